What follows belongs to an exercise in optimizing a design on an open flow for small area and a short achievable clock period; a production flow would make more cautious choices. Function was checked by simulation only, so behaviour that the tests miss may differ from the original. Runs are listed by start time; runs that overlapped did not see each other's results, and the first one shown may already differ from the original design. Some runs may be left out. An edit can pass the tests and still lose a function that they never use.

===== flow/constraint.sdc =====
create_clock -name core_clock -period 25.0 [get_ports {CLK}]
set_input_delay 5.0000 -clock core_clock [delete_from_list [all_inputs] [get_ports {CLK}]]
set_output_delay 5.0000 -clock core_clock [all_outputs]
set_load 0.01 [all_outputs]

===== flow/design.v =====
module MUX #(
    parameter WIDTH = 32
) (
    input   wire [WIDTH - 1 : 0]  In1,
    input   wire [WIDTH - 1 : 0]  In2,
    input   wire                  sel,
    output  wire [WIDTH - 1 : 0]  Out
);
assign Out = !sel ? In1 : In2;    
endmodule
module Adder (
    input   wire    [31:0]  A,
    input   wire    [31:0]  B,
    output  wire    [31:0]  C
);
assign  C = A + B;
endmodule
module SignExtend
(
    input   wire    [15:0]  Inst,
    output  wire    [31:0]  SignImm
);
    assign  SignImm = {{16{Inst[15]}},Inst};
endmodule
module ALU 
(
    input   wire    [31:0]   SrcA,
    input   wire    [31:0]   SrcB,
    input   wire    [2:0]    ALUControl,
    output  reg     [31:0]  ALUResult,   
    output  wire            Zero
);
localparam AND  = 3'b000;
localparam OR   = 3'b001;
localparam PLS  = 3'b010;
localparam MIN  = 3'b100;
localparam MUL  = 3'b101;
localparam SLT  = 3'b110;
    always @ (*)
        begin
            case (ALUControl)
                AND :   ALUResult <= SrcA & SrcB ;
                OR  :   ALUResult <= SrcA | SrcB ;
                PLS :   ALUResult <= SrcA + SrcB ;
                MIN :   ALUResult <= SrcA - SrcB ;
                MUL :   ALUResult <= SrcA * SrcB ;
                SLT :   ALUResult <= (SrcA < SrcB);
                default :   ALUResult <= 32'b0 ;
            endcase
        end
    assign  Zero  = ~|ALUResult;
endmodule
module Register_file(
    output	wire	[31 : 0] RD1,
    output	wire	[31 : 0] RD2,
    input  	wire	[31 : 0] WD3,
    input  	wire	[ 4 : 0] A1,
    input  	wire	[ 4 : 0] A2,
    input  	wire	[ 4 : 0] A3,
    input   wire       		 CLK, 
    input   wire       		 WE3,
    input   wire       		 reset
);
	localparam 	FILE_SIZE = 32;
	integer 			k;
	reg		[31:0]		regfile [FILE_SIZE - 1 : 0];
	assign	RD1 = regfile[A1];
	assign	RD2 = regfile[A2];
	always @(posedge CLK, negedge reset ) 
		begin
			if (~reset) 
				begin
					for(k = 0; k < 32; k = k + 1) 
						begin
							regfile[k] <= 0;
						end
				end
			else 
				begin
					if (WE3) regfile[A3] <= WD3;
				end
		end
endmodule
module ProgramCounter
(
    input   wire            CLK,
    input   wire            reset,
    input   wire   [31:0]   PC_in,
    output  reg    [31:0]   PC
);
always @(posedge CLK , negedge reset)
    begin
        if (~reset)
            begin
                PC <= 32'b0;
            end
        else
            begin
                PC <= PC_in;
            end
    end
endmodule
module ControlUnit
(
    input   wire    [31:0]  Instruction,
    input   wire            Zero,
    output  reg             Jmp,
    output  reg             MemtoReg,
    output  reg             MemWrite,
    output  reg             PCSrc,
    output  reg             ALUSrc,
    output  reg             RegDst,
    output  reg             RegWrite,
    output  reg     [2:0]   ALUControl
);
    localparam  rType           = 6'b00_0000;
    localparam  loadWord        = 6'b10_0011;
    localparam  storeWord       = 6'b10_1011;
    localparam  addImmediate    = 6'b00_1000;
    localparam  branchIfEqual   = 6'b00_0100;
    localparam  jump_inst       = 6'b00_0010;
    localparam  AND =   6'b10_0100;
    localparam  OR  =   6'b10_0101;
    localparam  ADD =   6'b10_0000;
    localparam  SUB =   6'b10_0010;
    localparam  SLT =   6'b10_1010;
    localparam  MUL =   6'b01_1100;
    reg     [1:0]   ALUOp;
    reg             Branch;      
    wire    [5:0]   OpCode;
    wire    [5:0]   Funct;
    assign  OpCode  =   Instruction [31 : 26];
    assign  Funct   =   Instruction [5 : 0];
    always @(*) 
        begin
            case (OpCode)
                rType :
                    begin
                        Jmp         =   1'b0; 
                        ALUOp       =   2'b10;
                        MemWrite    =   1'b0;
                        RegWrite    =   1'b1;
                        RegDst      =   1'b1;
                        ALUSrc      =   1'b0;
                        MemtoReg    =   1'b0;
                        Branch      =   1'b0;
                    end
                loadWord :
                    begin
                        Jmp         =   1'b0; 
                        ALUOp       =   2'b00;
                        MemWrite    =   1'b0;
                        RegWrite    =   1'b1;
                        RegDst      =   1'b0;
                        ALUSrc      =   1'b1;
                        MemtoReg    =   1'b1;
                        Branch      =   1'b0;
                    end
                storeWord :
                    begin
                        Jmp         =   1'b0; 
                        ALUOp       =   2'b00;
                        MemWrite    =   1'b1;
                        RegWrite    =   1'b0;
                        RegDst      =   1'b0;
                        ALUSrc      =   1'b1;
                        MemtoReg    =   1'b1;
                        Branch      =   1'b0;
                    end
                addImmediate :
                    begin
                        Jmp         =   1'b0; 
                        ALUOp       =   2'b00;
                        MemWrite    =   1'b0;
                        RegWrite    =   1'b1;
                        RegDst      =   1'b0;
                        ALUSrc      =   1'b1;
                        MemtoReg    =   1'b0;
                        Branch      =   1'b0;
                    end
                branchIfEqual :
                    begin
                        Jmp         =   1'b0; 
                        ALUOp       =   2'b01;
                        MemWrite    =   1'b0;
                        RegWrite    =   1'b0;
                        RegDst      =   1'b0;
                        ALUSrc      =   1'b0;
                        MemtoReg    =   1'b0;
                        Branch      =   1'b1;
                    end
                jump_inst :
                    begin
                        Jmp         =   1'b1; 
                        ALUOp       =   2'b00;
                        MemWrite    =   1'b0;
                        RegWrite    =   1'b0;
                        RegDst      =   1'b0;
                        ALUSrc      =   1'b0;
                        MemtoReg    =   1'b0;
                        Branch      =   1'b0;
                    end
                default : 
                    begin
                        Jmp         =   1'b0; 
                        ALUOp       =   2'b00;
                        MemWrite    =   1'b0;
                        RegWrite    =   1'b0;
                        RegDst      =   1'b0;
                        ALUSrc      =   1'b0;
                        MemtoReg    =   1'b0;
                        Branch      =   1'b0;
                    end  
            endcase
        end
    always @(*) 
        begin
           case (ALUOp)
               2'b00    :   ALUControl  =   3'b010;
               2'b01    :   ALUControl  =   3'b100; 
               2'b10    :   
                    begin        
                        case (Funct)
                            AND :       ALUControl  =   3'b000;
                            OR  :       ALUControl  =   3'b001;
                            ADD :       ALUControl  =   3'b010;
                            SUB :       ALUControl  =   3'b100;
                            SLT :       ALUControl  =   3'b110;
                            MUL :       ALUControl  =   3'b101;
                            default:    ALUControl  =   3'b010;
                        endcase
                    end
               default  :   ALUControl  =   3'b010;
           endcase  
        end
     always @(*) 
        begin
            PCSrc = Branch & Zero;    
        end
endmodule
module DatapathUnit (
    input   wire            CLK,
    input   wire            reset,
    input   wire    [31:0]  Instr,
    input   wire            Jmp,
    input   wire            MemtoReg,
    input   wire            PCSrc,
    input   wire            ALUSrc,
    input   wire            RegDst,
    input   wire            RegWrite,    
    input   wire    [ 2:0]  ALUControl,
    input   wire    [31:0]  ReadData,
    output  wire    [31:0]  PC,
    output  wire    [31:0]  ALUResult,
    output  wire    [31:0]  WriteData,      
    output  wire            Zero
);
    wire            [ 4:0]   A1 ;
    wire            [ 4:0]   A2 ;
    wire            [ 4:0]   A3 ;
    wire            [31:0]   WD3;    
    wire            [31:0]   RD1;
    wire            [31:0]   RD2;
    wire            [31:0]   SrcA   ;
    wire            [31:0]   SrcB   ;   
    wire            [15:0]  Imm     ;
    wire            [31:0]  SignImm ;
    wire            [31:0]  PCBranch_in  ;
    wire            [31:0]  PCPlus4  ;
    wire            [31:0]  PCBranch ;
    wire            [31:0]  PC_in    ;
    wire            [31:0]  PC4      ;
    wire            [31:0]  PC_JUMP  ;
    wire            [31:0]  PC_JIn   ;
    wire            [27:0]  JUMP_IMM ;
    assign A1 = Instr[25:21];
    assign A2 = Instr[20:16];
    Register_file M1
    (   
        .RD1(RD1),
        .RD2(RD2),
        .WD3(WD3),
        .A1(A1),
        .A2(A2),
        .A3(A3),
        .CLK(CLK), 
        .WE3(RegWrite),
        .reset(reset)
    );
    MUX #(.WIDTH(32))   rData_MUX 
    ( 
        .In1(ALUResult), 
        .In2(ReadData), 
        .sel(MemtoReg), 
        .Out(WD3)
    );            
    MUX #(.WIDTH(5))    wReg_MUX 
    (  
        .In1(Instr[20:16]), 
        .In2(Instr[15:11]), 
        .sel(RegDst), 
        .Out(A3)
    );            
    SignExtend S1
    (
        .Inst(Instr[15:0]),
        .SignImm(SignImm)
    );
    assign  SrcA = RD1  ;
    MUX #(.WIDTH(32))   SrcB_mux 
    (  
        .In1(RD2), 
        .In2(SignImm), 
        .sel(ALUSrc), 
        .Out(SrcB)
    ); 
    assign WriteData = RD2;
    ALU AL1
    (
        .SrcA(SrcA), 
        .SrcB(SrcB), 
        .ALUControl(ALUControl), 
        .Zero(Zero), 
        .ALUResult(ALUResult) 
    );     
    assign PC4 = 32'b100    ;
    Adder ADD1 
    (    
        .A  (PC),
        .B  (PC4),
        .C  (PCPlus4)
    );
    assign  PCBranch_in = SignImm<<32'd2    ;
    Adder ADD2 
    (    
        .A(PCBranch_in),
        .B(PCPlus4),
        .C(PCBranch)
    );
    MUX #(.WIDTH(32))   PC_MUX 
    (
        .In1(PCPlus4), 
        .In2(PCBranch), 
        .sel(PCSrc), 
        .Out(PC_in)
    );
    assign JUMP_IMM     =   Instr[25:0] ;
    assign PC_JUMP      =   {PCPlus4[31:28],JUMP_IMM<<2}    ;
    MUX #(.WIDTH(32))   PC_J_MUX 
    (
        .In1(PC_in), 
        .In2(PC_JUMP), 
        .sel(Jmp), 
        .Out(PC_JIn)
    );
    ProgramCounter PC1 
    (
        .CLK(CLK), 
        .reset(reset), 
        .PC_in(PC_JIn), 
        .PC(PC)
    );
endmodule
module MIPS(
    input   wire                CLK,
    input   wire                reset,
    input   wire     [31:0]     Instr,
    input   wire     [31:0]     ReadData,
    output  wire     [31:0]     PC,
    output  wire     [31:0]     ALUResult,
    output  wire     [31:0]     WriteData,
    output  wire                MemWrite
);
    wire            Jmp;
    wire            MemtoReg;
    wire            PCSrc;
    wire            ALUSrc;
    wire            RegDst;
    wire            RegWrite;     
    wire    [2:0]   ALUControl;
    wire            Zero;
    ControlUnit C1
    (
        .Instruction(Instr),
        .Zero(Zero),
        .Jmp(Jmp),
        .MemtoReg(MemtoReg),
        .MemWrite(MemWrite),
        .PCSrc(PCSrc),
        .ALUSrc(ALUSrc),
        .RegDst(RegDst),
        .RegWrite(RegWrite),
        .ALUControl(ALUControl)
    );
    DatapathUnit D1 
    (
        .CLK(CLK),
        .reset(reset),
        .Instr(Instr),
        .Jmp(Jmp),
        .MemtoReg(MemtoReg),
        .PCSrc(PCSrc),
        .ALUSrc(ALUSrc),
        .RegDst(RegDst),
        .RegWrite(RegWrite),
        .ALUControl(ALUControl),
        .ReadData(ReadData),
        .PC(PC),
        .ALUResult(ALUResult),
        .WriteData(WriteData),    
        .Zero(Zero)
    );
endmodule

===== flow/run.sh =====
#!/bin/bash
# synth_recipe.tcl (not shown) runs the flow's synth.tcl, then flattens the netlist and writes it again
# the make line also repeats each setting of config.mk as NAME=value (left out here)
make -C /OpenROAD-flow-scripts/flow DESIGN_CONFIG=/design/flow/config.mk WORK_HOME=/design/flow/orfs CLKGATE_MAP_FILE= SYNTH_SCRIPT=/design/flow/synth_recipe.tcl finish

===== flow/config.mk =====
export PLATFORM = sky130hd
export DESIGN_NAME = MIPS
export DESIGN_NICKNAME = MIPS
export VERILOG_FILES = /design/flow/design.v
export SDC_FILE = /design/flow/constraint.sdc
export NUM_CORES = 4
export LEC_CHECK = 0
export CAP_MARGIN = 40
export CORE_MARGIN = 2
export CORE_UTILIZATION = 40
export PLACE_DENSITY = 0.6
export SLEW_MARGIN = 40

==> flow_summary_export.csv, run 1 <==
group,metric,value,unit
status,status,"finished clean",
sta,final_min_period_over_clock_period,91.82,%
clock_tree,clk_path_buf_depth,3,
clock_tree,cts_resized,0,
setup_path,critical_path.endpoint,"ALUResult[31]",
layout,drive_above_1_share,10.71,%
synthesis,synth.avg_cell_area,8.639,µm²
layout,instances_no_fill,11170,
sta,setup_tns,0,ns
layout,final_util,45.58,%
clock_tree,cts_root_buf,"clkbuf_16",
setup_path,worst_path_max_delay_cell,"nor2_2",
synthesis,yosysSeqAreaShare,35.15,%
setup_path,critPathLaunchType,"input pin",
synthesis,yosys_warnings,5,
setup_path,rr_worst_depth,35,
setup_path,r2r_start,"D1.M1.regfile[10][7]$_DFFE_PN0P_",
sta,setup_violations,0,
die,die_area,191100,µm²
die,fp.dieH,437.1,µm
sta,tightest_slew,1.038,ns
setup_path,crit_required,20.00,ns
clock_tree,cts_hold_buf,0,
route,vias_per_cell,6.806,
setup_path,worst_path_most_repeated_cell,"fa_1",
synthesis,synth_xor_area_share,1.836,%
synthesis,ys_ff_latch,1054,
sta,fmax,43.56,MHz
route,drt_iter0_drc,13150,
layout,layout_commonest_cell,"nand2_1",
grt,grtUsageTotal,43.34,%
run,maxCapViolCount,0,
sta,finalMaxSlewViolations,0,
setup_path,crit_path_max_incr_delay,0.80,ns
synthesis,synthMuxAreaShare,3.383,%
route,num_vias,76020,
die,io_pins,163,
setup_path,critical_path.endpoint_type,"primary output",
clock_tree,cts_setup_buffers,0,
route,wl,423200,µm
die,initial_core_util,40.38,%
route,ant_nets,0,
clock_tree,clock_latency,0.84,ns
placed_design,dpl.cell_count,10930,
sta,fin_worst_skew,0.09403,ns
placed_design,hpwlAfterDp,292700,µm
layout,final_cell_mix,"1,371 x nand2_1, 1,054 x dfrtp_1, 951 x o21ai_0",
grt,grt_pass1_wl,583500,µm
synthesis,synth_cell_type_count,97,
setup_path,cp.arrival,17.95,ns
synthesis,synth_edf_count,0,
grt,antenna_found_initial,43,
placed_design,gp_congestion,1.060,
placed_design,portBuffers,160,
die,die_w,437.1,µm
synthesis,yosys_most_used_dff,"dfrtp_1",
sta,max-slew-margin-rel,30.80,%
grt,grt_max_degree,91,
synthesis,synth-compound-area-share,19.20,%
setup_path,crit_start,"Instr[16]",
hold_path,hold_class,"flip-flop to flip-flop",
layout,fill_cells,18160,
synthesis,synthCells,8685,
layout,syn_to_final_growth,12.89,%
setup_path,path_class,"input pin to primary output",
route,post_drt_wl_per_cell,37.89,µm
synthesis,synthArstFlopShare,100.0,%
synthesis,synthesis.area,75030,µm²
route,dr.pass1.iters,10,
die,fp-row-count,158,
layout,fin_nets,9299,
die,core,185800,µm²
clock_tree,cts_tree,"done",
synthesis,synth_top_family_by_area,"compound AO/OA/AOI/OAI gates",
setup_path,r2r_end,"D1.PC1.PC[27]$_DFF_PN0_",
sta,min_period,22.95,ns
clock_tree,cts_htree_levels,3,
sta,rsz0062_at_grt,"false",
grt,grt_pass1_vias,72600,
synthesis,synthAdderAreaFrac,15.15,%
clock_tree,clk_pin_slew,0.06,ns
clock_tree,cts_sinks,1054,
sta,finalHoldViolCount,0,
grt,overflow,0,
clock_tree,cts_inserted_buffers,116,
route,drc,0,
setup_path,path_max_fanout,33,
sta,hold_slack,0.5084,ns
setup_path,regToRegSetupSlack,11.66,ns
synthesis,yosys.area_share.simple,18.06,%
cells in the mapped netlist, drive strengths merged, types with 60 or more instances:
library cell | count | share of area, %
clkbuf | 487 | 2.4
xnor2 | 106 | 1.2
mux2i | 60 | 0.82
buf | 215 | 1.5
dfrtp | 1054 | 35
mux2 | 171 | 2.6
nand3 | 315 | 2.1
o21ai | 968 | 6.5
nor2 | 558 | 2.8
nand2 | 1374 | 6.9
a2111oi | 66 | 0.80
ha | 251 | 4.2
a22oi | 621 | 6.2
a21oi | 194 | 1.3
inv | 645 | 3.2
nand4 | 148 | 1.2
and3 | 213 | 1.8
fa | 411 | 11
cell families (layout without fill, tap and decap cells):
| kind of cell | count (synthesis) | in the layout |
|---|---|---|
| simple gates | 2980 | 2980 |
| compound gates | 2247 | 2247 |
| buf+inv | 1363 | 1340 |
| flops | 1054 | 1054 |
| fa+ha+maj | 662 | 662 |
| mux | 231 | 231 |
| xor+xnor | 147 | 147 |
| other cells | 1 | 28 |
routing by layer:
layer	track usage, %	share of wire [%]
met5	0.2016	0.070
met4	28.89	8.4
met1	54.91	37
met3	18.49	15
met2	59.63	39
state kept, by name, summed over array words and instances (netlist names):
signal and flops:
D1.M1.regfile 1024, D1.PC1.PC 30
worst min-delay path by stage:
stage               slack, ns                           endpoint  cells past startpoint                               from
detailed placement       0.49  D1.M1.regfile[26][28]$_DFFE_PN0P_                      2  D1.M1.regfile[26][28]$_DFFE_PN0P_
finish                   0.51    D1.M1.regfile[6][8]$_DFFE_PN0P_                      2    D1.M1.regfile[6][8]$_DFFE_PN0P_
global route             0.53   D1.M1.regfile[16][5]$_DFFE_PN0P_                      2   D1.M1.regfile[16][5]$_DFFE_PN0P_
global placement         0.48  D1.M1.regfile[14][12]$_DFFE_PN0P_                      2  D1.M1.regfile[14][12]$_DFFE_PN0P_
floorplan                0.46   D1.M1.regfile[12][6]$_DFFE_PN0P_                      2   D1.M1.regfile[12][6]$_DFFE_PN0P_
CTS                      0.51  D1.M1.regfile[26][28]$_DFFE_PN0P_                      2  D1.M1.regfile[26][28]$_DFFE_PN0P_
critical path, delay by kind of cell:
| kind | cells | cell delay [ns] |
|---|---|---|
| XOR/XNOR | 1 | 0.31 |
| AND/OR/NAND/NOR | 8 | 2.74 |
| adder cells (fa/ha/maj) | 9 | 4.23 |
| buffers and inverters | 9 | 2.95 |
| AO/OA/AOI/OAI | 10 | 2.65 |
through the flow:
stage | cell area (µm²) | setup WS (ns)
2_1_floorplan | 75040 | 5.794
3_3_place_gp | 79830 | 1.978
3_5_place_dp | 80370 | 2.508
4_1_cts | 84440 | 2.490
5_1_grt | 84650 | 1.908
6_report | 84710 | 2.046
area by class of cell:
cell class	instances	area (µm²)	area share, %
well taps	2480	3103	3.663
repair buffers	469	4260	5.029
multi-input cells	6269	44350	52.36
flip-flops and latches	1054	26380	31.14
inverters	661	2482	2.930
clock inverters	56	834.6	0.9852
clock buffers	154	3237	3.821
diodes	26	65.06	0.07681
Power of run 1 is not shown: the default activity estimate is doubtful for this run.
==> run 2, diff against run 1 <==
==> flow/design.v (replaced) <==
module MUX #(
    parameter WIDTH = 32
) (
    input   wire [WIDTH - 1 : 0]  In1,
    input   wire [WIDTH - 1 : 0]  In2,
    input   wire                  sel,
    output  wire [WIDTH - 1 : 0]  Out
);
assign Out = !sel ? In1 : In2;    
endmodule
module AddrAdder(input wire [31:0] a, input wire [31:0] b, output wire [31:0] s);
    wire [31:0] p = a ^ b;
    wire [31:0] g = a & b;
    wire G0 = g[1] | (p[1] & g[0]);
    wire G1 = g[3] | (p[3] & g[2]);
    wire P2 = p[3] & p[2];
    wire G3 = g[5] | (p[5] & g[4]);
    wire P4 = p[5] & p[4];
    wire G5 = g[7] | (p[7] & g[6]);
    wire P6 = p[7] & p[6];
    wire G7 = g[9] | (p[9] & g[8]);
    wire P8 = p[9] & p[8];
    wire G9 = g[11] | (p[11] & g[10]);
    wire P10 = p[11] & p[10];
    wire G11 = g[13] | (p[13] & g[12]);
    wire P12 = p[13] & p[12];
    wire G13 = g[15] | (p[15] & g[14]);
    wire P14 = p[15] & p[14];
    wire G15 = g[17] | (p[17] & g[16]);
    wire P16 = p[17] & p[16];
    wire G17 = g[19] | (p[19] & g[18]);
    wire P18 = p[19] & p[18];
    wire G19 = g[21] | (p[21] & g[20]);
    wire P20 = p[21] & p[20];
    wire G21 = g[23] | (p[23] & g[22]);
    wire P22 = p[23] & p[22];
    wire G23 = g[25] | (p[25] & g[24]);
    wire P24 = p[25] & p[24];
    wire G25 = g[27] | (p[27] & g[26]);
    wire P26 = p[27] & p[26];
    wire G27 = g[29] | (p[29] & g[28]);
    wire P28 = p[29] & p[28];
    wire G29 = g[31] | (p[31] & g[30]);
    wire P30 = p[31] & p[30];
    wire G31 = g[2] | (p[2] & G0);
    wire G32 = G1 | (P2 & G0);
    wire G33 = g[6] | (p[6] & G3);
    wire P34 = p[6] & P4;
    wire G35 = G5 | (P6 & G3);
    wire P36 = P6 & P4;
    wire G37 = g[10] | (p[10] & G7);
    wire P38 = p[10] & P8;
    wire G39 = G9 | (P10 & G7);
    wire P40 = P10 & P8;
    wire G41 = g[14] | (p[14] & G11);
    wire P42 = p[14] & P12;
    wire G43 = G13 | (P14 & G11);
    wire P44 = P14 & P12;
    wire G45 = g[18] | (p[18] & G15);
    wire P46 = p[18] & P16;
    wire G47 = G17 | (P18 & G15);
    wire P48 = P18 & P16;
    wire G49 = g[22] | (p[22] & G19);
    wire P50 = p[22] & P20;
    wire G51 = G21 | (P22 & G19);
    wire P52 = P22 & P20;
    wire G53 = g[26] | (p[26] & G23);
    wire P54 = p[26] & P24;
    wire G55 = G25 | (P26 & G23);
    wire P56 = P26 & P24;
    wire G57 = g[30] | (p[30] & G27);
    wire P58 = p[30] & P28;
    wire G59 = G29 | (P30 & G27);
    wire P60 = P30 & P28;
    wire G61 = g[4] | (p[4] & G32);
    wire G62 = G3 | (P4 & G32);
    wire G63 = G33 | (P34 & G32);
    wire G64 = G35 | (P36 & G32);
    wire G65 = g[12] | (p[12] & G39);
    wire P66 = p[12] & P40;
    wire G67 = G11 | (P12 & G39);
    wire P68 = P12 & P40;
    wire G69 = G41 | (P42 & G39);
    wire P70 = P42 & P40;
    wire G71 = G43 | (P44 & G39);
    wire P72 = P44 & P40;
    wire G73 = g[20] | (p[20] & G47);
    wire P74 = p[20] & P48;
    wire G75 = G19 | (P20 & G47);
    wire P76 = P20 & P48;
    wire G77 = G49 | (P50 & G47);
    wire P78 = P50 & P48;
    wire G79 = G51 | (P52 & G47);
    wire P80 = P52 & P48;
    wire G81 = g[28] | (p[28] & G55);
    wire P82 = p[28] & P56;
    wire G83 = G27 | (P28 & G55);
    wire P84 = P28 & P56;
    wire G85 = G57 | (P58 & G55);
    wire P86 = P58 & P56;
    wire G87 = G59 | (P60 & G55);
    wire P88 = P60 & P56;
    wire G89 = g[8] | (p[8] & G64);
    wire G90 = G7 | (P8 & G64);
    wire G91 = G37 | (P38 & G64);
    wire G92 = G39 | (P40 & G64);
    wire G93 = G65 | (P66 & G64);
    wire G94 = G67 | (P68 & G64);
    wire G95 = G69 | (P70 & G64);
    wire G96 = G71 | (P72 & G64);
    wire G97 = g[24] | (p[24] & G79);
    wire P98 = p[24] & P80;
    wire G99 = G23 | (P24 & G79);
    wire P100 = P24 & P80;
    wire G101 = G53 | (P54 & G79);
    wire P102 = P54 & P80;
    wire G103 = G55 | (P56 & G79);
    wire P104 = P56 & P80;
    wire G105 = G81 | (P82 & G79);
    wire P106 = P82 & P80;
    wire G107 = G83 | (P84 & G79);
    wire P108 = P84 & P80;
    wire G109 = G85 | (P86 & G79);
    wire P110 = P86 & P80;
    wire G111 = G87 | (P88 & G79);
    wire P112 = P88 & P80;
    wire G113 = g[16] | (p[16] & G96);
    wire G114 = G15 | (P16 & G96);
    wire G115 = G45 | (P46 & G96);
    wire G116 = G47 | (P48 & G96);
    wire G117 = G73 | (P74 & G96);
    wire G118 = G75 | (P76 & G96);
    wire G119 = G77 | (P78 & G96);
    wire G120 = G79 | (P80 & G96);
    wire G121 = G97 | (P98 & G96);
    wire G122 = G99 | (P100 & G96);
    wire G123 = G101 | (P102 & G96);
    wire G124 = G103 | (P104 & G96);
    wire G125 = G105 | (P106 & G96);
    wire G126 = G107 | (P108 & G96);
    wire G127 = G109 | (P110 & G96);
    wire G128 = G111 | (P112 & G96);
    assign s = {p[31] ^ G127, p[30] ^ G126, p[29] ^ G125, p[28] ^ G124, p[27] ^ G123, p[26] ^ G122, p[25] ^ G121, p[24] ^ G120, p[23] ^ G119, p[22] ^ G118, p[21] ^ G117, p[20] ^ G116, p[19] ^ G115, p[18] ^ G114, p[17] ^ G113, p[16] ^ G96, p[15] ^ G95, p[14] ^ G94, p[13] ^ G93, p[12] ^ G92, p[11] ^ G91, p[10] ^ G90, p[9] ^ G89, p[8] ^ G64, p[7] ^ G63, p[6] ^ G62, p[5] ^ G61, p[4] ^ G32, p[3] ^ G31, p[2] ^ G0, p[1] ^ g[0], p[0]};
endmodule
module AluAdder(input wire [31:0] a, input wire [31:0] b, input wire ci, output wire [31:0] s, output wire co);
    wire [31:0] p = a ^ b;
    wire [31:0] g = {a[31:1] & b[31:1], (a[0] & b[0]) | (ci & (a[0] ^ b[0]))};
    wire G0 = g[1] | (p[1] & g[0]);
    wire G1 = g[3] | (p[3] & g[2]);
    wire P2 = p[3] & p[2];
    wire G3 = g[5] | (p[5] & g[4]);
    wire P4 = p[5] & p[4];
    wire G5 = g[7] | (p[7] & g[6]);
    wire P6 = p[7] & p[6];
    wire G7 = g[9] | (p[9] & g[8]);
    wire P8 = p[9] & p[8];
    wire G9 = g[11] | (p[11] & g[10]);
    wire P10 = p[11] & p[10];
    wire G11 = g[13] | (p[13] & g[12]);
    wire P12 = p[13] & p[12];
    wire G13 = g[15] | (p[15] & g[14]);
    wire P14 = p[15] & p[14];
    wire G15 = g[17] | (p[17] & g[16]);
    wire P16 = p[17] & p[16];
    wire G17 = g[19] | (p[19] & g[18]);
    wire P18 = p[19] & p[18];
    wire G19 = g[21] | (p[21] & g[20]);
    wire P20 = p[21] & p[20];
    wire G21 = g[23] | (p[23] & g[22]);
    wire P22 = p[23] & p[22];
    wire G23 = g[25] | (p[25] & g[24]);
    wire P24 = p[25] & p[24];
    wire G25 = g[27] | (p[27] & g[26]);
    wire P26 = p[27] & p[26];
    wire G27 = g[29] | (p[29] & g[28]);
    wire P28 = p[29] & p[28];
    wire G29 = g[31] | (p[31] & g[30]);
    wire P30 = p[31] & p[30];
    wire G31 = G1 | (P2 & G0);
    wire G32 = G5 | (P6 & G3);
    wire P33 = P6 & P4;
    wire G34 = G9 | (P10 & G7);
    wire P35 = P10 & P8;
    wire G36 = G13 | (P14 & G11);
    wire P37 = P14 & P12;
    wire G38 = G17 | (P18 & G15);
    wire P39 = P18 & P16;
    wire G40 = G21 | (P22 & G19);
    wire P41 = P22 & P20;
    wire G42 = G25 | (P26 & G23);
    wire P43 = P26 & P24;
    wire G44 = G29 | (P30 & G27);
    wire P45 = P30 & P28;
    wire G46 = G32 | (P33 & G31);
    wire G47 = G36 | (P37 & G34);
    wire P48 = P37 & P35;
    wire G49 = G40 | (P41 & G38);
    wire P50 = P41 & P39;
    wire G51 = G44 | (P45 & G42);
    wire P52 = P45 & P43;
    wire G53 = G47 | (P48 & G46);
    wire G54 = G51 | (P52 & G49);
    wire P55 = P52 & P50;
    wire G56 = G54 | (P55 & G53);
    wire G57 = G49 | (P50 & G53);
    wire G58 = G34 | (P35 & G46);
    wire G59 = G38 | (P39 & G53);
    wire G60 = G42 | (P43 & G57);
    wire G61 = G3 | (P4 & G31);
    wire G62 = G7 | (P8 & G46);
    wire G63 = G11 | (P12 & G58);
    wire G64 = G15 | (P16 & G53);
    wire G65 = G19 | (P20 & G59);
    wire G66 = G23 | (P24 & G57);
    wire G67 = G27 | (P28 & G60);
    wire G68 = g[2] | (p[2] & G0);
    wire G69 = g[4] | (p[4] & G31);
    wire G70 = g[6] | (p[6] & G61);
    wire G71 = g[8] | (p[8] & G46);
    wire G72 = g[10] | (p[10] & G62);
    wire G73 = g[12] | (p[12] & G58);
    wire G74 = g[14] | (p[14] & G63);
    wire G75 = g[16] | (p[16] & G53);
    wire G76 = g[18] | (p[18] & G64);
    wire G77 = g[20] | (p[20] & G59);
    wire G78 = g[22] | (p[22] & G65);
    wire G79 = g[24] | (p[24] & G57);
    wire G80 = g[26] | (p[26] & G66);
    wire G81 = g[28] | (p[28] & G60);
    wire G82 = g[30] | (p[30] & G67);
    assign co = G56;
    assign s = {p[31] ^ G82, p[30] ^ G67, p[29] ^ G81, p[28] ^ G60, p[27] ^ G80, p[26] ^ G66, p[25] ^ G79, p[24] ^ G57, p[23] ^ G78, p[22] ^ G65, p[21] ^ G77, p[20] ^ G59, p[19] ^ G76, p[18] ^ G64, p[17] ^ G75, p[16] ^ G53, p[15] ^ G74, p[14] ^ G63, p[13] ^ G73, p[12] ^ G58, p[11] ^ G72, p[10] ^ G62, p[9] ^ G71, p[8] ^ G46, p[7] ^ G70, p[6] ^ G61, p[5] ^ G69, p[4] ^ G31, p[3] ^ G68, p[2] ^ G0, p[1] ^ g[0], p[0] ^ ci};
endmodule
module MulAdder(input wire [31:0] a, input wire [31:0] b, output wire [31:0] s);
    wire [31:0] p = a ^ b;
    wire [31:0] g = a & b;
    wire G0 = g[1] | (p[1] & g[0]);
    wire G1 = g[3] | (p[3] & g[2]);
    wire P2 = p[3] & p[2];
    wire G3 = g[5] | (p[5] & g[4]);
    wire P4 = p[5] & p[4];
    wire G5 = g[7] | (p[7] & g[6]);
    wire P6 = p[7] & p[6];
    wire G7 = g[9] | (p[9] & g[8]);
    wire P8 = p[9] & p[8];
    wire G9 = g[11] | (p[11] & g[10]);
    wire P10 = p[11] & p[10];
    wire G11 = g[13] | (p[13] & g[12]);
    wire P12 = p[13] & p[12];
    wire G13 = g[15] | (p[15] & g[14]);
    wire P14 = p[15] & p[14];
    wire G15 = g[17] | (p[17] & g[16]);
    wire P16 = p[17] & p[16];
    wire G17 = g[19] | (p[19] & g[18]);
    wire P18 = p[19] & p[18];
    wire G19 = g[21] | (p[21] & g[20]);
    wire P20 = p[21] & p[20];
    wire G21 = g[23] | (p[23] & g[22]);
    wire P22 = p[23] & p[22];
    wire G23 = g[25] | (p[25] & g[24]);
    wire P24 = p[25] & p[24];
    wire G25 = g[27] | (p[27] & g[26]);
    wire P26 = p[27] & p[26];
    wire G27 = g[29] | (p[29] & g[28]);
    wire P28 = p[29] & p[28];
    wire G29 = g[31] | (p[31] & g[30]);
    wire P30 = p[31] & p[30];
    wire G31 = g[2] | (p[2] & G0);
    wire G32 = G1 | (P2 & G0);
    wire G33 = g[6] | (p[6] & G3);
    wire P34 = p[6] & P4;
    wire G35 = G5 | (P6 & G3);
    wire P36 = P6 & P4;
    wire G37 = g[10] | (p[10] & G7);
    wire P38 = p[10] & P8;
    wire G39 = G9 | (P10 & G7);
    wire P40 = P10 & P8;
    wire G41 = g[14] | (p[14] & G11);
    wire P42 = p[14] & P12;
    wire G43 = G13 | (P14 & G11);
    wire P44 = P14 & P12;
    wire G45 = g[18] | (p[18] & G15);
    wire P46 = p[18] & P16;
    wire G47 = G17 | (P18 & G15);
    wire P48 = P18 & P16;
    wire G49 = g[22] | (p[22] & G19);
    wire P50 = p[22] & P20;
    wire G51 = G21 | (P22 & G19);
    wire P52 = P22 & P20;
    wire G53 = g[26] | (p[26] & G23);
    wire P54 = p[26] & P24;
    wire G55 = G25 | (P26 & G23);
    wire P56 = P26 & P24;
    wire G57 = g[30] | (p[30] & G27);
    wire P58 = p[30] & P28;
    wire G59 = G29 | (P30 & G27);
    wire P60 = P30 & P28;
    wire G61 = g[4] | (p[4] & G32);
    wire G62 = G3 | (P4 & G32);
    wire G63 = G33 | (P34 & G32);
    wire G64 = G35 | (P36 & G32);
    wire G65 = g[12] | (p[12] & G39);
    wire P66 = p[12] & P40;
    wire G67 = G11 | (P12 & G39);
    wire P68 = P12 & P40;
    wire G69 = G41 | (P42 & G39);
    wire P70 = P42 & P40;
    wire G71 = G43 | (P44 & G39);
    wire P72 = P44 & P40;
    wire G73 = g[20] | (p[20] & G47);
    wire P74 = p[20] & P48;
    wire G75 = G19 | (P20 & G47);
    wire P76 = P20 & P48;
    wire G77 = G49 | (P50 & G47);
    wire P78 = P50 & P48;
    wire G79 = G51 | (P52 & G47);
    wire P80 = P52 & P48;
    wire G81 = g[28] | (p[28] & G55);
    wire P82 = p[28] & P56;
    wire G83 = G27 | (P28 & G55);
    wire P84 = P28 & P56;
    wire G85 = G57 | (P58 & G55);
    wire P86 = P58 & P56;
    wire G87 = G59 | (P60 & G55);
    wire P88 = P60 & P56;
    wire G89 = g[8] | (p[8] & G64);
    wire G90 = G7 | (P8 & G64);
    wire G91 = G37 | (P38 & G64);
    wire G92 = G39 | (P40 & G64);
    wire G93 = G65 | (P66 & G64);
    wire G94 = G67 | (P68 & G64);
    wire G95 = G69 | (P70 & G64);
    wire G96 = G71 | (P72 & G64);
    wire G97 = g[24] | (p[24] & G79);
    wire P98 = p[24] & P80;
    wire G99 = G23 | (P24 & G79);
    wire P100 = P24 & P80;
    wire G101 = G53 | (P54 & G79);
    wire P102 = P54 & P80;
    wire G103 = G55 | (P56 & G79);
    wire P104 = P56 & P80;
    wire G105 = G81 | (P82 & G79);
    wire P106 = P82 & P80;
    wire G107 = G83 | (P84 & G79);
    wire P108 = P84 & P80;
    wire G109 = G85 | (P86 & G79);
    wire P110 = P86 & P80;
    wire G111 = G87 | (P88 & G79);
    wire P112 = P88 & P80;
    wire G113 = g[16] | (p[16] & G96);
    wire G114 = G15 | (P16 & G96);
    wire G115 = G45 | (P46 & G96);
    wire G116 = G47 | (P48 & G96);
    wire G117 = G73 | (P74 & G96);
    wire G118 = G75 | (P76 & G96);
    wire G119 = G77 | (P78 & G96);
    wire G120 = G79 | (P80 & G96);
    wire G121 = G97 | (P98 & G96);
    wire G122 = G99 | (P100 & G96);
    wire G123 = G101 | (P102 & G96);
    wire G124 = G103 | (P104 & G96);
    wire G125 = G105 | (P106 & G96);
    wire G126 = G107 | (P108 & G96);
    wire G127 = G109 | (P110 & G96);
    wire G128 = G111 | (P112 & G96);
    assign s = {p[31] ^ G127, p[30] ^ G126, p[29] ^ G125, p[28] ^ G124, p[27] ^ G123, p[26] ^ G122, p[25] ^ G121, p[24] ^ G120, p[23] ^ G119, p[22] ^ G118, p[21] ^ G117, p[20] ^ G116, p[19] ^ G115, p[18] ^ G114, p[17] ^ G113, p[16] ^ G96, p[15] ^ G95, p[14] ^ G94, p[13] ^ G93, p[12] ^ G92, p[11] ^ G91, p[10] ^ G90, p[9] ^ G89, p[8] ^ G64, p[7] ^ G63, p[6] ^ G62, p[5] ^ G61, p[4] ^ G32, p[3] ^ G31, p[2] ^ G0, p[1] ^ g[0], p[0]};
endmodule
module SignExtend
(
    input   wire    [15:0]  Inst,
    output  wire    [31:0]  SignImm
);
    assign  SignImm = {{16{Inst[15]}},Inst};
endmodule
module ALU
(
    input   wire    [31:0]  SrcA,
    input   wire    [31:0]  SrcB,
    input   wire    [ 4:0]  ROp,
    output  wire    [31:0]  ALUResult,
    output  wire    [31:0]  Product
);
    wire            Sub = ROp[2] | ROp[3];
    wire    [31:0]  Sum;
    wire            Carry;
    wire            Less = ~Carry;
    AluAdder ADD1
    (
        .a(SrcA),
        .b(SrcB ^ {32{Sub}}),
        .ci(Sub),
        .s(Sum),
        .co(Carry)
    );
    wire            Logic = ROp[0] | ROp[1];
    wire    [31:0]  LogicResult = (SrcA & SrcB) | ({32{ROp[1]}} & (SrcA | SrcB));
    wire    [31:0]  ArithResult = ROp[3] ? {31'b0, Less} : Sum;
    assign ALUResult = Logic ? LogicResult : ArithResult;
    Multiplier MUL1
    (
        .A(SrcA),
        .B(SrcB),
        .P(Product)
    );
endmodule
module Multiplier
(
    input   wire    [31:0]  A,
    input   wire    [31:0]  B,
    output  wire    [31:0]  P
);
    wire    [32:0]  bb = {B, 1'b0};
    wire one0  = bb[0] ^ bb[1];
    wire two0  = (bb[2] & ~bb[1] & ~bb[0]) | (~bb[2] & bb[1] & bb[0]);
    wire neg0  = bb[2] & ~(bb[1] & bb[0]);
    wire [31:0] pp0;
    assign pp0[0] = (one0 & A[0]) ^ neg0;
    assign pp0[1] = ((one0 & A[1]) | (two0 & A[0])) ^ neg0;
    assign pp0[2] = ((one0 & A[2]) | (two0 & A[1])) ^ neg0;
    assign pp0[3] = ((one0 & A[3]) | (two0 & A[2])) ^ neg0;
    assign pp0[4] = ((one0 & A[4]) | (two0 & A[3])) ^ neg0;
    assign pp0[5] = ((one0 & A[5]) | (two0 & A[4])) ^ neg0;
    assign pp0[6] = ((one0 & A[6]) | (two0 & A[5])) ^ neg0;
    assign pp0[7] = ((one0 & A[7]) | (two0 & A[6])) ^ neg0;
    assign pp0[8] = ((one0 & A[8]) | (two0 & A[7])) ^ neg0;
    assign pp0[9] = ((one0 & A[9]) | (two0 & A[8])) ^ neg0;
    assign pp0[10] = ((one0 & A[10]) | (two0 & A[9])) ^ neg0;
    assign pp0[11] = ((one0 & A[11]) | (two0 & A[10])) ^ neg0;
    assign pp0[12] = ((one0 & A[12]) | (two0 & A[11])) ^ neg0;
    assign pp0[13] = ((one0 & A[13]) | (two0 & A[12])) ^ neg0;
    assign pp0[14] = ((one0 & A[14]) | (two0 & A[13])) ^ neg0;
    assign pp0[15] = ((one0 & A[15]) | (two0 & A[14])) ^ neg0;
    assign pp0[16] = ((one0 & A[16]) | (two0 & A[15])) ^ neg0;
    assign pp0[17] = ((one0 & A[17]) | (two0 & A[16])) ^ neg0;
    assign pp0[18] = ((one0 & A[18]) | (two0 & A[17])) ^ neg0;
    assign pp0[19] = ((one0 & A[19]) | (two0 & A[18])) ^ neg0;
    assign pp0[20] = ((one0 & A[20]) | (two0 & A[19])) ^ neg0;
    assign pp0[21] = ((one0 & A[21]) | (two0 & A[20])) ^ neg0;
    assign pp0[22] = ((one0 & A[22]) | (two0 & A[21])) ^ neg0;
    assign pp0[23] = ((one0 & A[23]) | (two0 & A[22])) ^ neg0;
    assign pp0[24] = ((one0 & A[24]) | (two0 & A[23])) ^ neg0;
    assign pp0[25] = ((one0 & A[25]) | (two0 & A[24])) ^ neg0;
    assign pp0[26] = ((one0 & A[26]) | (two0 & A[25])) ^ neg0;
    assign pp0[27] = ((one0 & A[27]) | (two0 & A[26])) ^ neg0;
    assign pp0[28] = ((one0 & A[28]) | (two0 & A[27])) ^ neg0;
    assign pp0[29] = ((one0 & A[29]) | (two0 & A[28])) ^ neg0;
    assign pp0[30] = ((one0 & A[30]) | (two0 & A[29])) ^ neg0;
    assign pp0[31] = ((one0 & A[31]) | (two0 & A[30])) ^ neg0;
    wire one1  = bb[2] ^ bb[3];
    wire two1  = (bb[4] & ~bb[3] & ~bb[2]) | (~bb[4] & bb[3] & bb[2]);
    wire neg1  = bb[4] & ~(bb[3] & bb[2]);
    wire [29:0] pp1;
    assign pp1[0] = (one1 & A[0]) ^ neg1;
    assign pp1[1] = ((one1 & A[1]) | (two1 & A[0])) ^ neg1;
    assign pp1[2] = ((one1 & A[2]) | (two1 & A[1])) ^ neg1;
    assign pp1[3] = ((one1 & A[3]) | (two1 & A[2])) ^ neg1;
    assign pp1[4] = ((one1 & A[4]) | (two1 & A[3])) ^ neg1;
    assign pp1[5] = ((one1 & A[5]) | (two1 & A[4])) ^ neg1;
    assign pp1[6] = ((one1 & A[6]) | (two1 & A[5])) ^ neg1;
    assign pp1[7] = ((one1 & A[7]) | (two1 & A[6])) ^ neg1;
    assign pp1[8] = ((one1 & A[8]) | (two1 & A[7])) ^ neg1;
    assign pp1[9] = ((one1 & A[9]) | (two1 & A[8])) ^ neg1;
    assign pp1[10] = ((one1 & A[10]) | (two1 & A[9])) ^ neg1;
    assign pp1[11] = ((one1 & A[11]) | (two1 & A[10])) ^ neg1;
    assign pp1[12] = ((one1 & A[12]) | (two1 & A[11])) ^ neg1;
    assign pp1[13] = ((one1 & A[13]) | (two1 & A[12])) ^ neg1;
    assign pp1[14] = ((one1 & A[14]) | (two1 & A[13])) ^ neg1;
    assign pp1[15] = ((one1 & A[15]) | (two1 & A[14])) ^ neg1;
    assign pp1[16] = ((one1 & A[16]) | (two1 & A[15])) ^ neg1;
    assign pp1[17] = ((one1 & A[17]) | (two1 & A[16])) ^ neg1;
    assign pp1[18] = ((one1 & A[18]) | (two1 & A[17])) ^ neg1;
    assign pp1[19] = ((one1 & A[19]) | (two1 & A[18])) ^ neg1;
    assign pp1[20] = ((one1 & A[20]) | (two1 & A[19])) ^ neg1;
    assign pp1[21] = ((one1 & A[21]) | (two1 & A[20])) ^ neg1;
    assign pp1[22] = ((one1 & A[22]) | (two1 & A[21])) ^ neg1;
    assign pp1[23] = ((one1 & A[23]) | (two1 & A[22])) ^ neg1;
    assign pp1[24] = ((one1 & A[24]) | (two1 & A[23])) ^ neg1;
    assign pp1[25] = ((one1 & A[25]) | (two1 & A[24])) ^ neg1;
    assign pp1[26] = ((one1 & A[26]) | (two1 & A[25])) ^ neg1;
    assign pp1[27] = ((one1 & A[27]) | (two1 & A[26])) ^ neg1;
    assign pp1[28] = ((one1 & A[28]) | (two1 & A[27])) ^ neg1;
    assign pp1[29] = ((one1 & A[29]) | (two1 & A[28])) ^ neg1;
    wire one2  = bb[4] ^ bb[5];
    wire two2  = (bb[6] & ~bb[5] & ~bb[4]) | (~bb[6] & bb[5] & bb[4]);
    wire neg2  = bb[6] & ~(bb[5] & bb[4]);
    wire [27:0] pp2;
    assign pp2[0] = (one2 & A[0]) ^ neg2;
    assign pp2[1] = ((one2 & A[1]) | (two2 & A[0])) ^ neg2;
    assign pp2[2] = ((one2 & A[2]) | (two2 & A[1])) ^ neg2;
    assign pp2[3] = ((one2 & A[3]) | (two2 & A[2])) ^ neg2;
    assign pp2[4] = ((one2 & A[4]) | (two2 & A[3])) ^ neg2;
    assign pp2[5] = ((one2 & A[5]) | (two2 & A[4])) ^ neg2;
    assign pp2[6] = ((one2 & A[6]) | (two2 & A[5])) ^ neg2;
    assign pp2[7] = ((one2 & A[7]) | (two2 & A[6])) ^ neg2;
    assign pp2[8] = ((one2 & A[8]) | (two2 & A[7])) ^ neg2;
    assign pp2[9] = ((one2 & A[9]) | (two2 & A[8])) ^ neg2;
    assign pp2[10] = ((one2 & A[10]) | (two2 & A[9])) ^ neg2;
    assign pp2[11] = ((one2 & A[11]) | (two2 & A[10])) ^ neg2;
    assign pp2[12] = ((one2 & A[12]) | (two2 & A[11])) ^ neg2;
    assign pp2[13] = ((one2 & A[13]) | (two2 & A[12])) ^ neg2;
    assign pp2[14] = ((one2 & A[14]) | (two2 & A[13])) ^ neg2;
    assign pp2[15] = ((one2 & A[15]) | (two2 & A[14])) ^ neg2;
    assign pp2[16] = ((one2 & A[16]) | (two2 & A[15])) ^ neg2;
    assign pp2[17] = ((one2 & A[17]) | (two2 & A[16])) ^ neg2;
    assign pp2[18] = ((one2 & A[18]) | (two2 & A[17])) ^ neg2;
    assign pp2[19] = ((one2 & A[19]) | (two2 & A[18])) ^ neg2;
    assign pp2[20] = ((one2 & A[20]) | (two2 & A[19])) ^ neg2;
    assign pp2[21] = ((one2 & A[21]) | (two2 & A[20])) ^ neg2;
    assign pp2[22] = ((one2 & A[22]) | (two2 & A[21])) ^ neg2;
    assign pp2[23] = ((one2 & A[23]) | (two2 & A[22])) ^ neg2;
    assign pp2[24] = ((one2 & A[24]) | (two2 & A[23])) ^ neg2;
    assign pp2[25] = ((one2 & A[25]) | (two2 & A[24])) ^ neg2;
    assign pp2[26] = ((one2 & A[26]) | (two2 & A[25])) ^ neg2;
    assign pp2[27] = ((one2 & A[27]) | (two2 & A[26])) ^ neg2;
    wire one3  = bb[6] ^ bb[7];
    wire two3  = (bb[8] & ~bb[7] & ~bb[6]) | (~bb[8] & bb[7] & bb[6]);
    wire neg3  = bb[8] & ~(bb[7] & bb[6]);
    wire [25:0] pp3;
    assign pp3[0] = (one3 & A[0]) ^ neg3;
    assign pp3[1] = ((one3 & A[1]) | (two3 & A[0])) ^ neg3;
    assign pp3[2] = ((one3 & A[2]) | (two3 & A[1])) ^ neg3;
    assign pp3[3] = ((one3 & A[3]) | (two3 & A[2])) ^ neg3;
    assign pp3[4] = ((one3 & A[4]) | (two3 & A[3])) ^ neg3;
    assign pp3[5] = ((one3 & A[5]) | (two3 & A[4])) ^ neg3;
    assign pp3[6] = ((one3 & A[6]) | (two3 & A[5])) ^ neg3;
    assign pp3[7] = ((one3 & A[7]) | (two3 & A[6])) ^ neg3;
    assign pp3[8] = ((one3 & A[8]) | (two3 & A[7])) ^ neg3;
    assign pp3[9] = ((one3 & A[9]) | (two3 & A[8])) ^ neg3;
    assign pp3[10] = ((one3 & A[10]) | (two3 & A[9])) ^ neg3;
    assign pp3[11] = ((one3 & A[11]) | (two3 & A[10])) ^ neg3;
    assign pp3[12] = ((one3 & A[12]) | (two3 & A[11])) ^ neg3;
    assign pp3[13] = ((one3 & A[13]) | (two3 & A[12])) ^ neg3;
    assign pp3[14] = ((one3 & A[14]) | (two3 & A[13])) ^ neg3;
    assign pp3[15] = ((one3 & A[15]) | (two3 & A[14])) ^ neg3;
    assign pp3[16] = ((one3 & A[16]) | (two3 & A[15])) ^ neg3;
    assign pp3[17] = ((one3 & A[17]) | (two3 & A[16])) ^ neg3;
    assign pp3[18] = ((one3 & A[18]) | (two3 & A[17])) ^ neg3;
    assign pp3[19] = ((one3 & A[19]) | (two3 & A[18])) ^ neg3;
    assign pp3[20] = ((one3 & A[20]) | (two3 & A[19])) ^ neg3;
    assign pp3[21] = ((one3 & A[21]) | (two3 & A[20])) ^ neg3;
    assign pp3[22] = ((one3 & A[22]) | (two3 & A[21])) ^ neg3;
    assign pp3[23] = ((one3 & A[23]) | (two3 & A[22])) ^ neg3;
    assign pp3[24] = ((one3 & A[24]) | (two3 & A[23])) ^ neg3;
    assign pp3[25] = ((one3 & A[25]) | (two3 & A[24])) ^ neg3;
    wire one4  = bb[8] ^ bb[9];
    wire two4  = (bb[10] & ~bb[9] & ~bb[8]) | (~bb[10] & bb[9] & bb[8]);
    wire neg4  = bb[10] & ~(bb[9] & bb[8]);
    wire [23:0] pp4;
    assign pp4[0] = (one4 & A[0]) ^ neg4;
    assign pp4[1] = ((one4 & A[1]) | (two4 & A[0])) ^ neg4;
    assign pp4[2] = ((one4 & A[2]) | (two4 & A[1])) ^ neg4;
    assign pp4[3] = ((one4 & A[3]) | (two4 & A[2])) ^ neg4;
    assign pp4[4] = ((one4 & A[4]) | (two4 & A[3])) ^ neg4;
    assign pp4[5] = ((one4 & A[5]) | (two4 & A[4])) ^ neg4;
    assign pp4[6] = ((one4 & A[6]) | (two4 & A[5])) ^ neg4;
    assign pp4[7] = ((one4 & A[7]) | (two4 & A[6])) ^ neg4;
    assign pp4[8] = ((one4 & A[8]) | (two4 & A[7])) ^ neg4;
    assign pp4[9] = ((one4 & A[9]) | (two4 & A[8])) ^ neg4;
    assign pp4[10] = ((one4 & A[10]) | (two4 & A[9])) ^ neg4;
    assign pp4[11] = ((one4 & A[11]) | (two4 & A[10])) ^ neg4;
    assign pp4[12] = ((one4 & A[12]) | (two4 & A[11])) ^ neg4;
    assign pp4[13] = ((one4 & A[13]) | (two4 & A[12])) ^ neg4;
    assign pp4[14] = ((one4 & A[14]) | (two4 & A[13])) ^ neg4;
    assign pp4[15] = ((one4 & A[15]) | (two4 & A[14])) ^ neg4;
    assign pp4[16] = ((one4 & A[16]) | (two4 & A[15])) ^ neg4;
    assign pp4[17] = ((one4 & A[17]) | (two4 & A[16])) ^ neg4;
    assign pp4[18] = ((one4 & A[18]) | (two4 & A[17])) ^ neg4;
    assign pp4[19] = ((one4 & A[19]) | (two4 & A[18])) ^ neg4;
    assign pp4[20] = ((one4 & A[20]) | (two4 & A[19])) ^ neg4;
    assign pp4[21] = ((one4 & A[21]) | (two4 & A[20])) ^ neg4;
    assign pp4[22] = ((one4 & A[22]) | (two4 & A[21])) ^ neg4;
    assign pp4[23] = ((one4 & A[23]) | (two4 & A[22])) ^ neg4;
    wire one5  = bb[10] ^ bb[11];
    wire two5  = (bb[12] & ~bb[11] & ~bb[10]) | (~bb[12] & bb[11] & bb[10]);
    wire neg5  = bb[12] & ~(bb[11] & bb[10]);
    wire [21:0] pp5;
    assign pp5[0] = (one5 & A[0]) ^ neg5;
    assign pp5[1] = ((one5 & A[1]) | (two5 & A[0])) ^ neg5;
    assign pp5[2] = ((one5 & A[2]) | (two5 & A[1])) ^ neg5;
    assign pp5[3] = ((one5 & A[3]) | (two5 & A[2])) ^ neg5;
    assign pp5[4] = ((one5 & A[4]) | (two5 & A[3])) ^ neg5;
    assign pp5[5] = ((one5 & A[5]) | (two5 & A[4])) ^ neg5;
    assign pp5[6] = ((one5 & A[6]) | (two5 & A[5])) ^ neg5;
    assign pp5[7] = ((one5 & A[7]) | (two5 & A[6])) ^ neg5;
    assign pp5[8] = ((one5 & A[8]) | (two5 & A[7])) ^ neg5;
    assign pp5[9] = ((one5 & A[9]) | (two5 & A[8])) ^ neg5;
    assign pp5[10] = ((one5 & A[10]) | (two5 & A[9])) ^ neg5;
    assign pp5[11] = ((one5 & A[11]) | (two5 & A[10])) ^ neg5;
    assign pp5[12] = ((one5 & A[12]) | (two5 & A[11])) ^ neg5;
    assign pp5[13] = ((one5 & A[13]) | (two5 & A[12])) ^ neg5;
    assign pp5[14] = ((one5 & A[14]) | (two5 & A[13])) ^ neg5;
    assign pp5[15] = ((one5 & A[15]) | (two5 & A[14])) ^ neg5;
    assign pp5[16] = ((one5 & A[16]) | (two5 & A[15])) ^ neg5;
    assign pp5[17] = ((one5 & A[17]) | (two5 & A[16])) ^ neg5;
    assign pp5[18] = ((one5 & A[18]) | (two5 & A[17])) ^ neg5;
    assign pp5[19] = ((one5 & A[19]) | (two5 & A[18])) ^ neg5;
    assign pp5[20] = ((one5 & A[20]) | (two5 & A[19])) ^ neg5;
    assign pp5[21] = ((one5 & A[21]) | (two5 & A[20])) ^ neg5;
    wire one6  = bb[12] ^ bb[13];
    wire two6  = (bb[14] & ~bb[13] & ~bb[12]) | (~bb[14] & bb[13] & bb[12]);
    wire neg6  = bb[14] & ~(bb[13] & bb[12]);
    wire [19:0] pp6;
    assign pp6[0] = (one6 & A[0]) ^ neg6;
    assign pp6[1] = ((one6 & A[1]) | (two6 & A[0])) ^ neg6;
    assign pp6[2] = ((one6 & A[2]) | (two6 & A[1])) ^ neg6;
    assign pp6[3] = ((one6 & A[3]) | (two6 & A[2])) ^ neg6;
    assign pp6[4] = ((one6 & A[4]) | (two6 & A[3])) ^ neg6;
    assign pp6[5] = ((one6 & A[5]) | (two6 & A[4])) ^ neg6;
    assign pp6[6] = ((one6 & A[6]) | (two6 & A[5])) ^ neg6;
    assign pp6[7] = ((one6 & A[7]) | (two6 & A[6])) ^ neg6;
    assign pp6[8] = ((one6 & A[8]) | (two6 & A[7])) ^ neg6;
    assign pp6[9] = ((one6 & A[9]) | (two6 & A[8])) ^ neg6;
    assign pp6[10] = ((one6 & A[10]) | (two6 & A[9])) ^ neg6;
    assign pp6[11] = ((one6 & A[11]) | (two6 & A[10])) ^ neg6;
    assign pp6[12] = ((one6 & A[12]) | (two6 & A[11])) ^ neg6;
    assign pp6[13] = ((one6 & A[13]) | (two6 & A[12])) ^ neg6;
    assign pp6[14] = ((one6 & A[14]) | (two6 & A[13])) ^ neg6;
    assign pp6[15] = ((one6 & A[15]) | (two6 & A[14])) ^ neg6;
    assign pp6[16] = ((one6 & A[16]) | (two6 & A[15])) ^ neg6;
    assign pp6[17] = ((one6 & A[17]) | (two6 & A[16])) ^ neg6;
    assign pp6[18] = ((one6 & A[18]) | (two6 & A[17])) ^ neg6;
    assign pp6[19] = ((one6 & A[19]) | (two6 & A[18])) ^ neg6;
    wire one7  = bb[14] ^ bb[15];
    wire two7  = (bb[16] & ~bb[15] & ~bb[14]) | (~bb[16] & bb[15] & bb[14]);
    wire neg7  = bb[16] & ~(bb[15] & bb[14]);
    wire [17:0] pp7;
    assign pp7[0] = (one7 & A[0]) ^ neg7;
    assign pp7[1] = ((one7 & A[1]) | (two7 & A[0])) ^ neg7;
    assign pp7[2] = ((one7 & A[2]) | (two7 & A[1])) ^ neg7;
    assign pp7[3] = ((one7 & A[3]) | (two7 & A[2])) ^ neg7;
    assign pp7[4] = ((one7 & A[4]) | (two7 & A[3])) ^ neg7;
    assign pp7[5] = ((one7 & A[5]) | (two7 & A[4])) ^ neg7;
    assign pp7[6] = ((one7 & A[6]) | (two7 & A[5])) ^ neg7;
    assign pp7[7] = ((one7 & A[7]) | (two7 & A[6])) ^ neg7;
    assign pp7[8] = ((one7 & A[8]) | (two7 & A[7])) ^ neg7;
    assign pp7[9] = ((one7 & A[9]) | (two7 & A[8])) ^ neg7;
    assign pp7[10] = ((one7 & A[10]) | (two7 & A[9])) ^ neg7;
    assign pp7[11] = ((one7 & A[11]) | (two7 & A[10])) ^ neg7;
    assign pp7[12] = ((one7 & A[12]) | (two7 & A[11])) ^ neg7;
    assign pp7[13] = ((one7 & A[13]) | (two7 & A[12])) ^ neg7;
    assign pp7[14] = ((one7 & A[14]) | (two7 & A[13])) ^ neg7;
    assign pp7[15] = ((one7 & A[15]) | (two7 & A[14])) ^ neg7;
    assign pp7[16] = ((one7 & A[16]) | (two7 & A[15])) ^ neg7;
    assign pp7[17] = ((one7 & A[17]) | (two7 & A[16])) ^ neg7;
    wire one8  = bb[16] ^ bb[17];
    wire two8  = (bb[18] & ~bb[17] & ~bb[16]) | (~bb[18] & bb[17] & bb[16]);
    wire neg8  = bb[18] & ~(bb[17] & bb[16]);
    wire [15:0] pp8;
    assign pp8[0] = (one8 & A[0]) ^ neg8;
    assign pp8[1] = ((one8 & A[1]) | (two8 & A[0])) ^ neg8;
    assign pp8[2] = ((one8 & A[2]) | (two8 & A[1])) ^ neg8;
    assign pp8[3] = ((one8 & A[3]) | (two8 & A[2])) ^ neg8;
    assign pp8[4] = ((one8 & A[4]) | (two8 & A[3])) ^ neg8;
    assign pp8[5] = ((one8 & A[5]) | (two8 & A[4])) ^ neg8;
    assign pp8[6] = ((one8 & A[6]) | (two8 & A[5])) ^ neg8;
    assign pp8[7] = ((one8 & A[7]) | (two8 & A[6])) ^ neg8;
    assign pp8[8] = ((one8 & A[8]) | (two8 & A[7])) ^ neg8;
    assign pp8[9] = ((one8 & A[9]) | (two8 & A[8])) ^ neg8;
    assign pp8[10] = ((one8 & A[10]) | (two8 & A[9])) ^ neg8;
    assign pp8[11] = ((one8 & A[11]) | (two8 & A[10])) ^ neg8;
    assign pp8[12] = ((one8 & A[12]) | (two8 & A[11])) ^ neg8;
    assign pp8[13] = ((one8 & A[13]) | (two8 & A[12])) ^ neg8;
    assign pp8[14] = ((one8 & A[14]) | (two8 & A[13])) ^ neg8;
    assign pp8[15] = ((one8 & A[15]) | (two8 & A[14])) ^ neg8;
    wire one9  = bb[18] ^ bb[19];
    wire two9  = (bb[20] & ~bb[19] & ~bb[18]) | (~bb[20] & bb[19] & bb[18]);
    wire neg9  = bb[20] & ~(bb[19] & bb[18]);
    wire [13:0] pp9;
    assign pp9[0] = (one9 & A[0]) ^ neg9;
    assign pp9[1] = ((one9 & A[1]) | (two9 & A[0])) ^ neg9;
    assign pp9[2] = ((one9 & A[2]) | (two9 & A[1])) ^ neg9;
    assign pp9[3] = ((one9 & A[3]) | (two9 & A[2])) ^ neg9;
    assign pp9[4] = ((one9 & A[4]) | (two9 & A[3])) ^ neg9;
    assign pp9[5] = ((one9 & A[5]) | (two9 & A[4])) ^ neg9;
    assign pp9[6] = ((one9 & A[6]) | (two9 & A[5])) ^ neg9;
    assign pp9[7] = ((one9 & A[7]) | (two9 & A[6])) ^ neg9;
    assign pp9[8] = ((one9 & A[8]) | (two9 & A[7])) ^ neg9;
    assign pp9[9] = ((one9 & A[9]) | (two9 & A[8])) ^ neg9;
    assign pp9[10] = ((one9 & A[10]) | (two9 & A[9])) ^ neg9;
    assign pp9[11] = ((one9 & A[11]) | (two9 & A[10])) ^ neg9;
    assign pp9[12] = ((one9 & A[12]) | (two9 & A[11])) ^ neg9;
    assign pp9[13] = ((one9 & A[13]) | (two9 & A[12])) ^ neg9;
    wire one10  = bb[20] ^ bb[21];
    wire two10  = (bb[22] & ~bb[21] & ~bb[20]) | (~bb[22] & bb[21] & bb[20]);
    wire neg10  = bb[22] & ~(bb[21] & bb[20]);
    wire [11:0] pp10;
    assign pp10[0] = (one10 & A[0]) ^ neg10;
    assign pp10[1] = ((one10 & A[1]) | (two10 & A[0])) ^ neg10;
    assign pp10[2] = ((one10 & A[2]) | (two10 & A[1])) ^ neg10;
    assign pp10[3] = ((one10 & A[3]) | (two10 & A[2])) ^ neg10;
    assign pp10[4] = ((one10 & A[4]) | (two10 & A[3])) ^ neg10;
    assign pp10[5] = ((one10 & A[5]) | (two10 & A[4])) ^ neg10;
    assign pp10[6] = ((one10 & A[6]) | (two10 & A[5])) ^ neg10;
    assign pp10[7] = ((one10 & A[7]) | (two10 & A[6])) ^ neg10;
    assign pp10[8] = ((one10 & A[8]) | (two10 & A[7])) ^ neg10;
    assign pp10[9] = ((one10 & A[9]) | (two10 & A[8])) ^ neg10;
    assign pp10[10] = ((one10 & A[10]) | (two10 & A[9])) ^ neg10;
    assign pp10[11] = ((one10 & A[11]) | (two10 & A[10])) ^ neg10;
    wire one11  = bb[22] ^ bb[23];
    wire two11  = (bb[24] & ~bb[23] & ~bb[22]) | (~bb[24] & bb[23] & bb[22]);
    wire neg11  = bb[24] & ~(bb[23] & bb[22]);
    wire [9:0] pp11;
    assign pp11[0] = (one11 & A[0]) ^ neg11;
    assign pp11[1] = ((one11 & A[1]) | (two11 & A[0])) ^ neg11;
    assign pp11[2] = ((one11 & A[2]) | (two11 & A[1])) ^ neg11;
    assign pp11[3] = ((one11 & A[3]) | (two11 & A[2])) ^ neg11;
    assign pp11[4] = ((one11 & A[4]) | (two11 & A[3])) ^ neg11;
    assign pp11[5] = ((one11 & A[5]) | (two11 & A[4])) ^ neg11;
    assign pp11[6] = ((one11 & A[6]) | (two11 & A[5])) ^ neg11;
    assign pp11[7] = ((one11 & A[7]) | (two11 & A[6])) ^ neg11;
    assign pp11[8] = ((one11 & A[8]) | (two11 & A[7])) ^ neg11;
    assign pp11[9] = ((one11 & A[9]) | (two11 & A[8])) ^ neg11;
    wire one12  = bb[24] ^ bb[25];
    wire two12  = (bb[26] & ~bb[25] & ~bb[24]) | (~bb[26] & bb[25] & bb[24]);
    wire neg12  = bb[26] & ~(bb[25] & bb[24]);
    wire [7:0] pp12;
    assign pp12[0] = (one12 & A[0]) ^ neg12;
    assign pp12[1] = ((one12 & A[1]) | (two12 & A[0])) ^ neg12;
    assign pp12[2] = ((one12 & A[2]) | (two12 & A[1])) ^ neg12;
    assign pp12[3] = ((one12 & A[3]) | (two12 & A[2])) ^ neg12;
    assign pp12[4] = ((one12 & A[4]) | (two12 & A[3])) ^ neg12;
    assign pp12[5] = ((one12 & A[5]) | (two12 & A[4])) ^ neg12;
    assign pp12[6] = ((one12 & A[6]) | (two12 & A[5])) ^ neg12;
    assign pp12[7] = ((one12 & A[7]) | (two12 & A[6])) ^ neg12;
    wire one13  = bb[26] ^ bb[27];
    wire two13  = (bb[28] & ~bb[27] & ~bb[26]) | (~bb[28] & bb[27] & bb[26]);
    wire neg13  = bb[28] & ~(bb[27] & bb[26]);
    wire [5:0] pp13;
    assign pp13[0] = (one13 & A[0]) ^ neg13;
    assign pp13[1] = ((one13 & A[1]) | (two13 & A[0])) ^ neg13;
    assign pp13[2] = ((one13 & A[2]) | (two13 & A[1])) ^ neg13;
    assign pp13[3] = ((one13 & A[3]) | (two13 & A[2])) ^ neg13;
    assign pp13[4] = ((one13 & A[4]) | (two13 & A[3])) ^ neg13;
    assign pp13[5] = ((one13 & A[5]) | (two13 & A[4])) ^ neg13;
    wire one14  = bb[28] ^ bb[29];
    wire two14  = (bb[30] & ~bb[29] & ~bb[28]) | (~bb[30] & bb[29] & bb[28]);
    wire neg14  = bb[30] & ~(bb[29] & bb[28]);
    wire [3:0] pp14;
    assign pp14[0] = (one14 & A[0]) ^ neg14;
    assign pp14[1] = ((one14 & A[1]) | (two14 & A[0])) ^ neg14;
    assign pp14[2] = ((one14 & A[2]) | (two14 & A[1])) ^ neg14;
    assign pp14[3] = ((one14 & A[3]) | (two14 & A[2])) ^ neg14;
    wire one15  = bb[30] ^ bb[31];
    wire two15  = (bb[32] & ~bb[31] & ~bb[30]) | (~bb[32] & bb[31] & bb[30]);
    wire neg15  = bb[32] & ~(bb[31] & bb[30]);
    wire [1:0] pp15;
    assign pp15[0] = (one15 & A[0]) ^ neg15;
    assign pp15[1] = ((one15 & A[1]) | (two15 & A[0])) ^ neg15;
    wire s1, s2;
    HA ha0 (.a(pp0[24]), .b(pp1[22]), .s(s1), .co(s2));
    wire s3, s4;
    HA ha1 (.a(pp0[25]), .b(pp1[23]), .s(s3), .co(s4));
    wire s5, s6;
    FA fa0 (.a(pp0[26]), .b(pp1[24]), .c(pp2[22]), .s(s5), .co(s6));
    wire s7, s8;
    HA ha2 (.a(pp3[20]), .b(pp4[18]), .s(s7), .co(s8));
    wire s9, s10;
    FA fa1 (.a(pp0[27]), .b(pp1[25]), .c(pp2[23]), .s(s9), .co(s10));
    wire s11, s12;
    HA ha3 (.a(pp3[21]), .b(pp4[19]), .s(s11), .co(s12));
    wire s13, s14;
    FA fa2 (.a(pp0[28]), .b(pp1[26]), .c(pp2[24]), .s(s13), .co(s14));
    wire s15, s16;
    FA fa3 (.a(pp3[22]), .b(pp4[20]), .c(pp5[18]), .s(s15), .co(s16));
    wire s17, s18;
    HA ha4 (.a(pp6[16]), .b(pp7[14]), .s(s17), .co(s18));
    wire s19, s20;
    FA fa4 (.a(pp0[29]), .b(pp1[27]), .c(pp2[25]), .s(s19), .co(s20));
    wire s21, s22;
    FA fa5 (.a(pp3[23]), .b(pp4[21]), .c(pp5[19]), .s(s21), .co(s22));
    wire s23, s24;
    HA ha5 (.a(pp6[17]), .b(pp7[15]), .s(s23), .co(s24));
    wire s25, s26;
    FA fa6 (.a(pp0[30]), .b(pp1[28]), .c(pp2[26]), .s(s25), .co(s26));
    wire s27, s28;
    FA fa7 (.a(pp3[24]), .b(pp4[22]), .c(pp5[20]), .s(s27), .co(s28));
    wire s29, s30;
    FA fa8 (.a(pp6[18]), .b(pp7[16]), .c(pp8[14]), .s(s29), .co(s30));
    wire s31, s32;
    HA ha6 (.a(pp9[12]), .b(pp10[10]), .s(s31), .co(s32));
    wire s33 = pp0[31] ^ pp1[29] ^ pp2[27];
    wire s35 = pp3[25] ^ pp4[23] ^ pp5[21];
    wire s37 = pp6[19] ^ pp7[17] ^ pp8[15];
    wire s39 = pp9[13] ^ pp10[11];
    wire s41, s42;
    HA ha8 (.a(pp0[16]), .b(pp1[14]), .s(s41), .co(s42));
    wire s43, s44;
    HA ha9 (.a(pp0[17]), .b(pp1[15]), .s(s43), .co(s44));
    wire s45, s46;
    FA fa12 (.a(pp0[18]), .b(pp1[16]), .c(pp2[14]), .s(s45), .co(s46));
    wire s47, s48;
    HA ha10 (.a(pp3[12]), .b(pp4[10]), .s(s47), .co(s48));
    wire s49, s50;
    FA fa13 (.a(pp0[19]), .b(pp1[17]), .c(pp2[15]), .s(s49), .co(s50));
    wire s51, s52;
    HA ha11 (.a(pp3[13]), .b(pp4[11]), .s(s51), .co(s52));
    wire s53, s54;
    FA fa14 (.a(pp0[20]), .b(pp1[18]), .c(pp2[16]), .s(s53), .co(s54));
    wire s55, s56;
    FA fa15 (.a(pp3[14]), .b(pp4[12]), .c(pp5[10]), .s(s55), .co(s56));
    wire s57, s58;
    HA ha12 (.a(pp6[8]), .b(pp7[6]), .s(s57), .co(s58));
    wire s59, s60;
    FA fa16 (.a(pp0[21]), .b(pp1[19]), .c(pp2[17]), .s(s59), .co(s60));
    wire s61, s62;
    FA fa17 (.a(pp3[15]), .b(pp4[13]), .c(pp5[11]), .s(s61), .co(s62));
    wire s63, s64;
    HA ha13 (.a(pp6[9]), .b(pp7[7]), .s(s63), .co(s64));
    wire s65, s66;
    FA fa18 (.a(pp0[22]), .b(pp1[20]), .c(pp2[18]), .s(s65), .co(s66));
    wire s67, s68;
    FA fa19 (.a(pp3[16]), .b(pp4[14]), .c(pp5[12]), .s(s67), .co(s68));
    wire s69, s70;
    FA fa20 (.a(pp6[10]), .b(pp7[8]), .c(pp8[6]), .s(s69), .co(s70));
    wire s71, s72;
    HA ha14 (.a(pp9[4]), .b(pp10[2]), .s(s71), .co(s72));
    wire s73, s74;
    FA fa21 (.a(pp0[23]), .b(pp1[21]), .c(pp2[19]), .s(s73), .co(s74));
    wire s75, s76;
    FA fa22 (.a(pp3[17]), .b(pp4[15]), .c(pp5[13]), .s(s75), .co(s76));
    wire s77, s78;
    FA fa23 (.a(pp6[11]), .b(pp7[9]), .c(pp8[7]), .s(s77), .co(s78));
    wire s79, s80;
    HA ha15 (.a(pp9[5]), .b(pp10[3]), .s(s79), .co(s80));
    wire s81, s82;
    FA fa24 (.a(s1), .b(pp2[20]), .c(pp3[18]), .s(s81), .co(s82));
    wire s83, s84;
    FA fa25 (.a(pp4[16]), .b(pp5[14]), .c(pp6[12]), .s(s83), .co(s84));
    wire s85, s86;
    FA fa26 (.a(pp7[10]), .b(pp8[8]), .c(pp9[6]), .s(s85), .co(s86));
    wire s87, s88;
    FA fa27 (.a(pp10[4]), .b(pp11[2]), .c(pp12[0]), .s(s87), .co(s88));
    wire s89, s90;
    FA fa28 (.a(s3), .b(pp2[21]), .c(pp3[19]), .s(s89), .co(s90));
    wire s91, s92;
    FA fa29 (.a(pp4[17]), .b(pp5[15]), .c(pp6[13]), .s(s91), .co(s92));
    wire s93, s94;
    FA fa30 (.a(pp7[11]), .b(pp8[9]), .c(pp9[7]), .s(s93), .co(s94));
    wire s95, s96;
    FA fa31 (.a(pp10[5]), .b(pp11[3]), .c(pp12[1]), .s(s95), .co(s96));
    wire s97, s98;
    FA fa32 (.a(s5), .b(s7), .c(pp5[16]), .s(s97), .co(s98));
    wire s99, s100;
    FA fa33 (.a(pp6[14]), .b(pp7[12]), .c(pp8[10]), .s(s99), .co(s100));
    wire s101, s102;
    FA fa34 (.a(pp9[8]), .b(pp10[6]), .c(pp11[4]), .s(s101), .co(s102));
    wire s103, s104;
    FA fa35 (.a(pp12[2]), .b(pp13[0]), .c(neg13), .s(s103), .co(s104));
    wire s105, s106;
    FA fa36 (.a(s9), .b(s11), .c(pp5[17]), .s(s105), .co(s106));
    wire s107, s108;
    FA fa37 (.a(pp6[15]), .b(pp7[13]), .c(pp8[11]), .s(s107), .co(s108));
    wire s109, s110;
    FA fa38 (.a(pp9[9]), .b(pp10[7]), .c(pp11[5]), .s(s109), .co(s110));
    wire s111, s112;
    FA fa39 (.a(pp12[3]), .b(pp13[1]), .c(s6), .s(s111), .co(s112));
    wire s113, s114;
    FA fa40 (.a(s13), .b(s15), .c(s17), .s(s113), .co(s114));
    wire s115, s116;
    FA fa41 (.a(pp8[12]), .b(pp9[10]), .c(pp10[8]), .s(s115), .co(s116));
    wire s117, s118;
    FA fa42 (.a(pp11[6]), .b(pp12[4]), .c(pp13[2]), .s(s117), .co(s118));
    wire s119, s120;
    FA fa43 (.a(pp14[0]), .b(neg14), .c(s10), .s(s119), .co(s120));
    wire s121, s122;
    FA fa44 (.a(s19), .b(s21), .c(s23), .s(s121), .co(s122));
    wire s123, s124;
    FA fa45 (.a(pp8[13]), .b(pp9[11]), .c(pp10[9]), .s(s123), .co(s124));
    wire s125, s126;
    FA fa46 (.a(pp11[7]), .b(pp12[5]), .c(pp13[3]), .s(s125), .co(s126));
    wire s127, s128;
    FA fa47 (.a(pp14[1]), .b(s14), .c(s16), .s(s127), .co(s128));
    wire s129, s130;
    FA fa48 (.a(s25), .b(s27), .c(s29), .s(s129), .co(s130));
    wire s131, s132;
    FA fa49 (.a(s31), .b(pp11[8]), .c(pp12[6]), .s(s131), .co(s132));
    wire s133, s134;
    FA fa50 (.a(pp13[4]), .b(pp14[2]), .c(pp15[0]), .s(s133), .co(s134));
    wire s135, s136;
    FA fa51 (.a(neg15), .b(s20), .c(s22), .s(s135), .co(s136));
    wire s137 = s33 ^ s35 ^ s37;
    wire s139 = s39 ^ pp11[9] ^ pp12[7];
    wire s141 = pp13[5] ^ pp14[3] ^ pp15[1];
    wire s143 = s26 ^ s28 ^ s30;
    wire s145, s146;
    HA ha16 (.a(pp0[10]), .b(pp1[8]), .s(s145), .co(s146));
    wire s147, s148;
    HA ha17 (.a(pp0[11]), .b(pp1[9]), .s(s147), .co(s148));
    wire s149, s150;
    FA fa56 (.a(pp0[12]), .b(pp1[10]), .c(pp2[8]), .s(s149), .co(s150));
    wire s151, s152;
    HA ha18 (.a(pp3[6]), .b(pp4[4]), .s(s151), .co(s152));
    wire s153, s154;
    FA fa57 (.a(pp0[13]), .b(pp1[11]), .c(pp2[9]), .s(s153), .co(s154));
    wire s155, s156;
    HA ha19 (.a(pp3[7]), .b(pp4[5]), .s(s155), .co(s156));
    wire s157, s158;
    FA fa58 (.a(pp0[14]), .b(pp1[12]), .c(pp2[10]), .s(s157), .co(s158));
    wire s159, s160;
    FA fa59 (.a(pp3[8]), .b(pp4[6]), .c(pp5[4]), .s(s159), .co(s160));
    wire s161, s162;
    HA ha20 (.a(pp6[2]), .b(pp7[0]), .s(s161), .co(s162));
    wire s163, s164;
    FA fa60 (.a(pp0[15]), .b(pp1[13]), .c(pp2[11]), .s(s163), .co(s164));
    wire s165, s166;
    FA fa61 (.a(pp3[9]), .b(pp4[7]), .c(pp5[5]), .s(s165), .co(s166));
    wire s167, s168;
    HA ha21 (.a(pp6[3]), .b(pp7[1]), .s(s167), .co(s168));
    wire s169, s170;
    FA fa62 (.a(s41), .b(pp2[12]), .c(pp3[10]), .s(s169), .co(s170));
    wire s171, s172;
    FA fa63 (.a(pp4[8]), .b(pp5[6]), .c(pp6[4]), .s(s171), .co(s172));
    wire s173, s174;
    FA fa64 (.a(pp7[2]), .b(pp8[0]), .c(neg8), .s(s173), .co(s174));
    wire s175, s176;
    FA fa65 (.a(s43), .b(pp2[13]), .c(pp3[11]), .s(s175), .co(s176));
    wire s177, s178;
    FA fa66 (.a(pp4[9]), .b(pp5[7]), .c(pp6[5]), .s(s177), .co(s178));
    wire s179, s180;
    FA fa67 (.a(pp7[3]), .b(pp8[1]), .c(s42), .s(s179), .co(s180));
    wire s181, s182;
    FA fa68 (.a(s45), .b(s47), .c(pp5[8]), .s(s181), .co(s182));
    wire s183, s184;
    FA fa69 (.a(pp6[6]), .b(pp7[4]), .c(pp8[2]), .s(s183), .co(s184));
    wire s185, s186;
    FA fa70 (.a(pp9[0]), .b(neg9), .c(s44), .s(s185), .co(s186));
    wire s187, s188;
    FA fa71 (.a(s49), .b(s51), .c(pp5[9]), .s(s187), .co(s188));
    wire s189, s190;
    FA fa72 (.a(pp6[7]), .b(pp7[5]), .c(pp8[3]), .s(s189), .co(s190));
    wire s191, s192;
    FA fa73 (.a(pp9[1]), .b(s46), .c(s48), .s(s191), .co(s192));
    wire s193, s194;
    FA fa74 (.a(s53), .b(s55), .c(s57), .s(s193), .co(s194));
    wire s195, s196;
    FA fa75 (.a(pp8[4]), .b(pp9[2]), .c(pp10[0]), .s(s195), .co(s196));
    wire s197, s198;
    FA fa76 (.a(neg10), .b(s50), .c(s52), .s(s197), .co(s198));
    wire s199, s200;
    FA fa77 (.a(s59), .b(s61), .c(s63), .s(s199), .co(s200));
    wire s201, s202;
    FA fa78 (.a(pp8[5]), .b(pp9[3]), .c(pp10[1]), .s(s201), .co(s202));
    wire s203, s204;
    FA fa79 (.a(s54), .b(s56), .c(s58), .s(s203), .co(s204));
    wire s205, s206;
    FA fa80 (.a(s65), .b(s67), .c(s69), .s(s205), .co(s206));
    wire s207, s208;
    FA fa81 (.a(s71), .b(pp11[0]), .c(neg11), .s(s207), .co(s208));
    wire s209, s210;
    FA fa82 (.a(s60), .b(s62), .c(s64), .s(s209), .co(s210));
    wire s211, s212;
    FA fa83 (.a(s73), .b(s75), .c(s77), .s(s211), .co(s212));
    wire s213, s214;
    FA fa84 (.a(s79), .b(pp11[1]), .c(s66), .s(s213), .co(s214));
    wire s215, s216;
    FA fa85 (.a(s68), .b(s70), .c(s72), .s(s215), .co(s216));
    wire s217, s218;
    FA fa86 (.a(s81), .b(s83), .c(s85), .s(s217), .co(s218));
    wire s219, s220;
    FA fa87 (.a(s87), .b(neg12), .c(s74), .s(s219), .co(s220));
    wire s221, s222;
    FA fa88 (.a(s76), .b(s78), .c(s80), .s(s221), .co(s222));
    wire s223, s224;
    FA fa89 (.a(s89), .b(s91), .c(s93), .s(s223), .co(s224));
    wire s225, s226;
    FA fa90 (.a(s95), .b(s2), .c(s82), .s(s225), .co(s226));
    wire s227, s228;
    FA fa91 (.a(s84), .b(s86), .c(s88), .s(s227), .co(s228));
    wire s229, s230;
    FA fa92 (.a(s97), .b(s99), .c(s101), .s(s229), .co(s230));
    wire s231, s232;
    FA fa93 (.a(s103), .b(s4), .c(s90), .s(s231), .co(s232));
    wire s233, s234;
    FA fa94 (.a(s92), .b(s94), .c(s96), .s(s233), .co(s234));
    wire s235, s236;
    FA fa95 (.a(s105), .b(s107), .c(s109), .s(s235), .co(s236));
    wire s237, s238;
    FA fa96 (.a(s111), .b(s8), .c(s98), .s(s237), .co(s238));
    wire s239, s240;
    FA fa97 (.a(s100), .b(s102), .c(s104), .s(s239), .co(s240));
    wire s241, s242;
    FA fa98 (.a(s113), .b(s115), .c(s117), .s(s241), .co(s242));
    wire s243, s244;
    FA fa99 (.a(s119), .b(s12), .c(s106), .s(s243), .co(s244));
    wire s245, s246;
    FA fa100 (.a(s108), .b(s110), .c(s112), .s(s245), .co(s246));
    wire s247, s248;
    FA fa101 (.a(s121), .b(s123), .c(s125), .s(s247), .co(s248));
    wire s249, s250;
    FA fa102 (.a(s127), .b(s18), .c(s114), .s(s249), .co(s250));
    wire s251, s252;
    FA fa103 (.a(s116), .b(s118), .c(s120), .s(s251), .co(s252));
    wire s253, s254;
    FA fa104 (.a(s129), .b(s131), .c(s133), .s(s253), .co(s254));
    wire s255, s256;
    FA fa105 (.a(s135), .b(s24), .c(s122), .s(s255), .co(s256));
    wire s257, s258;
    FA fa106 (.a(s124), .b(s126), .c(s128), .s(s257), .co(s258));
    wire s259 = s137 ^ s139 ^ s141;
    wire s261 = s143 ^ s32 ^ s130;
    wire s263 = s132 ^ s134 ^ s136;
    wire s265, s266;
    HA ha22 (.a(pp0[6]), .b(pp1[4]), .s(s265), .co(s266));
    wire s267, s268;
    HA ha23 (.a(pp0[7]), .b(pp1[5]), .s(s267), .co(s268));
    wire s269, s270;
    FA fa110 (.a(pp0[8]), .b(pp1[6]), .c(pp2[4]), .s(s269), .co(s270));
    wire s271, s272;
    HA ha24 (.a(pp3[2]), .b(pp4[0]), .s(s271), .co(s272));
    wire s273, s274;
    FA fa111 (.a(pp0[9]), .b(pp1[7]), .c(pp2[5]), .s(s273), .co(s274));
    wire s275, s276;
    HA ha25 (.a(pp3[3]), .b(pp4[1]), .s(s275), .co(s276));
    wire s277, s278;
    FA fa112 (.a(s145), .b(pp2[6]), .c(pp3[4]), .s(s277), .co(s278));
    wire s279, s280;
    FA fa113 (.a(pp4[2]), .b(pp5[0]), .c(neg5), .s(s279), .co(s280));
    wire s281, s282;
    FA fa114 (.a(s147), .b(pp2[7]), .c(pp3[5]), .s(s281), .co(s282));
    wire s283, s284;
    FA fa115 (.a(pp4[3]), .b(pp5[1]), .c(s146), .s(s283), .co(s284));
    wire s285, s286;
    FA fa116 (.a(s149), .b(s151), .c(pp5[2]), .s(s285), .co(s286));
    wire s287, s288;
    FA fa117 (.a(pp6[0]), .b(neg6), .c(s148), .s(s287), .co(s288));
    wire s289, s290;
    FA fa118 (.a(s153), .b(s155), .c(pp5[3]), .s(s289), .co(s290));
    wire s291, s292;
    FA fa119 (.a(pp6[1]), .b(s150), .c(s152), .s(s291), .co(s292));
    wire s293, s294;
    FA fa120 (.a(s157), .b(s159), .c(s161), .s(s293), .co(s294));
    wire s295, s296;
    FA fa121 (.a(neg7), .b(s154), .c(s156), .s(s295), .co(s296));
    wire s297, s298;
    FA fa122 (.a(s163), .b(s165), .c(s167), .s(s297), .co(s298));
    wire s299, s300;
    FA fa123 (.a(s158), .b(s160), .c(s162), .s(s299), .co(s300));
    wire s301, s302;
    FA fa124 (.a(s169), .b(s171), .c(s173), .s(s301), .co(s302));
    wire s303, s304;
    FA fa125 (.a(s164), .b(s166), .c(s168), .s(s303), .co(s304));
    wire s305, s306;
    FA fa126 (.a(s175), .b(s177), .c(s179), .s(s305), .co(s306));
    wire s307, s308;
    FA fa127 (.a(s170), .b(s172), .c(s174), .s(s307), .co(s308));
    wire s309, s310;
    FA fa128 (.a(s181), .b(s183), .c(s185), .s(s309), .co(s310));
    wire s311, s312;
    FA fa129 (.a(s176), .b(s178), .c(s180), .s(s311), .co(s312));
    wire s313, s314;
    FA fa130 (.a(s187), .b(s189), .c(s191), .s(s313), .co(s314));
    wire s315, s316;
    FA fa131 (.a(s182), .b(s184), .c(s186), .s(s315), .co(s316));
    wire s317, s318;
    FA fa132 (.a(s193), .b(s195), .c(s197), .s(s317), .co(s318));
    wire s319, s320;
    FA fa133 (.a(s188), .b(s190), .c(s192), .s(s319), .co(s320));
    wire s321, s322;
    FA fa134 (.a(s199), .b(s201), .c(s203), .s(s321), .co(s322));
    wire s323, s324;
    FA fa135 (.a(s194), .b(s196), .c(s198), .s(s323), .co(s324));
    wire s325, s326;
    FA fa136 (.a(s205), .b(s207), .c(s209), .s(s325), .co(s326));
    wire s327, s328;
    FA fa137 (.a(s200), .b(s202), .c(s204), .s(s327), .co(s328));
    wire s329, s330;
    FA fa138 (.a(s211), .b(s213), .c(s215), .s(s329), .co(s330));
    wire s331, s332;
    FA fa139 (.a(s206), .b(s208), .c(s210), .s(s331), .co(s332));
    wire s333, s334;
    FA fa140 (.a(s217), .b(s219), .c(s221), .s(s333), .co(s334));
    wire s335, s336;
    FA fa141 (.a(s212), .b(s214), .c(s216), .s(s335), .co(s336));
    wire s337, s338;
    FA fa142 (.a(s223), .b(s225), .c(s227), .s(s337), .co(s338));
    wire s339, s340;
    FA fa143 (.a(s218), .b(s220), .c(s222), .s(s339), .co(s340));
    wire s341, s342;
    FA fa144 (.a(s229), .b(s231), .c(s233), .s(s341), .co(s342));
    wire s343, s344;
    FA fa145 (.a(s224), .b(s226), .c(s228), .s(s343), .co(s344));
    wire s345, s346;
    FA fa146 (.a(s235), .b(s237), .c(s239), .s(s345), .co(s346));
    wire s347, s348;
    FA fa147 (.a(s230), .b(s232), .c(s234), .s(s347), .co(s348));
    wire s349, s350;
    FA fa148 (.a(s241), .b(s243), .c(s245), .s(s349), .co(s350));
    wire s351, s352;
    FA fa149 (.a(s236), .b(s238), .c(s240), .s(s351), .co(s352));
    wire s353, s354;
    FA fa150 (.a(s247), .b(s249), .c(s251), .s(s353), .co(s354));
    wire s355, s356;
    FA fa151 (.a(s242), .b(s244), .c(s246), .s(s355), .co(s356));
    wire s357, s358;
    FA fa152 (.a(s253), .b(s255), .c(s257), .s(s357), .co(s358));
    wire s359, s360;
    FA fa153 (.a(s248), .b(s250), .c(s252), .s(s359), .co(s360));
    wire s361 = s259 ^ s261 ^ s263;
    wire s363 = s254 ^ s256 ^ s258;
    wire s365, s366;
    HA ha26 (.a(pp0[4]), .b(pp1[2]), .s(s365), .co(s366));
    wire s367, s368;
    HA ha27 (.a(pp0[5]), .b(pp1[3]), .s(s367), .co(s368));
    wire s369, s370;
    FA fa156 (.a(s265), .b(pp2[2]), .c(pp3[0]), .s(s369), .co(s370));
    wire s371, s372;
    FA fa157 (.a(s267), .b(pp2[3]), .c(pp3[1]), .s(s371), .co(s372));
    wire s373, s374;
    FA fa158 (.a(s269), .b(s271), .c(neg4), .s(s373), .co(s374));
    wire s375, s376;
    FA fa159 (.a(s273), .b(s275), .c(s270), .s(s375), .co(s376));
    wire s377, s378;
    FA fa160 (.a(s277), .b(s279), .c(s274), .s(s377), .co(s378));
    wire s379, s380;
    FA fa161 (.a(s281), .b(s283), .c(s278), .s(s379), .co(s380));
    wire s381, s382;
    FA fa162 (.a(s285), .b(s287), .c(s282), .s(s381), .co(s382));
    wire s383, s384;
    FA fa163 (.a(s289), .b(s291), .c(s286), .s(s383), .co(s384));
    wire s385, s386;
    FA fa164 (.a(s293), .b(s295), .c(s290), .s(s385), .co(s386));
    wire s387, s388;
    FA fa165 (.a(s297), .b(s299), .c(s294), .s(s387), .co(s388));
    wire s389, s390;
    FA fa166 (.a(s301), .b(s303), .c(s298), .s(s389), .co(s390));
    wire s391, s392;
    FA fa167 (.a(s305), .b(s307), .c(s302), .s(s391), .co(s392));
    wire s393, s394;
    FA fa168 (.a(s309), .b(s311), .c(s306), .s(s393), .co(s394));
    wire s395, s396;
    FA fa169 (.a(s313), .b(s315), .c(s310), .s(s395), .co(s396));
    wire s397, s398;
    FA fa170 (.a(s317), .b(s319), .c(s314), .s(s397), .co(s398));
    wire s399, s400;
    FA fa171 (.a(s321), .b(s323), .c(s318), .s(s399), .co(s400));
    wire s401, s402;
    FA fa172 (.a(s325), .b(s327), .c(s322), .s(s401), .co(s402));
    wire s403, s404;
    FA fa173 (.a(s329), .b(s331), .c(s326), .s(s403), .co(s404));
    wire s405, s406;
    FA fa174 (.a(s333), .b(s335), .c(s330), .s(s405), .co(s406));
    wire s407, s408;
    FA fa175 (.a(s337), .b(s339), .c(s334), .s(s407), .co(s408));
    wire s409, s410;
    FA fa176 (.a(s341), .b(s343), .c(s338), .s(s409), .co(s410));
    wire s411, s412;
    FA fa177 (.a(s345), .b(s347), .c(s342), .s(s411), .co(s412));
    wire s413, s414;
    FA fa178 (.a(s349), .b(s351), .c(s346), .s(s413), .co(s414));
    wire s415, s416;
    FA fa179 (.a(s353), .b(s355), .c(s350), .s(s415), .co(s416));
    wire s417, s418;
    FA fa180 (.a(s357), .b(s359), .c(s354), .s(s417), .co(s418));
    wire s419 = s361 ^ s363 ^ s358;
    wire s421, s422;
    HA ha28 (.a(pp0[2]), .b(pp1[0]), .s(s421), .co(s422));
    wire s423, s424;
    HA ha29 (.a(pp0[3]), .b(pp1[1]), .s(s423), .co(s424));
    wire s425, s426;
    FA fa182 (.a(s365), .b(pp2[0]), .c(neg2), .s(s425), .co(s426));
    wire s427, s428;
    FA fa183 (.a(s367), .b(pp2[1]), .c(s366), .s(s427), .co(s428));
    wire s429, s430;
    FA fa184 (.a(s369), .b(neg3), .c(s368), .s(s429), .co(s430));
    wire s431, s432;
    FA fa185 (.a(s371), .b(s266), .c(s370), .s(s431), .co(s432));
    wire s433, s434;
    FA fa186 (.a(s373), .b(s268), .c(s372), .s(s433), .co(s434));
    wire s435, s436;
    FA fa187 (.a(s375), .b(s272), .c(s374), .s(s435), .co(s436));
    wire s437, s438;
    FA fa188 (.a(s377), .b(s276), .c(s376), .s(s437), .co(s438));
    wire s439, s440;
    FA fa189 (.a(s379), .b(s280), .c(s378), .s(s439), .co(s440));
    wire s441, s442;
    FA fa190 (.a(s381), .b(s284), .c(s380), .s(s441), .co(s442));
    wire s443, s444;
    FA fa191 (.a(s383), .b(s288), .c(s382), .s(s443), .co(s444));
    wire s445, s446;
    FA fa192 (.a(s385), .b(s292), .c(s384), .s(s445), .co(s446));
    wire s447, s448;
    FA fa193 (.a(s387), .b(s296), .c(s386), .s(s447), .co(s448));
    wire s449, s450;
    FA fa194 (.a(s389), .b(s300), .c(s388), .s(s449), .co(s450));
    wire s451, s452;
    FA fa195 (.a(s391), .b(s304), .c(s390), .s(s451), .co(s452));
    wire s453, s454;
    FA fa196 (.a(s393), .b(s308), .c(s392), .s(s453), .co(s454));
    wire s455, s456;
    FA fa197 (.a(s395), .b(s312), .c(s394), .s(s455), .co(s456));
    wire s457, s458;
    FA fa198 (.a(s397), .b(s316), .c(s396), .s(s457), .co(s458));
    wire s459, s460;
    FA fa199 (.a(s399), .b(s320), .c(s398), .s(s459), .co(s460));
    wire s461, s462;
    FA fa200 (.a(s401), .b(s324), .c(s400), .s(s461), .co(s462));
    wire s463, s464;
    FA fa201 (.a(s403), .b(s328), .c(s402), .s(s463), .co(s464));
    wire s465, s466;
    FA fa202 (.a(s405), .b(s332), .c(s404), .s(s465), .co(s466));
    wire s467, s468;
    FA fa203 (.a(s407), .b(s336), .c(s406), .s(s467), .co(s468));
    wire s469, s470;
    FA fa204 (.a(s409), .b(s340), .c(s408), .s(s469), .co(s470));
    wire s471, s472;
    FA fa205 (.a(s411), .b(s344), .c(s410), .s(s471), .co(s472));
    wire s473, s474;
    FA fa206 (.a(s413), .b(s348), .c(s412), .s(s473), .co(s474));
    wire s475, s476;
    FA fa207 (.a(s415), .b(s352), .c(s414), .s(s475), .co(s476));
    wire s477, s478;
    FA fa208 (.a(s417), .b(s356), .c(s416), .s(s477), .co(s478));
    wire s479 = s419 ^ s360 ^ s418;
    wire [31:0] x = {s479, s477, s475, s473, s471, s469, s467, s465, s463, s461, s459, s457, s455, s453, s451, s449, s447, s445, s443, s441, s439, s437, s435, s433, s431, s429, s427, s425, s423, s421, pp0[1], pp0[0]};
    wire [31:0] y = {s478, s476, s474, s472, s470, s468, s466, s464, s462, s460, s458, s456, s454, s452, s450, s448, s446, s444, s442, s440, s438, s436, s434, s432, s430, s428, s426, s424, s422, neg1, 1'b0, neg0};
    MulAdder FIN (.a(x), .b(y), .s(P));
endmodule
module FA(input wire a, input wire b, input wire c, output wire s, output wire co);
    assign s  = a ^ b ^ c;
    assign co = (a & b) | (a & c) | (b & c);
endmodule
module HA(input wire a, input wire b, output wire s, output wire co);
    assign s  = a ^ b;
    assign co = a & b;
endmodule
module Register_file(
    output  wire    [31 : 0] RD1,
    output  wire    [31 : 0] RD2,
    input   wire    [31 : 0] WD3,
    input   wire    [ 4 : 0] A1,
    input   wire    [ 4 : 0] A2,
    input   wire    [ 4 : 0] A3,
    input   wire             CLK,
    input   wire             WE3,
    input   wire             reset
);
    reg     [31:0]      regfile [31:0];
    reg     [31:0]      valid;
    wire    [31:0]      sel1, sel2, wen;
    wire    [31:0]      wdn = ~WD3;
    genvar i, j;
    generate
        for (i = 0; i < 32; i = i + 1) begin : r
            wire [31:0] d;
            assign wen[i]  = WE3 & (A3 == i);
            assign sel1[i] = valid[i] & (A1 == i);
            assign sel2[i] = valid[i] & (A2 == i);
            for (j = 0; j < 32; j = j + 1) begin : h
                RegHold h (.q(regfile[i][j]), .enn(~wen[i]), .wdn(wdn[j]), .d(d[j]));
            end
            always @(posedge CLK)
                regfile[i] <= d;
            always @(posedge CLK, negedge reset)
                if (~reset)
                    valid[i] <= 1'b0;
                else if (wen[i])
                    valid[i] <= 1'b1;
        end
        for (j = 0; j < 32; j = j + 1) begin : b
            wire [31:0] col;
            for (i = 0; i < 32; i = i + 1) begin : c
                assign col[i] = regfile[i][j];
            end
            ReadMux m1 (.d(col), .s(sel1), .y(RD1[j]));
            ReadMux m2 (.d(col), .s(sel2), .y(RD2[j]));
        end
    endgenerate
endmodule
module RegHold(
    input   wire    q,
    input   wire    enn,
    input   wire    wdn,
    output  wire    d
);
    assign d = enn ? q : ~wdn;
endmodule
module ReadMux(
    input   wire    [31:0]  d,
    input   wire    [31:0]  s,
    output  wire            y
);
    wire    [10:0]  yn;
    genvar k;
    generate
        for (k = 0; k < 10; k = k + 1) begin : g
            AndOr3N a (.d(d[3*k+2:3*k]), .s(s[3*k+2:3*k]), .yn(yn[k]));
        end
    endgenerate
    AndOr2N a10 (.d(d[31:30]), .s(s[31:30]), .yn(yn[10]));
    assign y = ~&yn;
endmodule
module AndOr3N(
    input   wire    [2:0]   d,
    input   wire    [2:0]   s,
    output  wire            yn
);
    assign yn = ~|(d & s);
endmodule
module AndOr2N(
    input   wire    [1:0]   d,
    input   wire    [1:0]   s,
    output  wire            yn
);
    assign yn = ~|(d & s);
endmodule
module ProgramCounter
(
    input   wire            CLK,
    input   wire            reset,
    input   wire            Taken,
    input   wire            Jmp,
    input   wire   [31:0]   Instr,
    output  wire   [31:0]   PC
);
    reg     [29:0]  PCW;
    wire    [29:0]  PCPlus1;
    wire    [15:0]  BrLo;
    wire            BrC;
    wire    [13:0]  HiInc, HiDec;
    wire    [13:0]  BrHi;
    wire    [29:0]  PCNext;
    wire            Sign = Instr[15];
    Incrementer #(.WIDTH(30)) INC1 (.A(PCW), .Y(PCPlus1));
    Incrementer #(.WIDTH(14)) INC2 (.A(PCW[29:16]), .Y(HiInc));
    Decrementer #(.WIDTH(14)) DEC1 (.A(PCW[29:16]), .Y(HiDec));
    RippleAdder1 #(.WIDTH(16)) ADD1 (.A(PCW[15:0]), .B(Instr[15:0]), .S(BrLo), .CO(BrC));
    assign BrHi   = (BrC == Sign) ? PCW[29:16] : (BrC ? HiInc : HiDec);
    assign PCNext = Jmp   ? {PCPlus1[29:26], Instr[25:0]} :
                    Taken ? {BrHi, BrLo} :
                            PCPlus1;
    always @(posedge CLK, negedge reset)
        begin
            if (~reset)
                PCW <= 30'b0;
            else
                PCW <= PCNext;
        end
    assign PC = {PCW, 2'b00};
endmodule
module Incrementer #(parameter WIDTH = 30)
(
    input   wire    [WIDTH-1:0] A,
    output  wire    [WIDTH-1:0] Y
);
    wire    [WIDTH:0]   c;
    assign c[0] = 1'b1;
    genvar i;
    generate
        for (i = 0; i < WIDTH; i = i + 1) begin : b
            assign Y[i]   = A[i] ^ c[i];
            assign c[i+1] = A[i] & c[i];
        end
    endgenerate
endmodule
module Decrementer #(parameter WIDTH = 14)
(
    input   wire    [WIDTH-1:0] A,
    output  wire    [WIDTH-1:0] Y
);
    wire    [WIDTH:0]   bw;
    assign bw[0] = 1'b1;
    genvar i;
    generate
        for (i = 0; i < WIDTH; i = i + 1) begin : b
            assign Y[i]   = A[i] ^ bw[i];
            assign bw[i+1] = ~A[i] & bw[i];
        end
    endgenerate
endmodule
module RippleAdder1 #(parameter WIDTH = 16)
(
    input   wire    [WIDTH-1:0] A,
    input   wire    [WIDTH-1:0] B,
    output  wire    [WIDTH-1:0] S,
    output  wire                CO
);
    wire    [WIDTH:0]   c;
    assign S[0] = ~(A[0] ^ B[0]);
    assign c[1] = A[0] | B[0];
    genvar i;
    generate
        for (i = 1; i < WIDTH; i = i + 1) begin : b
            FA fa (.a(A[i]), .b(B[i]), .c(c[i]), .s(S[i]), .co(c[i+1]));
        end
    endgenerate
    assign CO = c[WIDTH];
endmodule
module ControlUnit
(
    input   wire    [31:0]  Instruction,
    output  wire            Jmp,
    output  wire            Branch,
    output  wire            MemtoReg,
    output  wire            MemWrite,
    output  wire            RegDst,
    output  wire            RegWrite,
    output  wire            RType,
    output  wire    [4:0]   ROp
);
    wire    [5:0]   OpCode  =   Instruction [31 : 26];
    wire    [5:0]   Funct   =   Instruction [5 : 0];
    wire    isR     =   (OpCode == 6'b00_0000);
    wire    isLw    =   (OpCode == 6'b10_0011);
    wire    isSw    =   (OpCode == 6'b10_1011);
    wire    isAddi  =   (OpCode == 6'b00_1000);
    wire    isBeq   =   (OpCode == 6'b00_0100);
    wire    isJ     =   (OpCode == 6'b00_0010);
    assign  Jmp      =   isJ;
    assign  Branch   =   isBeq;
    assign  MemtoReg =   isLw;
    assign  MemWrite =   isSw;
    assign  RegDst   =   isR;
    assign  RegWrite =   isR | isLw | isAddi;
    assign  RType    =   isR;
    assign  ROp[0]   =   (Funct == 6'b10_0100);
    assign  ROp[1]   =   (Funct == 6'b10_0101);
    assign  ROp[2]   =   (Funct == 6'b10_0010);
    assign  ROp[3]   =   (Funct == 6'b10_1010);
    assign  ROp[4]   =   (Funct == 6'b01_1100);
endmodule
module DatapathUnit (
    input   wire            CLK,
    input   wire            reset,
    input   wire    [31:0]  Instr,
    input   wire            Jmp,
    input   wire            Branch,
    input   wire            MemtoReg,
    input   wire            RegDst,
    input   wire            RegWrite,
    input   wire            RType,
    input   wire    [ 4:0]  ROp,
    input   wire    [31:0]  ReadData,
    output  wire    [31:0]  PC,
    output  wire    [31:0]  ALUResult,
    output  wire    [31:0]  WriteData
);
    wire    [31:0]  RD1;
    wire    [31:0]  RD2;
    wire    [31:0]  WD3;
    wire    [ 4:0]  A3;
    wire    [31:0]  SignImm;
    wire    [31:0]  RResult;
    wire    [31:0]  Product;
    wire    [31:0]  OtherResult;
    Register_file M1
    (
        .RD1(RD1),
        .RD2(RD2),
        .WD3(WD3),
        .A1(Instr[25:21]),
        .A2(Instr[20:16]),
        .A3(A3),
        .CLK(CLK),
        .WE3(RegWrite),
        .reset(reset)
    );
    MUX #(.WIDTH(5)) wReg_MUX
    (
        .In1(Instr[20:16]),
        .In2(Instr[15:11]),
        .sel(RegDst),
        .Out(A3)
    );
    SignExtend S1
    (
        .Inst(Instr[15:0]),
        .SignImm(SignImm)
    );
    AddrAdder ADDR
    (
        .a(RD1),
        .b(SignImm),
        .s(ALUResult)
    );
    assign WriteData = RD2;
    ALU AL1
    (
        .SrcA(RD1),
        .SrcB(RD2),
        .ROp(ROp),
        .ALUResult(RResult),
        .Product(Product)
    );
    assign OtherResult = MemtoReg ? ReadData : (RType ? RResult : ALUResult);
    assign WD3 = (RType & ROp[4]) ? Product : OtherResult;
    ProgramCounter PC1
    (
        .CLK(CLK),
        .reset(reset),
        .Taken(Branch & (RD1 == RD2)),
        .Jmp(Jmp),
        .Instr(Instr),
        .PC(PC)
    );
endmodule
module MIPS(
    input   wire                CLK,
    input   wire                reset,
    input   wire     [31:0]     Instr,
    input   wire     [31:0]     ReadData,
    output  wire     [31:0]     PC,
    output  wire     [31:0]     ALUResult,
    output  wire     [31:0]     WriteData,
    output  wire                MemWrite
);
    wire            Jmp;
    wire            Branch;
    wire            MemtoReg;
    wire            RegDst;
    wire            RegWrite;
    wire            RType;
    wire    [4:0]   ROp;
    ControlUnit C1
    (
        .Instruction(Instr),
        .Jmp(Jmp),
        .Branch(Branch),
        .MemtoReg(MemtoReg),
        .MemWrite(MemWrite),
        .RegDst(RegDst),
        .RegWrite(RegWrite),
        .RType(RType),
        .ROp(ROp)
    );
    DatapathUnit D1
    (
        .CLK(CLK),
        .reset(reset),
        .Instr(Instr),
        .Jmp(Jmp),
        .Branch(Branch),
        .MemtoReg(MemtoReg),
        .RegDst(RegDst),
        .RegWrite(RegWrite),
        .RType(RType),
        .ROp(ROp),
        .ReadData(ReadData),
        .PC(PC),
        .ALUResult(ALUResult),
        .WriteData(WriteData)
    );
endmodule
==> flow/config.mk (replaced) <==
export PLATFORM = sky130hd
export DESIGN_NAME = MIPS
export DESIGN_NICKNAME = MIPS
export VERILOG_FILES = /design/flow/design.v
export SDC_FILE = /design/flow/constraint.sdc
export NUM_CORES = 4
export LEC_CHECK = 0
export CAP_MARGIN = 20
export CORE_MARGIN = 2
export CORE_UTILIZATION = 55
export PLACE_DENSITY = 0.7
export SLEW_MARGIN = 20
export SYNTH_HIERARCHICAL = 1
==> flow_summary_export.csv, run 2 <==
group,metric,value,unit
grt,overflow,0,
layout,final_util,62.63,%
die,io_pins,163,
synthesis,synth.most_common_cell,"nand2_1",
clock_tree,cts_hold_buf,0,
sta,setup_tns,0,ns
grt,grt_pass1_vias,55700,
route,ant_nets,0,
synthesis,synth.top_cell.area_share,33.82,%
layout,fin_nets,7369,
synthesis,ys_ff_latch,1086,
synthesis,yosysSeqAreaShare,36.38,%
die,die_w,336.0,µm
layout,final_cell_mix,"1,207 x nand2_1, 1,035 x o21ai_1, 1,024 x dfxtp_1",
status,status,"finished clean",
clock_tree,clk_path_buf_depth,3,
die,fp-row-count,121,
grt,grt_max_degree,65,
sta,rsz0062_at_grt,"false",
die,initial_core_util,55.53,%
grt,antenna_found_initial,2,
sta,fin_worst_skew,0.1099,ns
synthesis,synth_edf_count,0,
sta,final_min_period_over_clock_period,67.79,%
clock_tree,clock_latency,0.75,ns
clock_tree,cts_root_buf,"clkbuf_16",
sta,fmax,59.00,MHz
synthesis,synth_area_leader_cell,"dfxtp_1",
hold_path,hold_class,"flip-flop to flip-flop",
setup_path,path_max_fanout,37,
sta,setup_violations,0,
layout,top_register,"D1.M1.regfile",
clock_tree,cts_htree_levels,3,
synthesis,synthArstFlopShare,5.709,%
route,dr.pass1.iters,15,
sta,tightest_slew,1.304,ns
clock_tree,clk_pin_slew,0.06,ns
clock_tree,cts_tree,"done",
run,maxCapViolCount,0,
route,num_vias,59080,
die,die_area,112900,µm²
clock_tree,cts_resized,0,
setup_path,critical_path.endpoint_type,"primary output",
route,drt_iter0_drc,10950,
sta,min_period,16.95,ns
grt,grtUsageTotal,42.08,%
placed_design,gp_congestion,0.9852,
route,drc,0,
layout,largest_register_ffs,1024,
die,core,109200,µm²
die,fp.dieH,336.0,µm
layout,layout_commonest_cell,"nand2_1",
route,wl,243900,µm
synthesis,yosys_warnings,10,
grt,grt_pass1_wl,357300,µm
synthesis,ys_top_cells_by_area,"dfxtp_1 34%, a222oi_1 11%, o21ai_1 8.5%, fa_1 7.9%, nand2_1 7.7%",
route,vias_per_cell,6.992,
placed_design,hpwlAfterDp,153700,µm
sta,finalMaxSlewViolations,0,
route,post_drt_wl_per_cell,28.86,µm
placed_design,dpl.cell_count,8240,
sta,finalHoldViolCount,0,
clock_tree,cts_sinks,1086,
synthesis,yosys-top-cells-count,"1,239 x nand2_1, 1,034 x o21ai_1, 1,024 x dfxtp_1, 640 x a222oi_1, 308 x xnor2_1",
clock_tree,cts_setup_buffers,0,
synthesis,synth.avg_cell_area,9.127,µm²
synthesis,yosys_most_used_dff,"dfxtp_1",
synthesis,synthCells,6641,
setup_path,crit_required,20.00,ns
setup_path,critPathLaunchType,"input pin",
setup_path,path_class,"input pin to primary output",
layout,drive_above_1_share,8.305,%
setup_path,cp.arrival,11.95,ns
sta,max-slew-margin-rel,12.17,%
layout,top_regs,"D1.M1.regfile x1024, D1.M1.valid x32, D1.PC1.PCW x30",
synthesis,synthesis.area,60610,µm²
layout,syn_to_final_growth,12.79,%
sta,hold_slack,0.4619,ns
layout,instances_no_fill,8450,
placed_design,portBuffers,160,
synthesis,synth_cell_type_count,98,
clock_tree,cts_inserted_buffers,110,
==> run 2: worst paths after layout <==
kind / startpoint / to / slack (ns) / depth (start not counted)
max: Instr[22] / ALUResult[26] / 8.05 / 17
min: D1.M1.regfile[13][30]$_DFF_P_ / D1.M1.regfile[13][30]$_DFF_P_ / 0.46 / 2
max reg2reg: D1.M1.valid[22]$_DFFE_PN0P_ / D1.M1.regfile[16][31]$_DFF_P_ / 14.86 / 30
min reg2reg: D1.M1.regfile[13][30]$_DFF_P_ / D1.M1.regfile[13][30]$_DFF_P_ / 0.46 / 2
max in group asynchronous: reset / D1.M1.valid[26]$_DFFE_PN0P_ / 19.80 / 2
min in group asynchronous: reset / D1.PC1.PCW[15]$_DFF_PN0_ / 4.49 / 2
==> run 2: per-layer routing <==
layer  GRT usage (%)  vias up  part of all wire, %
met5               0        -                0.011
met4           29.50        4                  8.2
met3           14.09     1040                   15
met2           60.36     4245                   41
met1           53.16    27600                   37
li1                -    26200                    -
==> run 2: worst max-delay path, stage by stage <==
cell and delay, ns:
clkdlybuf4s50_1 0.65, nor2b_1 0.61, and3_2 1.08, a222oi_1 0.26
nand4_1 0.18, or3_2 0.24, buf_4 0.47, ha_1 0.25
inv_1 0.05, fa_1 0.39, nand2b_1 0.19, a211oi_1 0.36
o211ai_2 0.24, a21oi_2 0.32, o41ai_1 0.12, xnor2_1 0.73
clkdlybuf4s50_1 0.72
==> run 2: per-module statistics from Yosys, one instance, submodules excluded, a selection <==
module	times used	area, µm²	cells
ReadMux	64	23.77	4
DatapathUnit	1	1339	223
AluAdder	1	1411	168
ControlUnit	1	155.1	19
RegHold	1024	8.758	2
AndOr3N	640	10.01	1
AndOr2N	64	12.51	1
==> run 2: cell families after synthesis <==
| kind of cell | synth area share [%] |
|---|---|
| compound gates | 27.42 |
| simple gates | 14.73 |
| flops | 36.38 |
| fa+ha+maj | 11.72 |
| xor+xnor | 5.656 |
| buf+inv | 2.735 |
| mux | 1.348 |
| other cells | 0.01239 |
==> run 2: cell type report <==
type	instances	area, µm²
tap	1476	1847
antenna	2	5.005
multi-input combinational	5188	37090
clock buffer	157	3169
clock inverter	49	639.4
sequential	1086	22050
timing repair buffer	339	2980
inverter	153	574.3
fill	9390	40800
==> run 2: per-stage QoR <==
stage	setup WS (ns)	instance area, µm²
after floorplan	10.94	60610
after global placement	8.383	64480
after detailed placement	8.403	64480
after CTS	8.388	68290
after global routing	8.084	68360
final	8.052	68360
Power of run 2 is not shown: the default activity estimate is doubtful for this run.
==> run 3, diff against run 2 <==
--- a/flow/config.mk
+++ b/flow/config.mk
@@ -8,6 +8,7 @@
 export CAP_MARGIN = 20
 export CORE_MARGIN = 2
 export CORE_UTILIZATION = 55
+export CTS_BUF_LIST = sky130_fd_sc_hd__clkbuf_4 sky130_fd_sc_hd__clkbuf_8
 export PLACE_DENSITY = 0.7
 export SLEW_MARGIN = 20
 export SYNTH_HIERARCHICAL = 1
==> flow_summary_export.csv, run 3 <==
group,metric,value,unit
status,status,"finished clean",
synthesis,yosys_warnings,10,
sta,max-slew-margin-rel,14.34,%
synthesis,yosys_most_used_dff,"dfxtp_1",
setup_path,crit_required,20.00,ns
synthesis,synth_cell_type_count,98,
synthesis,ys_top_cells_by_area,"dfxtp_1 34%, a222oi_1 11%, o21ai_1 8.5%, fa_1 7.9%, nand2_1 7.7%",
run,maxCapViolCount,0,
route,num_vias,59510,
synthesis,yosys-top-cells-count,"1,239 x nand2_1, 1,034 x o21ai_1, 1,024 x dfxtp_1, 640 x a222oi_1, 308 x xnor2_1",
route,ant_nets,0,
clock_tree,clock_latency,0.89,ns
sta,tightest_slew,1.271,ns
grt,grt-busiest-layer,"met2",
placed_design,hpwlAfterDp,153700,µm
clock_tree,cts_htree_levels,4,
synthesis,synth_xor_area_share,5.656,%
sta,finalHoldViolCount,0,
clock_tree,cts_sinks,1086,
synthesis,yosys.area_share.simple,14.73,%
grt,grtUsageTotal,42.10,%
synthesis,synthAdderAreaFrac,11.72,%
grt,grt_max_degree,65,
sta,rsz0062_at_grt,"false",
route,drc,0,
setup_path,critPathLaunchType,"input pin",
sta,final_min_period_over_clock_period,68.02,%
grt,overflow,0,
layout,final_cell_mix,"1,207 x nand2_1, 1,035 x o21ai_1, 1,024 x dfxtp_1",
setup_path,cp.arrival,12.01,ns
synthesis,synth_top_family_by_area,"compound AO/OA/AOI/OAI gates",
synthesis,synthesis.area,60610,µm²
layout,drive_above_1_share,10.03,%
grt,use_met1,53.71,%
clock_tree,cts_resized,0,
setup_path,path_class,"input pin to primary output",
die,fp-row-count,121,
synthesis,ys_ff_latch,1086,
layout,largest_register_ffs,1024,
hold_path,hold_class,"flip-flop to flip-flop",
layout,top_regs,"D1.M1.regfile x1024, D1.M1.valid x32, D1.PC1.PCW x30",
synthesis,synthCells,6641,
sta,setup_tns,0,ns
synthesis,synth.avg_cell_area,9.127,µm²
clock_tree,cts_root_buf,"clkbuf_8",
sta,fmax,58.80,MHz
grt,grt_pass1_vias,55720,
die,initial_core_util,55.53,%
sta,min_period,17.01,ns
setup_path,critical_path.endpoint_type,"primary output",
route,drt_iter0_drc,10950,
synthesis,synth.top_cell.area_share,33.82,%
layout,layout_commonest_cell,"nand2_1",
layout,fin_nets,7434,
die,die_area,112900,µm²
synthesis,synth-compound-area-share,27.42,%
layout,fill_cells,9461,
die,fp.dieH,336.0,µm
placed_design,gp_congestion,0.9852,
synthesis,synthMuxAreaShare,1.348,%
die,io_pins,163,
grt,grt_pass1_wl,356900,µm
clock_tree,cts_setup_buffers,0,
sta,setup_violations,0,
route,dr.pass1.iters,13,
synthesis,synth_edf_count,0,
route,post_drt_wl_per_cell,28.41,µm
placed_design,portBuffers,160,
sta,finalMaxSlewViolations,0,
clock_tree,clk_pin_slew,0.06,ns
synthesis,yosysSeqAreaShare,36.38,%
synthesis,synth_area_leader_cell,"dfxtp_1",
layout,syn_to_final_growth,12.60,%
sta,fin_worst_skew,0.07493,ns
die,core,109200,µm²
setup_path,path_max_fanout,37,
grt,met2_usage,60.58,%
synthesis,synth.most_common_cell,"nand2_1",
die,die_w,336.0,µm
clock_tree,cts_tree,"done",
clock_tree,clk_path_buf_depth,3,
grt,use_met3,13.84,%
grt,antenna_found_initial,14,
synthesis,synthArstFlopShare,5.709,%
layout,top_register,"D1.M1.regfile",
clock_tree,cts_inserted_buffers,176,
route,vias_per_cell,6.952,
clock_tree,cts_hold_buf,0,
route,wl,243200,µm
[run 3: modules after synthesis (local to each module, per instance), excerpt]
module	copies in the design	area (µm²)
AndOr3N	640	10.01
Register_file	1	22570
HA	29	12.51
AluAdder	1	1411
RegHold	1024	8.758
ControlUnit	1	155.1
ProgramCounter	1	1742
[run 3: cell families after synthesis]
family	after synthesis
buf+inv	368
flops	1086
simple gates	1962
other cells	2
compound gates	2338
xor+xnor	382
fa+ha+maj	425
mux	78
[run 3: cell type report]
class	instances	area, µm²	area share (%)
Antenna cell	4	10.01	0.01467
Clock buffer	276	3430	5.025
Timing Repair Buffer	338	2940	4.308
Tap cell	1476	1847	2.706
Inverter	153	574.3	0.8415
Multi-Input combinational cell	5188	37090	54.35
Sequential cell	1086	22050	32.31
Clock inverter	39	299.0	0.4382
[run 3: final timing paths]
path	from	end	slack, ns	cells after the start
max in group asynchronous	reset	D1.M1.valid[0]$_DFFE_PN0P_	20.00	2
setup / recovery	Instr[22]	ALUResult[26]	7.99	17
hold reg to reg	D1.M1.regfile[22][16]$_DFF_P_	D1.M1.regfile[22][16]$_DFF_P_	0.46	2
min in group asynchronous	reset	D1.PC1.PCW[14]$_DFF_PN0_	4.34	2
hold / removal	D1.M1.regfile[22][16]$_DFF_P_	D1.M1.regfile[22][16]$_DFF_P_	0.46	2
setup reg to reg	D1.M1.valid[22]$_DFFE_PN0P_	D1.M1.regfile[0][31]$_DFF_P_	14.86	31
[run 3: routing by layer]
metal | vias to the layer above | routed length [µm]
li1 | 26330 | -
met1 | 27720 | 89500
met2 | 4434 | 99300
met3 | 1009 | 35860
met4 | 14 | 18440
met5 | - | 94
[run 3: worst max-delay path, stage by stage]
cell	delay, ns
clkdlybuf4s50_1	0.67
nor2b_1	0.63
and3_2	1.09
a222oi_1	0.26
nand4_1	0.19
or3_2	0.23
buf_4	0.50
ha_1	0.24
inv_1	0.05
fa_1	0.40
nand2b_1	0.20
a211oi_1	0.36
o211ai_2	0.24
a21oi_2	0.32
o41ai_1	0.12
xnor2_1	0.73
clkdlybuf4s50_1	0.72
[run 3: stage by stage]
| stage | utilization, % | worst slack, ns | area, µm² | hold WS (ns) | std cells |
|---|---|---|---|---|---|
| 5_1_grt | 62.52 | 8.079 | 68240 | 0.4782 | 8558 |
| 6_report | 62.52 | 7.994 | 68250 | 0.4627 | 8560 |
| 3_3_place_gp | 59.07 | 8.383 | 64480 | 0.4429 | 8240 |
| 2_1_floorplan | - | 10.94 | 60610 | 0.4332 | 6642 |
| 3_5_place_dp | 59.07 | 8.403 | 64480 | 0.4536 | 8240 |
| 4_1_cts | 62.49 | 8.387 | 68210 | 0.4623 | 8555 |
Power of run 3 is not shown: the default activity estimate is doubtful for this run.
==> run 4, diff against run 3 <==
==> flow/flow/run.sh (new file) <==
#!/bin/bash
# The standard layout (standard.sh, unchanged synthesis), with timing
# repair aiming for a setup slack margin so the achieved period drops below
# the (loose) clock period. Each tool's log is under orfs/logs/; this script's
# own output goes to run.log.
set -euo pipefail
MARGIN=$(cat flow/margin.txt)
bash standard.sh SETUP_SLACK_MARGIN=$MARGIN finish > run.log 2>&1
==> flow/flow/margin.txt (new file) <==
10
==> flow/standard.sh (new file) <==
#!/bin/bash
# synth_recipe.tcl (not shown) runs the flow's synth.tcl, then flattens the netlist and writes it again
# the make line also repeats each setting of config.mk as NAME=value (left out here)
make -C /OpenROAD-flow-scripts/flow DESIGN_CONFIG=/design/flow/config.mk WORK_HOME=/design/flow/orfs CLKGATE_MAP_FILE= SYNTH_SCRIPT=/design/flow/synth_recipe.tcl "${@:-finish}"
removed: flow/run.sh
==> flow_summary_export.csv, run 4 <==
group,metric,value,unit
placed_design,gp_congestion,0.9852,
setup_path,cp.arrival,10.05,ns
setup_path,worst_path_most_repeated_cell,"buf_4",
route,drt_iter0_drc,11480,
setup_path,rr_worst_depth,30,
die,initial_core_util,55.53,%
die,die_w,336.0,µm
clock_tree,cts_root_buf,"clkbuf_8",
grt,grt_pass1_wl,359800,µm
clock_tree,cts_sinks,1086,
layout,largest_register_ffs,1024,
synthesis,synthCells,6641,
synthesis,synth_edf_count,0,
placed_design,dpl.cell_count,8240,
clock_tree,clock_latency,0.89,ns
die,io_pins,163,
route,drc,0,
synthesis,ys_top_cells_by_area,"dfxtp_1 34%, a222oi_1 11%, o21ai_1 8.5%, fa_1 7.9%, nand2_1 7.7%",
grt,grtUsageTotal,42.55,%
route,num_vias,59950,
layout,seq_area,22050,µm²
grt,grt_max_degree,65,
layout,top_regs,"D1.M1.regfile x1024, D1.M1.valid x32, D1.PC1.PCW x30",
synthesis,synth_cell_type_count,98,
layout,final_util,63.17,%
setup_path,crit_required,20.00,ns
setup_path,path_max_fanout,32,
grt,grt_pass1_vias,55870,
setup_path,r2r_start,"D1.M1.valid[6]$_DFFE_PN0P_",
layout,fill_cells,9370,
die,fp.dieH,336.0,µm
placed_design,portBuffers,160,
setup_path,critical_path.endpoint,"ALUResult[26]",
grt,overflow,0,
sta,setup_tns,0,ns
route,post_drt_wl_per_cell,28.66,µm
synthesis,yosys-top-cells-count,"1,239 x nand2_1, 1,034 x o21ai_1, 1,024 x dfxtp_1, 640 x a222oi_1, 308 x xnor2_1",
synthesis,synth.most_common_cell,"nand2_1",
sta,fmax,66.46,MHz
sta,tightest_slew,1.253,ns
layout,final_cell_mix,"1,207 x nand2_1, 1,036 x o21ai_1, 1,024 x dfxtp_1",
run,maxCapViolCount,0,
status,status,"finished clean",
layout,instances_no_fill,8593,
setup_path,critical_path.endpoint_type,"primary output",
clock_tree,clk_pin_slew,0.06,ns
synthesis,yosys_warnings,10,
synthesis,synthArstFlopShare,5.709,%
clock_tree,cts_inserted_buffers,176,
layout,layout_commonest_cell,"nand2_1",
synthesis,synth.avg_cell_area,9.127,µm²
synthesis,synth_area_leader_cell,"dfxtp_1",
clock_tree,cts_htree_levels,4,
placed_design,placed_area,64480,µm²
sta,setup_violations,0,
clock_tree,cts_tree,"done",
setup_path,r2r_end,"D1.M1.regfile[0][31]$_DFF_P_",
setup_path,regToRegSetupSlack,15.06,ns
synthesis,ys_ff_latch,1086,
setup_path,crit_path_cell_trace,"clkbuf_4 -> and3b_2 -> and3_1 -> buf_8 -> a222oi_1 -> nand4_1 -> or3_1 -> buf_4 -> ha_2 -> a21o_1 -> a221oi_4 -> a22oi_4 -> o41ai_4 -> xnor2_2 -> buf_4 -> clkdlybuf4s50_1",
layout,stdcell_area,68950,µm²
route,ant_nets,0,
route,vias_per_cell,6.977,
setup_path,worst_path_max_delay_cell,"clkdlybuf4s50_1",
layout,fin_nets,7462,
placed_design,hpwlAfterDp,153700,µm
setup_path,path_class,"input pin to primary output",
die,core,109200,µm²
route,wl,246300,µm
setup_path,critPathLaunchType,"input pin",
layout,drive_above_1_share,11.13,%
grt,antenna_found_initial,9,
setup_path,crit_start,"Instr[25]",
synthesis,synthesis.area,60610,µm²
sta,max-slew-margin-rel,15.58,%
sta,final_min_period_over_clock_period,60.19,%
die,die_area,112900,µm²
sta,finalHoldViolCount,0,
sta,min_period,15.05,ns
clock_tree,cts_hold_buf,0,
sta,fin_worst_skew,0.06808,ns
synthesis,yosys_most_used_dff,"dfxtp_1",
hold_path,hold_class,"flip-flop to flip-flop",
layout,multi_input_area,37450,µm²
layout,top_register,"D1.M1.regfile",
clock_tree,clk_path_buf_depth,3,
setup_path,crit_path_max_incr_delay,0.58,ns
layout,syn_to_final_growth,13.76,%
synthesis,synth.top_cell.area_share,33.82,%
sta,finalMaxSlewViolations,0,
sta,rsz0062_at_grt,"true",
die,fp-row-count,121,
route,dr.pass1.iters,14,
synthesis,yosysSeqAreaShare,36.38,%
## run 4: final cells by class
cell class                      instances  area share [%]
Clock buffer                          276           4.974
Multi-Input combinational cell       5192           54.32
Antenna cell                            9         0.03266
Sequential cell                      1086           31.98
Clock inverter                         39          0.4337
Tap cell                             1476           2.678
Timing Repair Buffer                  362           4.744
Inverter                              153          0.8366
## run 4: per-layer routing
layer	vias up	wire length (µm)	part of all wire, %	track usage (%)
met5	-	35	0.014	0
met4	6	19180	7.8	29.14
met3	1020	37120	15	14.93
met2	4528	100700	41	61.14
met1	27990	89260	36	53.51
li1	26410	-	-	-
## run 4: critical path, delay by kind of cell
family / cells / cell delay, ns
XOR/XNOR: 1 / 0.16
adder cells (fa/ha/maj): 1 / 0.39
buffers and inverters: 5 / 1.48
AO/OA/AOI/OAI: 5 / 1.48
AND/OR/NAND/NOR: 4 / 1.48
## run 4: per-stage QoR
step,hold slack (ns),setup WS [ns]
after floorplan,0.4332,10.94
after global placement,0.4429,8.383
final,0.4623,9.952
after global routing,0.4782,9.931
after CTS,0.4623,9.952
after detailed placement,0.4536,8.403
## run 4: worst min-delay path by stage
stage               depth (start not counted)                          start                            end
global route                                2  D1.M1.regfile[21][18]$_DFF_P_  D1.M1.regfile[21][18]$_DFF_P_
floorplan                                   1     D1.M1.valid[0]$_DFFE_PN0P_     D1.M1.valid[0]$_DFFE_PN0P_
global placement                            1    D1.M1.valid[12]$_DFFE_PN0P_    D1.M1.valid[12]$_DFFE_PN0P_
CTS                                         2  D1.M1.regfile[22][16]$_DFF_P_  D1.M1.regfile[22][16]$_DFF_P_
finish                                      2   D1.M1.regfile[19][7]$_DFF_P_   D1.M1.regfile[19][7]$_DFF_P_
detailed placement                          2  D1.M1.regfile[22][16]$_DFF_P_  D1.M1.regfile[22][16]$_DFF_P_
## run 4: kinds of logic (layout without fill, tap and decap cells)
family | after synthesis | count (layout) | share of synthesized area [%]
AOI/OAI and AO/OA | 2338 | 2338 | 27.42
and+or+nand+nor | 1962 | 1966 | 14.73
DFF | 1086 | 1086 | 36.38
adders and majority gates | 425 | 425 | 11.72
xor gates and xnor gates | 382 | 382 | 5.656
buffers and inverters | 368 | 830 | 2.735
muxes | 78 | 78 | 1.348
other | 2 | 12 | 0.01239
## run 4: repair_timing
action                                  in CTS  in global routing
cloned                                       3                  1
buffers inserted                             9                 15
gates resized for setup                     85                 79
endpoints found under the setup margin      30                117
pin swaps                                   16                 30
hold endpoints to repair                     0                  0
## run 4: modules after synthesis, one instance, submodules excluded, a selection
module         cells inside  copies in the design
AndOr2N                   1                    64
AluAdder                168                     1
DatapathUnit            223                     1
ALU                     177                     1
AndOr3N                   1                   640
FA                        1                   211
SignExtend               32                     1
Register_file          1266                     1
Power of run 4 is not shown: the default activity estimate is doubtful for this run.
==> run 5, diff against run 4 <==
--- a/flow/design.v
+++ b/flow/design.v
@@ -1226,7 +1226,7 @@
 module Register_file(
     output  wire    [31 : 0] RD1,
     output  wire    [31 : 0] RD2,
-    input   wire    [31 : 0] WD3,
+    input   wire    [31 : 0] WD3N,      
     input   wire    [ 4 : 0] A1,
     input   wire    [ 4 : 0] A2,
     input   wire    [ 4 : 0] A3,
@@ -1237,7 +1237,7 @@
     reg     [31:0]      regfile [31:0];
     reg     [31:0]      valid;
     wire    [31:0]      sel1, sel2, wen;
-    wire    [31:0]      wdn = ~WD3;
+    wire    [31:0]      wdn = WD3N;
     genvar i, j;
     generate
         for (i = 0; i < 32; i = i + 1) begin : r
@@ -1436,7 +1436,7 @@
 );
     wire    [31:0]  RD1;
     wire    [31:0]  RD2;
-    wire    [31:0]  WD3;
+    wire    [31:0]  WD3N;
     wire    [ 4:0]  A3;
     wire    [31:0]  SignImm;
     wire    [31:0]  RResult;
@@ -1446,7 +1446,7 @@
     (
         .RD1(RD1),
         .RD2(RD2),
-        .WD3(WD3),
+        .WD3N(WD3N),
         .A1(Instr[25:21]),
         .A2(Instr[20:16]),
         .A3(A3),
@@ -1482,7 +1482,7 @@
         .Product(Product)
     );
     assign OtherResult = MemtoReg ? ReadData : (RType ? RResult : ALUResult);
-    assign WD3 = (RType & ROp[4]) ? Product : OtherResult;
+    assign WD3N = ~((RType & ROp[4]) ? Product : OtherResult);
     ProgramCounter PC1
     (
         .CLK(CLK),
==> flow/flow/run.sh (replaced) <==
#!/bin/bash
# The standard layout (standard.sh, unchanged synthesis), with timing
# repair aiming for a setup slack margin so the achieved period drops below
# the (loose) clock period, clock tree synthesis without dummy loads, and
# plain buf_2 cells (not delay cells) as the port buffers.
# Each tool's log is under orfs/logs/; this script's own output goes to run.log.
set -euo pipefail
MARGIN=$(cat flow/margin.txt)
bash standard.sh SETUP_SLACK_MARGIN=$MARGIN TNS_END_PERCENT=$(cat flow/tns.txt) \
  "CTS_ARGS=-sink_clustering_enable -repair_clock_nets -dont_use_dummy_load -buf_list {sky130_fd_sc_hd__clkbuf_4 sky130_fd_sc_hd__clkbuf_8}" \
  "BUFFER_PORTS_ARGS=-buffer_cell sky130_fd_sc_hd__buf_2" \
  finish > run.log 2>&1
==> flow/flow/margin.txt (replaced) <==
12
==> flow/flow/tns.txt (new file) <==
0
==> flow_summary_export.csv, run 5 <==
group,metric,value,unit
layout,syn_to_final_growth,14.05,%
route,drt_iter0_drc,12490,
placed_design,hpwlAfterDp,155800,µm
synthesis,ys_ff_latch,1086,
sta,max-slew-margin-rel,23.88,%
status,status,"finished clean",
setup_path,critPathLaunchType,"input pin",
grt,grtUsageTotal,45.34,%
hold_path,hold_start,"D1.M1.regfile[16][9]$_DFF_P_",
synthesis,synth.top_cell.area_share,33.89,%
die,fp-row-count,121,
setup_path,crit_path_cell_trace,"buf_12 -> nor3b_4 -> buf_6 -> buf_4 -> and3_4 -> a222oi_1 -> nand4_1 -> or3_4 -> buf_12 -> ha_4 -> o211ai_1 -> a211oi_2 -> o211ai_4 -> buf_12 -> a21oi_4 -> buf_4 -> o21a_1 -> o2111ai_1 -> buf_2",
die,die_w,335.7,µm
synthesis,synth_edf_count,0,
route,ant_nets,0,
route,post_drt_wl_per_cell,31.08,µm
sta,fmax,69.20,MHz
sta,finalHoldViolCount,0,
synthesis,synth.avg_cell_area,9.202,µm²
placed_design,gp_congestion,0.9659,
clock_tree,cts_htree_levels,4,
layout,fin_nets,7531,
synthesis,synth.most_common_cell,"nand2_1",
synthesis,yosys_warnings,10,
clock_tree,clk_pin_slew,0.06,ns
route,drc,0,
layout,seq_area,22050,µm²
layout,final_cell_mix,"1,206 x nand2_1, 1,030 x o21ai_1, 1,024 x dfxtp_1",
grt,overflow,0,
layout,stdcell_area,69000,µm²
setup_path,worst_path_most_repeated_cell,"buf_12",
synthesis,synthesis.area,60500,µm²
sta,rsz0062_at_grt,"true",
synthesis,ys_top_cells_by_area,"dfxtp_1 34%, a222oi_1 11%, o21ai_1 8.5%, fa_1 7.9%, nand2_1 7.7%",
setup_path,cp.arrival,9.45,ns
setup_path,crit_required,20.00,ns
setup_path,path_max_fanout,34,
route,dr.pass1.iters,14,
setup_path,crit_start,"Instr[25]",
die,io_pins,163,
clock_tree,cts_root_buf,"clkbuf_8",
route,dr_wl_met3,43500,µm
synthesis,yosys-top-cells-count,"1,239 x nand2_1, 1,033 x o21ai_1, 1,024 x dfxtp_1, 640 x a222oi_1, 304 x xnor2_1",
layout,top_regs,"D1.M1.regfile x1024, D1.M1.valid x32, D1.PC1.PCW x30",
route,wl,263200,µm
synthesis,synth_cell_type_count,99,
setup_path,rr_worst_depth,24,
grt,antenna_found_initial,21,
setup_path,r2r_end,"D1.M1.regfile[24][30]$_DFF_P_",
sta,fin_ws,10.55,ns
sta,setup_violations,0,
setup_path,worst_path_max_delay_cell,"or3_4",
route,routed.top_layer,"met5",
sta,finalMaxSlewViolations,0,
setup_path,critical_path.endpoint_type,"primary output",
clock_tree,clock_latency,0.92,ns
hold_path,hold_path_depth,2,
synthesis,synthArstFlopShare,5.709,%
setup_path,regToRegSetupSlack,14.76,ns
layout,top_register,"D1.M1.regfile",
layout,drive_above_1_share,14.17,%
grt,grt_max_degree,74,
placed_design,portBuffers,160,
setup_path,r2r_start,"D1.M1.valid[12]$_DFFE_PN0P_",
route,vias_per_cell,7.294,
clock_tree,cts_inserted_buffers,176,
setup_path,path_class,"input pin to primary output",
placed_design,post-place-ws,9.572,ns
sta,final_min_period_over_clock_period,57.81,%
hold_path,hold_class,"flip-flop to flip-flop",
route,m1WireLength,91090,µm
hold_path,hold_path_end,"D1.M1.regfile[16][9]$_DFF_P_",
grt,grt_pass1_vias,56950,
route,num_vias,61780,
die,fp.dieH,335.7,µm
grt,grt_pass1_wl,377600,µm
sta,tightest_slew,1.142,ns
run,maxCapViolCount,0,
clock_tree,clk_path_buf_depth,3,
clock_tree,cts_sinks,1086,
layout,final_util,63.30,%
layout,multi_input_area,38500,µm²
layout,fill_cells,9216,
sta,setup_tns,0,ns
sta,fin_worst_skew,0.1337,ns
layout,layout_commonest_cell,"nand2_1",
placed_design,placed_area,63740,µm²
synthesis,synth_area_leader_cell,"dfxtp_1",
layout,largest_register_ffs,1024,
setup_path,crit_path_max_incr_delay,0.54,ns
die,initial_core_util,55.50,%
route,met2_length,104100,µm
clock_tree,cts_hold_buf,0,
sta,min_period,14.45,ns
synthesis,yosysSeqAreaShare,36.45,%
synthesis,yosys_most_used_dff,"dfxtp_1",
die,die_area,112700,µm²
clock_tree,cts_tree,"done",
synthesis,synthCells,6574,
die,core,109000,µm²
run 5: metrics by stage:
step	instances	hold WS, ns
after floorplan	6575	0.4327
after global placement	8086	0.4467
after detailed placement	8087	0.4523
after CTS	8413	0.4628
after global routing	8459	0.4764
final	8469	0.4624
run 5: layout make-up:
type                            count  share of cell area, %
Clock buffer                      176                  3.511
Tap cell                         1414                  2.564
Timing Repair Buffer              462                  5.442
Sequential cell                  1086                  31.96
Inverter                          120                 0.6565
Multi-Input combinational cell   5194                  55.81
Antenna cell                       17                0.06166
run 5: critical path, delay by kind of cell:
| kind | cells | cell delay (ns) |
|---|---|---|
| AO/OA/AOI/OAI | 7 | 1.53 |
| adder cells (fa/ha/maj) | 1 | 0.32 |
| buffers and inverters | 7 | 1.10 |
| AND/OR/NAND/NOR | 4 | 1.44 |
run 5: worst max-delay path by stage:
stage	endpoint	slack (ns)	depth (start not counted)
floorplan	ALUResult[17]	11.71	14
global placement	ALUResult[25]	9.65	17
detailed placement	ALUResult[25]	9.57	17
CTS	ALUResult[28]	10.92	17
global route	D1.M1.regfile[16][31]$_DFF_P_	10.54	30
finish	ALUResult[27]	10.55	19
run 5: cell families after synthesis:
logic type	after synthesis	synth area share [%]
simple gates	1933	14.53
compound gates	2305	27.10
other cells	2	0.01241
buf+inv	331	2.612
xor+xnor	382	5.667
flops	1086	36.45
mux	110	1.880
fa+ha+maj	425	11.74
run 5: Yosys stat by module (local to each module, per instance), a selection:
| module | times used | flip-flops and latches |
|---|---|---|
| Register_file | 1 | 1056 |
| ProgramCounter | 1 | 30 |
| AddrAdder | 1 | 0 |
| AluAdder | 1 | 0 |
| DatapathUnit | 1 | 0 |
| ALU | 1 | 0 |
| SignExtend | 1 | 0 |
| AndOr3N | 640 | 0 |
run 5: layer usage:
layer / global-route usage (%) / up-vias
met5: 2.779 / -
met4: 34.13 / 26
met3: 19.33 / 1376
met2: 63.37 / 5245
met1: 54.78 / 28660
li1: - / 26470
run 5: repair_timing:
item,CTS,global route
setup buffers,110,36
cloned,40,2
pin swaps,121,20
endpoints found under the setup margin,567,652
gates resized for setup,191,33
Power of run 5 is not shown: the default activity estimate is doubtful for this run.

==> separate check: timing with driven ports <==
In the flow no input, the clock included, has a driving cell. The finished layouts below were timed again as built, in two steps.
Step 1 (the two cells are an assumption about what drives the block):
set clk [get_ports {CLK}]
set_driving_cell -lib_cell sky130_fd_sc_hd__clkbuf_16 $clk
set_driving_cell -lib_cell sky130_fd_sc_hd__buf_2 [delete_from_list [all_inputs] $clk]
Step 2 also shifts input and output timing later by t, the mid clock arrival at the registers, as if the neighbouring blocks saw the same clock.
Three values: ideal ports, drivers, drivers and shift; two values: the first two.
| run | t, ns | slack for setup (ns) | slew at the worst register clock pin (ns) |
|---|---|---|---|
| run 1 | 0.876 | 2.046 / 2.025 / 2.025 | 0.10 / 0.10 |
| run 2 | 0.762 | 8.052 / 8.029 / 8.029 | 0.07 / 0.07 |
| run 3 | 0.925 | 7.994 / 7.971 / 7.971 | 0.08 / 0.08 |
| run 4 | 0.925 | 9.952 / 9.930 / 9.226 | 0.07 / 0.07 |
| run 5 | 0.927 | 10.549 / 10.502 / 9.713 | 0.07 / 0.07 |
After both steps every run listed still meets setup and hold. For run 5, which loses most, drivers alone change the setup slack by -0.047 ns; drivers and shift together by -0.836 ns.
